From an optimization exercise on the open Yosys and OpenROAD flow, aimed at small area, a short achievable clock period and few clock cycles per item; shortcuts taken in it are not production practice.
Only simulation tests tie the RTL to the original design; equivalence was not proved.
Order is by start time. A run may have started before the one above it ended, and the first run may already hold edits.
Some runs may be left out. An edit can pass the tests and still lose a function that they never use.

**design/flow/run.sh**
```bash
#!/bin/bash
# synth_recipe.tcl (not shown) runs the flow's synth.tcl, then flattens the netlist and writes it again
# the make line also repeats each setting of config.mk as NAME=value (left out here)
make -C /OpenROAD-flow-scripts/flow DESIGN_CONFIG=/design/flow/config.mk WORK_HOME=/design/flow/orfs CLKGATE_MAP_FILE= SYNTH_SCRIPT=/design/flow/synth_recipe.tcl finish
```
**design/flow/config.mk**
```make
export PLATFORM = sky130hd
export DESIGN_NAME = mul
export DESIGN_NICKNAME = mul
export VERILOG_FILES = /design/flow/design.v
export SDC_FILE = /design/flow/constraint.sdc
export NUM_CORES = 4
export LEC_CHECK = 0
export CAP_MARGIN = 20
export CORE_MARGIN = 2
export CORE_UTILIZATION = 40
export SETUP_SLACK_MARGIN = 0.3
export SLEW_MARGIN = 20
```
**design/flow/constraint.sdc**
```tcl
create_clock -name core_clock -period 14.0 [get_ports {CLK}]
set_input_delay 2.8000 -clock core_clock [delete_from_list [all_inputs] [get_ports {CLK}]]
set_output_delay 2.8000 -clock core_clock [all_outputs]
set_load 0.01 [all_outputs]
```
**design/flow/design.v**
```verilog
`timescale 1 ns / 1 ps
module gen_dffr # (
	parameter DW = 32,
	parameter rstValue = {DW{1'b0}}
)
(
	input [DW-1:0] dnxt,
	output [DW-1:0] qout,
	input CLK,
	input RSTn
);
reg [DW-1:0] qout_r;
always @(posedge CLK or negedge RSTn) begin
	if ( ~RSTn )
		qout_r <= rstValue;
	else                  
		qout_r <= dnxt;
end
assign qout = qout_r;
endmodule
`timescale 1 ns / 1 ps
module gen_rsffr # (
	parameter DW = 1,
	parameter rstValue = {DW{1'b0}}
)
(
	input [DW-1:0] set_in,
	input [DW-1:0] rst_in,
	output [DW-1:0] qout,
	input CLK,
	input RSTn
);
reg [DW-1:0] qout_r;
generate
	for ( genvar i = 0; i < DW; i = i + 1 ) begin
		always @(posedge CLK or negedge RSTn) begin
			if ( ~RSTn ) begin
				qout_r[i] <= rstValue[i];
			end 
			else begin
				qout_r[i] <= qout_r[i];
				if ( set_in[i] ) begin
					qout_r[i] <= 1'b1;
				end
				if ( rst_in[i] ) begin
					qout_r[i] <= 1'b0;	
				end
			end
		end
	end
endgenerate
assign qout = qout_r;
endmodule
`timescale 1 ns / 1 ps
module mul #(
	parameter DW = 13+(5+$clog2(4))
)
(
	input mul_exeparam_valid,
	output mul_execute_ready,
	input [DW-1:0] mul_exeparam,
	output mul_writeback_valid,
	output [63:0] mul_res_qout,
	output [(5+$clog2(4))-1:0] mul_rd0_qout,
	input [63:0] src1,
	input [63:0] src2,
	input flush,
	input CLK,
	input RSTn		
);
	wire rv64m_mul, rv64m_mulh, rv64m_mullhsu, rv64m_mulhu, rv64m_div, rv64m_divu, rv64m_rem, rv64m_remu, rv64m_mulw, rv64m_divw, rv64m_divuw, rv64_remw, rv64m_remuw;
	wire [(5+$clog2(4))-1:0] mul_rd0_dnxt;
	assign {
			rv64m_mul,
			rv64m_mulh,
			rv64m_mullhsu,
			rv64m_mulhu,
			rv64m_div,
			rv64m_divu,
			rv64m_rem,
			rv64m_remu,
			rv64m_mulw,
			rv64m_divw,
			rv64m_divuw,
			rv64_remw,
			rv64m_remuw,
			mul_rd0_dnxt
			} = mul_exeparam;
	wire valid_dnxt;
	wire mul_fun = rv64m_mul | rv64m_mulh | rv64m_mullhsu | rv64m_mulhu | rv64m_mulw;
	wire mul_op1_sign = (rv64m_mul | rv64m_mulh | rv64m_mullhsu | rv64m_mulw) & ( rv64m_mulw ? src1[31] : src1[63]);
	wire mul_op2_sign = (rv64m_mul | rv64m_mulh | rv64m_mulw) & ( rv64m_mulw ? src2[31] : src2[63]);
	wire [64:0] mul_op1 = rv64m_mulw ? { {33{mul_op1_sign}}, src1[31:0] } : { mul_op1_sign, src1 };
	wire [64:0] mul_op2 = rv64m_mulw ? { {33{mul_op2_sign}}, src2[31:0] } : { mul_op2_sign, src2 };
	wire signed [127:0] muls = $signed(mul_op1) * $signed(mul_op2);
	wire div_fun = 
		rv64m_div
		| rv64m_divu
		| rv64m_rem
		| rv64m_remu
		| rv64m_divw
		| rv64m_divuw
		| rv64_remw
		| rv64m_remuw;
	wire is32w = rv64m_divw | rv64m_divuw | rv64_remw | rv64m_remuw;
	wire isUsi = rv64m_divu | rv64m_remu | rv64m_divuw | rv64m_remuw;
	wire [127:0] dividend_dnxt, dividend_qout;
	wire [63:0] divisor_dnxt, divisor_qout;
	wire [63:0] div_res_dnxt, div_res_qout;
	wire [6:0] div_cnt_dnxt, div_cnt_qout;
	wire [63:0] dividend_load = isUsi ? 
									(is32w ? {32'b0, src1[31:0]} : src1) : 
									( 
										is32w ?  
											{ 32'b0, (src1[31] ? $signed(-src1[31:0]) : src1[31:0])} : 
											(src1[63] ? $signed(-src1) : src1)
									);
	wire [63:0] divisor_load = isUsi ? 
									(is32w ? {32'b0, src2[31:0]} : src2) : 
									( 
										is32w ?  
										{ {32'b0}, (src2[31] ? $signed(-src2[31:0]) : src2[31:0])} : 
											(src2[63] ? $signed(-src2) : src2)
									);
	wire div_cmp;
	wire [127:0] dividend_shift;
	wire [127:0] divided;
	assign dividend_dnxt = 
		(mul_exeparam_valid & div_fun) ? 
			{64'd0, dividend_load} :
			((div_cnt_qout == 7'd64) ? dividend_qout : divided)
			;
	assign divisor_dnxt = (mul_exeparam_valid & div_fun) ? 
						divisor_load :
						divisor_qout;
	assign div_cnt_dnxt = (mul_exeparam_valid & div_fun) ? 
							7'd0 :
							(div_cnt_qout == 7'd65 ? div_cnt_qout : div_cnt_qout + 1);
	assign dividend_shift = dividend_qout << 1;
	assign div_cmp = dividend_shift[127:64] >= divisor_qout;
	assign divided = div_cmp ? 
						{(dividend_shift[127:64] - divisor_qout), dividend_shift[63:1], 1'b1} :
						dividend_shift;
	wire dividend_sign = isUsi ? 1'b0 : (is32w ? src1[31] : src1[63]);
	wire divisor_sign  = isUsi ? 1'b0 : (is32w ? src2[31] : src2[63]);
	wire div_by_zero = is32w ? (src2[31:0] == 32'd0) : (src2 == 64'd0);
	wire div_overflow = ~isUsi & 
							(
								(is32w & (src1[31] & ~(|src1[30:0])) & (&src2[31:0]))
								|
								(~is32w & (src1[63] & ~(|src1[62:0])) & (&src2[63:0]))								
							);
	wire [63:0] quot = 
		({64{div_by_zero}} & {64{1'b1}})
		|
		({64{div_overflow}} & (is32w ? { {33{1'b1}}, 31'b0 } : {1'b1, 63'b0}))
		|
		(
			{64{(~div_by_zero)&(~div_overflow)}} &
				((dividend_sign^divisor_sign) ? $signed(-dividend_qout[63:0]) : dividend_qout[63:0])
		);
	wire [63:0] rema = 
		({64{div_by_zero}} & (is32w ? { {32{src1[31]}}, src1} : src1 ) )
		|
		({64{div_overflow}} & 64'd0 )
		|
		(
			{64{(~div_by_zero)&(~div_overflow)}} &
				((dividend_sign) ? $signed(-dividend_qout[127:64]): dividend_qout[127:64])
		);
	gen_dffr # (.DW(128)) dividend ( .dnxt(dividend_dnxt), .qout(dividend_qout), .CLK(CLK), .RSTn(RSTn));
	gen_dffr # (.DW(64)) divisor ( .dnxt(divisor_dnxt), .qout(divisor_qout), .CLK(CLK), .RSTn(RSTn));
	gen_dffr # (.DW(7)) div_cnt ( .dnxt(div_cnt_dnxt), .qout(div_cnt_qout), .CLK(CLK), .RSTn(RSTn));
	wire [63:0] mul_res_dnxt = {64{valid_dnxt}} & 
		(
			( {64{rv64m_mul}} & muls[63:0] )
			| ({64{rv64m_mulh}} & muls[127:64] )
			| ({64{rv64m_mullhsu}} & muls[127:64] )
			| ({64{rv64m_mulhu}} & muls[127:64] )
			| ({64{rv64m_div}} & quot)
			| ({64{rv64m_divu}} & quot)
			| ({64{rv64m_rem}} & rema)
			| ({64{rv64m_remu}} & rema)
			| ({64{rv64m_mulw}} & {{32{muls[31]}},muls[31:0]} )
			| ({64{rv64m_divw}} & {{32{quot[31]}}, quot[31:0]} )
			| ({64{rv64m_divuw}} & {{32{quot[31]}}, quot[31:0]} )
			| ({64{rv64_remw}} & { {32{rema[31]}}, rema[31:0] } )
			| ({64{rv64m_remuw}} & { {32{rema[31]}}, rema[31:0]})
		);
	wire mul_valid;
	wire div_valid;
	assign mul_valid = mul_exeparam_valid & mul_fun;
	assign div_valid = div_fun & 
						(
							(mul_exeparam_valid & (div_by_zero | div_overflow))
							|
							(div_cnt_qout == 7'd64 & ~mul_execute_ready)
						);
	assign valid_dnxt = (~flush) & (mul_valid | div_valid);
	wire ready_set;
	wire ready_rst;
	assign ready_set = (mul_valid | div_valid) | flush;
	assign ready_rst = ~ready_set & mul_exeparam_valid & ~flush;
	gen_dffr # (.DW((5+$clog2(4)))) mul_rd0 ( .dnxt(mul_rd0_dnxt), .qout(mul_rd0_qout), .CLK(CLK), .RSTn(RSTn));
	gen_dffr # (.DW(64)) mul_res ( .dnxt(mul_res_dnxt), .qout(mul_res_qout), .CLK(CLK), .RSTn(RSTn));
	gen_dffr # (.DW(1)) valid ( .dnxt(valid_dnxt), .qout(mul_writeback_valid), .CLK(CLK), .RSTn(RSTn));
	gen_rsffr # (.DW(1), .rstValue(1'b1)) ready_rsffr ( .set_in(ready_set), .rst_in(ready_rst), .qout(mul_execute_ready), .CLK(CLK), .RSTn(RSTn));
endmodule
```
==> results.py, run 1 <==
metrics = {
    "setup_path": {
        "crit_top_cell": "fa_1",
        "rrSetupSlack_ns": 9.16,
        "end_kind": "flip-flop",
        "path_class": "primary input to flip-flop",
        "rr_startpoint": "dividend.qout_r[78]",
        "crit_required_ns": 14.42,
        "critPathMaxStageDelay_ns": 0.68,
        "critPathMaxFanout": 47,
        "start_kind": "primary input",
        "crit_path_top_delay_cell": "or4_1",
        "r2r-end": "mul_res.qout_r[61]",
        "arrival_ns": 13.89,
        "rr_worst_depth": 13,
    },
    "layout": {
        "syn_to_final_growth_pct": 8.07,
        "post-route-util_pct": 43.5,
        "fillers": 40300,
        "final_cell_mix": "fa_1 (4467), inv_1 (4210), nand2_1 (2492), and2_1 (1451), nor2_1 (1112)",
        "nets": 23400,
        "fin_cells": 23700,
        "final_common_cell": "fa_1",
        "drive_gt1_share_pct": 5.66,
    },
    "run_status": {
        "run_status": "timing/DRC/antenna clean",
    },
    "global_route": {
        "grt_max_degree": 116,
        "track_usage_pct": 31.0,
        "grt_pass1_vias": 137000,
        "grt_overflow": 0,
        "grt_pass1_wl_mm": 942,
        "antenna_found_initial": 61,
    },
    "route": {
        "drc": 0,
        "routed_wl_mm": 634,
        "viasPerCell": 5.49,
        "wl_per_cell_um": 26.7,
        "dr.pass1.iters": 6,
        "drt_iter0_drc": 12600,
        "antenna_left": 0,
        "vias": 130000,
    },
    "sta": {
        "period_share_pct": 96.2,
        "final_hold_viol_count": 0,
        "clock.fmax_mhz": 74.2,
        "relSlewSlack_pct": 19.6,
        "maxSlewViolCount": 0,
        "rsz0062_at_grt": "no",
        "setup_viol": 0,
        "tightest_slew_ns": 1.21,
        "fin_crit_ns": 13.47,
        "finalClockSkew_ns": 0.0263,
    },
    "floorplanning": {
        "die_area_um2": 414000,
        "die_h_um": 644,
        "start_util_pct": 40.2,
        "die_w_um": 644,
        "io_pins": 225,
        "core-area_um2": 407000,
        "rows": 234,
    },
    "yosys": {
        "yosys_warnings": 5,
        "syn_area_um2": 164000,
        "synth_seq_area_share_pct": 4.16,
        "syn_nets": 23600,
        "synthFlopType": "dfrtp_1",
        "syn_area_per_cell_um2": 8.88,
        "netlist_instances": 18400,
        "synth_seq_cells": 272,
        "synthArstFlopShare_pct": 100,
        "synth_edf_count": 0,
        "ys_types": 95,
    },
    "worst_hold_path": {
        "worstHoldEndpoint": "divisor.qout_r[25]",
        "min_path_cells": 2,
        "hold_start": "divisor.qout_r[25]",
        "hold_class": "flip-flop to flip-flop",
    },
    "cts": {
        "path_clk_slew_ns": 0.06,
        "cts_max_level": 2,
        "clock-root-buffer": "clkbuf_16",
        "cts_buffers": 34,
        "clock-sinks": 272,
        "insertion_delay_ns": 0.60,
        "cts_buffer_depth": 3,
        "tritoncts": "yes",
    },
    "run": {
        "maxCapViolCount": 0,
    },
    "place": {
        "numPortBuffers": 224,
        "hpwl_mm": 531,
        "dpl.cell_count": 23600,
        "gp_congestion": 1.04,
    },
}
layer usage:
metal	share of wire [%]	vias up	wire, um	global-route usage [%]
li1	-	53500	-	-
met1	39	69200	250000	41.2
met2	45	6168	283000	48.1
met3	9.8	1282	62000	6.74
met4	6.2	30	39200	15.5
met5	0.036	-	227	0
per-stage QoR:
stage	setup WS (ns)	hold slack (ns)	cell area (um^2)	TNS, ns
final	0.526	0.481	177000	0
after global routing	0.305	0.504	177000	0
after CTS	0.587	0.484	177000	0
after detailed placement	0.0579	0.471	175000	0
after global placement	-0.0732	0.465	175000	-0.0732
after floorplan	0.432	0.450	164000	0
critical path: cells and delay by family:
kind / cells / cell delay, ns
adders and majority gates: 11 / 5.83
xor gates and xnor gates: 1 / 0.42
buffers and inverters: 8 / 1.38
and+or+nand+nor: 6 / 2.20
AOI/OAI and AO/OA: 5 / 0.99
worst max-delay path by stage:
stage	cells after the start	end	slack, ns	start
6_report	31	mul_res.qout_r[46]	0.53	mul_exeparam[11]
5_1_grt	31	mul_res.qout_r[42]	0.30	mul_exeparam[11]
4_1_cts	32	mul_res.qout_r[29]	0.59	src1[44]
3_5_place_dp	31	mul_res.qout_r[42]	0.06	src1[44]
3_3_place_gp	33	mul_res.qout_r[54]	-0.07	mul_exeparam[17]
2_1_floorplan	37	mul_res.qout_r[62]	0.43	src1[31]
cells by family (layout without fill, tap and decap cells):
logic type / Yosys count / after routing / share of synthesized area [%]
AO/OA/AOI/OAI: 1624 / 1624 / 6.14
XOR/XNOR: 424 / 424 / 2.27
adder cells (fa/ha/maj): 4988 / 4988 / 58.6
buffers and inverters: 5385 / 5215 / 12.4
flip-flops: 272 / 272 / 4.16
multiplexers: 37 / 37 / 0.229
other: 0 / 27 / 0
AND/OR/NAND/NOR: 5703 / 5703 / 16.2
registers in the layout, indices dropped and copies added, names as in the netlist:
signal	flops
dividend.qout_r	128
div_cnt.qout_r	7
divisor.qout_r	64
ready_rsffr.qout_r	1
mul_rd0.qout_r	7
mul_res.qout_r	64
valid.qout_r	1
Yosys cell counts (9+ instances only):
library cell / count / area [um^2]
o21ai_1: 28 / 140
xnor2_1: 271 / 2370
a2111oi_0: 13 / 114
ha_1: 519 / 6490
a22oi_1: 35 / 263
and3_1: 36 / 225
o221ai_1: 9 / 78.8
o41ai_1: 23 / 201
or4_1: 23 / 173
mux2i_1: 34 / 340
o21ai_0: 323 / 1620
a211oi_1: 38 / 285
o211ai_1: 33 / 248
nor3_1: 110 / 551
nand4_1: 111 / 694
a21oi_1: 526 / 2630
nand3_1: 99 / 495
and2_1: 1454 / 9100
nand2b_1: 35 / 219
fa_1: 4469 / 89500
o21a_1: 33 / 248
inv_1: 4210 / 15800
or3_1: 36 / 225
dfrtp_1: 271 / 6780
o22ai_1: 115 / 719
nor2_1: 1116 / 4190
a221oi_1: 16 / 140
nand2_1: 2497 / 9370
xor2_1: 153 / 1340
a21boi_0: 14 / 105
o31ai_1: 44 / 330
nor4_1: 63 / 394
o21bai_1: 39 / 293
clkbuf_1: 1103 / 4140
a21o_1: 103 / 773
nor2b_1: 61 / 382
buf_2: 12 / 60.1
a31oi_1: 105 / 657
a41oi_1: 10 / 87.6
a311oi_1: 26 / 228
or2_2: 12 / 75.1
a211o_1: 10 / 87.6
buf_1: 49 / 184
final cells by class:
| cell class | instances | area [um^2] | share of cell area (%) |
|---|---|---|---|
| clock buffers | 45 | 993 | 0.562 |
| multi-input cells | 12800 | 138000 | 77.8 |
| repair buffers | 937 | 8550 | 4.84 |
| flip-flops and latches | 272 | 6810 | 3.85 |
| clock inverters | 16 | 166 | 0.0941 |
| inverters | 4217 | 15800 | 8.95 |
| well taps | 5428 | 6790 | 3.84 |
| diodes | 27 | 67.6 | 0.0382 |
what timing repair did:
item / 4_1_cts / 5_1_grt
hold buffers: 0 / 0
resized for setup: 0 / 5
setup endpoints to repair: 0 / 8
setup buffers: 0 / 15
Testbench counts, summed over its fixed seeds: cycles 85,175, items 2,560.
Power of run 1 is not shown: default switching activity piles up to over one toggle a cycle in this logic, so the estimate is an artifact.
==> inputs of run 2 (changes only) <==
==> design/flow/design.v (replaced) <==
`timescale 1 ns / 1 ps
module gen_dffr # (
	parameter DW = 32,
	parameter rstValue = {DW{1'b0}}
)
(
	input [DW-1:0] dnxt,
	output [DW-1:0] qout,
	input CLK,
	input RSTn
);
reg [DW-1:0] qout_r;
always @(posedge CLK or negedge RSTn) begin
	if ( ~RSTn )
		qout_r <= rstValue;
	else                  
		qout_r <= dnxt;
end
assign qout = qout_r;
endmodule
`timescale 1 ns / 1 ps
module gen_rsffr # (
	parameter DW = 1,
	parameter rstValue = {DW{1'b0}}
)
(
	input [DW-1:0] set_in,
	input [DW-1:0] rst_in,
	output [DW-1:0] qout,
	input CLK,
	input RSTn
);
reg [DW-1:0] qout_r;
generate
	for ( genvar i = 0; i < DW; i = i + 1 ) begin
		always @(posedge CLK or negedge RSTn) begin
			if ( ~RSTn ) begin
				qout_r[i] <= rstValue[i];
			end 
			else begin
				qout_r[i] <= qout_r[i];
				if ( set_in[i] ) begin
					qout_r[i] <= 1'b1;
				end
				if ( rst_in[i] ) begin
					qout_r[i] <= 1'b0;	
				end
			end
		end
	end
endgenerate
assign qout = qout_r;
endmodule
`timescale 1 ns / 1 ps
module mul #(
	parameter DW = 13+(5+$clog2(4))
)
(
	input mul_exeparam_valid,
	output mul_execute_ready,
	input [DW-1:0] mul_exeparam,
	output mul_writeback_valid,
	output [63:0] mul_res_qout,
	output [(5+$clog2(4))-1:0] mul_rd0_qout,
	input [63:0] src1,
	input [63:0] src2,
	input flush,
	input CLK,
	input RSTn
);
	function [6:0] bitlen64;
		input [63:0] v;
		integer j;
		begin
			bitlen64 = 7'd0;
			for (j = 0; j < 64; j = j + 1)
				if (v[j]) bitlen64 = j + 1;
		end
	endfunction
	function lowmask64;
		input [63:0] v;
		begin
			lowmask64 = ((v >> 1) & ~v) == 64'd0;
		end
	endfunction
	function [2:0] chunks;
		input [63:0] v;
		input s;
		begin
			if (s ? (&v[63:15] | ~|v[63:15]) : ~|v[63:16]) chunks = 3'd1;
			else if (s ? (&v[63:31] | ~|v[63:31]) : ~|v[63:32]) chunks = 3'd2;
			else if (s ? (&v[63:47] | ~|v[63:47]) : ~|v[63:48]) chunks = 3'd3;
			else chunks = 3'd4;
		end
	endfunction
	reg ready_q;
	reg c_valid;
	reg [63:0] c_a, c_b;
	reg [12:0] c_op;
	reg [6:0] c_tag;
	always @(posedge CLK) begin
		if (ready_q) begin
			c_a <= src1;
			c_b <= src2;
			c_op <= mul_exeparam[19:7];
			c_tag <= mul_exeparam[6:0];
		end
	end
	wire op_mul    = c_op[12];
	wire op_mulh   = c_op[11];
	wire op_mulhsu = c_op[10];
	wire op_mulhu  = c_op[9];
	wire op_div    = c_op[8];
	wire op_divu   = c_op[7];
	wire op_rem    = c_op[6];
	wire op_remu   = c_op[5];
	wire op_mulw   = c_op[4];
	wire op_divw   = c_op[3];
	wire op_divuw  = c_op[2];
	wire op_remw   = c_op[1];
	wire op_remuw  = c_op[0];
	wire c_is_mul = op_mul | op_mulh | op_mulhsu | op_mulhu | op_mulw;
	wire ms_a = op_mul | op_mulh | op_mulhsu | op_mulw;
	wire ms_b = op_mul | op_mulh | op_mulw;
	wire [63:0] ma = op_mulw ? {{32{c_a[31]}}, c_a[31:0]} : c_a;
	wire [63:0] mb = op_mulw ? {{32{c_b[31]}}, c_b[31:0]} : c_b;
	wire [2:0] na = chunks(ma, ms_a);
	wire [2:0] nb = chunks(mb, ms_b);
	wire mswap = na < nb;
	wire [64:0] m_x = mswap ? {ms_b & mb[63], mb} : {ms_a & ma[63], ma};
	wire [63:0] m_y = mswap ? ma : mb;
	wire m_ys = mswap ? ms_a : ms_b;
	wire [2:0] m_n = mswap ? na : nb;
	wire d_word = op_divw | op_divuw | op_remw | op_remuw;
	wire d_sgn = op_div | op_rem | op_divw | op_remw;
	wire d_isrem = op_rem | op_remu | op_remw | op_remuw;
	wire [63:0] da = d_word ? {{32{d_sgn & c_a[31]}}, c_a[31:0]} : c_a;
	wire [63:0] db = d_word ? {{32{d_sgn & c_b[31]}}, c_b[31:0]} : c_b;
	wire d_nega = d_sgn & da[63];
	wire d_negb = d_sgn & db[63];
	wire [63:0] d_absa = d_nega ? -da : da;
	wire [63:0] d_absb = d_negb ? -db : db;
	wire d_zero = d_word ? (c_b[31:0] == 32'd0) : (c_b == 64'd0);
	wire [63:0] d_ca = da ^ {64{d_nega}};
	wire [63:0] d_cb = db ^ {64{d_negb}};
	wire [6:0] la = bitlen64(d_ca) + {6'd0, d_nega & lowmask64(d_ca)};
	wire [6:0] lb = bitlen64(d_cb) + {6'd0, d_negb & lowmask64(d_cb)};
	wire [7:0] nq = {1'b0, la} - {1'b0, lb} + 8'd1;    
	wire [5:0] d_c = (d_zero | nq[7] | (nq == 8'd0)) ? 6'd0 : nq[6:1] + {5'd0, nq[0]};
	wire [63:0] r0 = d_absa;
	wire [5:0] d_n = (d_c == 6'd0) ? 6'd1 : d_c;
	wire [63:0] r1 = d_n[0] ? {r0[1:0], r0[63:2]} : r0;
	wire [63:0] r2 = d_n[1] ? {r1[3:0], r1[63:4]} : r1;
	wire [63:0] r3 = d_n[2] ? {r2[7:0], r2[63:8]} : r2;
	wire [63:0] r4 = d_n[3] ? {r3[15:0], r3[63:16]} : r3;
	wire [63:0] r5 = d_n[4] ? {r4[31:0], r4[63:32]} : r4;
	wire [63:0] d_mask = {64{1'b1}} >> {d_n, 1'b0};
	wire [63:0] d_r = r5 & d_mask;
	wire [63:0] d_q = r5 & ~d_mask;
	reg i_valid;
	reg [5:0] i_cnt;
	reg i_last;            
	reg [2:0] i_n;
	reg [81:0] i_acc;      
	reg [63:0] i_q;        
	reg [64:0] i_x;        
	reg i_yb;              
	reg i_ys;              
	reg [6:0] i_tag;
	reg i_mul, i_mulw, i_mulhi, i_word, i_rem, i_neg, i_zero;
	wire i_end = i_valid & i_last;
	wire i_free = ~i_valid | i_last;
	wire p_move = c_valid & i_free;
	wire [16:0] yb = {i_q[15:0], i_yb};
	wire [66:0] xs = {{2{i_x[64]}}, i_x};
	reg [66:0] pp [0:8];
	reg [16:0] negrow;
	integer j;
	always @(*) begin
		negrow = 17'd0;
		for (j = 0; j < 8; j = j + 1) begin : booth
			reg b0, b1, b2, one, two, neg;
			reg [66:0] sel;
			b0 = yb[2*j]; b1 = yb[2*j+1]; b2 = yb[2*j+2];
			one = b1 ^ b0;
			two = (b2 & ~b1 & ~b0) | (~b2 & b1 & b0);
			neg = b2;
			sel = ({67{one}} & xs) | ({67{two}} & {xs[65:0], 1'b0});
			sel = sel ^ {67{neg}};
			pp[j] = {~sel[66], sel[65:0]};
			negrow[2*j] = neg;
		end
		pp[8] = (i_last & ~i_ys & i_q[15]) ? {~xs[66], xs[65:0]} : {1'b1, 66'd0};
	end
	localparam [81:0] MCONST = - ((82'd1 << 66) + (82'd1 << 68) + (82'd1 << 70) + (82'd1 << 72)
	                            + (82'd1 << 74) + (82'd1 << 76) + (82'd1 << 78) + (82'd1 << 80)
	                            + (82'd1 << 82) + (82'd1 << 65));
	wire [81:0] m_next = {16'd0, ~i_acc[81], i_acc[80:16]}
	                   + {15'd0, pp[0]}
	                   + {13'd0, pp[1], 2'd0}
	                   + {11'd0, pp[2], 4'd0}
	                   + {9'd0, pp[3], 6'd0}
	                   + {7'd0, pp[4], 8'd0}
	                   + {5'd0, pp[5], 10'd0}
	                   + {3'd0, pp[6], 12'd0}
	                   + {1'd0, pp[7], 14'd0}
	                   + {pp[8][65:0], 16'd0}
	                   + {65'd0, negrow}
	                   + MCONST;
	wire [63:0] m_qnext = {m_next[15:0], i_q[63:16]};
	wire [64:0] t1 = {i_acc[63:0], i_q[63]};
	wire [65:0] s1 = {1'b0, t1} - {2'b0, i_x[63:0]};
	wire g1 = ~s1[65];
	wire [63:0] r1n = g1 ? s1[63:0] : t1[63:0];
	wire [63:0] q1n = {i_q[62:0], g1};
	wire [64:0] t2 = {r1n, q1n[63]};
	wire [65:0] s2 = {1'b0, t2} - {2'b0, i_x[63:0]};
	wire g2 = ~s2[65];
	wire [63:0] r2n = g2 ? s2[63:0] : t2[63:0];
	wire [63:0] q2n = {q1n[62:0], g2};
	wire [5:0] new_n = c_is_mul ? {3'd0, m_n} : d_n;
	wire [5:0] cnt_next = p_move ? new_n : i_cnt - 6'd1;
	wire i_valid_next = ~flush & (p_move | (i_valid & ~i_last));
	wire c_valid_next = ~flush & ((mul_exeparam_valid & ready_q) | (c_valid & ~p_move));
	wire last_next = (cnt_next == 6'd1);
	wire ready_next = ~c_valid_next | ~i_valid_next | last_next;
	always @(posedge CLK) begin
		if (p_move) begin
			i_n <= m_n;
			i_acc <= c_is_mul ? 82'd0 : {18'd0, d_r};
			i_q <= c_is_mul ? m_y : d_q;
			i_x <= c_is_mul ? m_x : {1'b0, d_absb};
			i_yb <= 1'b0;
			i_ys <= m_ys;
			i_tag <= c_tag;
			i_mul <= c_is_mul;
			i_mulw <= op_mulw;
			i_mulhi <= op_mulh | op_mulhsu | op_mulhu;
			i_word <= d_word;
			i_rem <= d_isrem;
			i_neg <= d_isrem ? d_nega : (d_nega ^ d_negb);
			i_zero <= d_zero;
		end else begin
			i_acc <= i_mul ? m_next : {18'd0, r2n};
			i_q <= i_mul ? m_qnext : q2n;
			i_yb <= i_q[15];
		end
	end
	reg g_valid;
	reg [81:0] g_hi;
	reg [47:0] g_lo;
	reg [2:0] g_n;
	reg [6:0] g_tag;
	reg g_mul, g_mulw, g_mulhi, g_word, g_rem, g_neg, g_zero;
	always @(posedge CLK) begin
		g_hi <= i_mul ? m_next : {18'd0, i_rem ? r2n : q2n};
		g_lo <= i_q[63:16];
		g_n <= i_n;
		g_tag <= i_tag;
		g_mul <= i_mul;
		g_mulw <= i_mulw;
		g_mulhi <= i_mulhi;
		g_word <= i_word;
		g_rem <= i_rem;
		g_neg <= i_neg;
		g_zero <= i_zero;
	end
	always @(posedge CLK or negedge RSTn) begin
		if (~RSTn) begin
			ready_q <= 1'b1;
			c_valid <= 1'b0;
			i_valid <= 1'b0;
			i_cnt <= 6'd0;
			i_last <= 1'b0;
			g_valid <= 1'b0;
		end else begin
			ready_q <= ready_next;
			c_valid <= c_valid_next;
			i_valid <= i_valid_next;
			i_cnt <= cnt_next;
			i_last <= last_next;
			g_valid <= i_end & ~flush;
		end
	end
	reg [63:0] lo64;
	always @(*) begin
		case (g_n)
			3'd1: lo64 = g_hi[63:0];
			3'd2: lo64 = {g_hi[47:0], g_lo[47:32]};
			3'd3: lo64 = {g_hi[31:0], g_lo[47:16]};
			default: lo64 = {g_hi[15:0], g_lo[47:0]};
		endcase
	end
	reg [63:0] hi64;
	always @(*) begin
		case (g_n)
			3'd1: hi64 = {{46{g_hi[81]}}, g_hi[81:64]};
			3'd2: hi64 = {{30{g_hi[81]}}, g_hi[81:48]};
			3'd3: hi64 = {{14{g_hi[81]}}, g_hi[81:32]};
			default: hi64 = g_hi[79:16];
		endcase
	end
	wire [63:0] m_res = g_mulhi ? hi64 : g_mulw ? {{32{lo64[31]}}, lo64[31:0]} : lo64;
	wire [63:0] d_raw = g_hi[63:0];
	wire [63:0] d_sres = g_neg ? -d_raw : d_raw;
	wire [63:0] d_res1 = (g_zero & ~g_rem) ? {64{1'b1}} : d_sres;
	wire [63:0] d_res = g_word ? {{32{d_res1[31]}}, d_res1[31:0]} : d_res1;
	reg [63:0] out_res;
	reg [6:0] out_tag;
	reg out_valid;
	always @(posedge CLK) begin
		out_res <= g_mul ? m_res : d_res;
		out_tag <= g_tag;
	end
	always @(posedge CLK or negedge RSTn) begin
		if (~RSTn) out_valid <= 1'b0;
		else out_valid <= g_valid & ~flush;
	end
	assign mul_execute_ready = ready_q;
	assign mul_writeback_valid = out_valid;
	assign mul_res_qout = out_res;
	assign mul_rd0_qout = out_tag;
endmodule
--- a/design/flow/config.mk
+++ b/design/flow/config.mk
@@ -10,3 +10,3 @@
 export CORE_UTILIZATION = 40
-export SETUP_SLACK_MARGIN = 0.3
+export SETUP_SLACK_MARGIN = 5
 export SLEW_MARGIN = 20
==> run 2 against run 1 <==
Maximum frequency increased by 50%. Critical path depth decreased by 1. Highest routed layer unchanged. Largest cell class unchanged. Die area decreased by 45%. Wire length decreased by 21%. Synthesized cell count decreased by 32%. Utilization increased by 0.69 points. Via count decreased by 21%. Non-clock buffer count decreased by 300. Count of clock-buffer cells in the layout increased by 52. Synthesized area decreased by 45%. Worst setup slack improved by 4.5 ns.
==> results.py, run 2 <==
metrics = {
    "floorplanning": {
        "die_w_um": 477,
        "core-area_um2": 223000,
        "rows": 173,
        "io_pins": 225,
        "die_h_um": 477,
        "start_util_pct": 40.3,
        "die_area_um2": 228000,
    },
    "sta": {
        "setup_viol": 0,
        "period_share_pct": 64.0,
        "rsz0062_at_grt": "no",
        "final_hold_viol_count": 0,
        "finalClockSkew_ns": 0.0506,
        "maxSlewViolCount": 0,
        "tightest_slew_ns": 1.31,
        "relSlewSlack_pct": 11.1,
        "fin_crit_ns": 8.97,
        "setup_slack_ns": 5.03,
        "clock.fmax_mhz": 112,
        "fin_tns_setup_ns": 0,
    },
    "cts": {
        "cts_hold_buffers": 0,
        "tritoncts": "yes",
        "clock-sinks": 607,
        "cts_buffer_depth": 3,
        "path_clk_slew_ns": 0.06,
        "insertion_delay_ns": 0.76,
        "clock-root-buffer": "clkbuf_16",
        "cts_buffers": 74,
        "cts_max_level": 3,
    },
    "place": {
        "hpwl_mm": 375,
        "gp_congestion": 1.12,
        "numPortBuffers": 223,
        "dp_slack_ns": 2.48,
        "placed_cell_area_um2": 93500,
    },
    "route": {
        "drt_iter0_drc": 14800,
        "drc": 0,
        "antenna_left": 0,
        "viasPerCell": 6.88,
        "routed_wl_mm": 502,
        "vias": 103000,
        "wl_per_cell_um": 33.6,
        "dr.pass1.iters": 7,
    },
    "yosys": {
        "yosys_warnings": 2,
        "synth_seq_area_share_pct": 16.2,
        "synth_seq_cells": 607,
        "synth_edf_count": 230,
        "syn_nets": 13500,
        "synth_largest_area_cell": "fa_1",
        "synthFlopType": "dfxtp_1",
        "ys_types": 98,
        "synth_common_cells": "a21oi_1 (1743), nor2_1 (1208), clkbuf_1 (1176), nand2_1 (1066), o21ai_0 (743)",
        "synthArstFlopShare_pct": 1.98,
        "syn_area_per_cell_um2": 7.18,
        "netlist_instances": 12500,
        "synth_area_leaders": "fa_1 (12%), a21oi_1 (9.7%), dfxtp_1 (8.2%), edfxtp_1 (7.7%), nor2_1 (5.1%)",
        "syn_area_um2": 89600,
        "yosysMostFrequentCell": "a21oi_1",
        "yosysTopAreaCellShare_pct": 11.5,
    },
    "setup_path": {
        "critPathMaxStageDelay_ns": 0.63,
        "crit_path_top_delay_cell": "or4_1",
        "rr_startpoint": "i_x[21]",
        "crit_required_ns": 14.58,
        "start_kind": "flip-flop",
        "critPathMaxFanout": 36,
        "end_kind": "flip-flop",
        "path_class": "flip-flop to flip-flop",
        "rr_worst_depth": 30,
        "rrSetupSlack_ns": 5.03,
        "r2r-end": "i_acc[15]",
        "arrival_ns": 9.55,
    },
    "layout": {
        "final_cell_mix": "a21oi_1 (1725), nor2_1 (1183), nand2_1 (1048), o21ai_0 (714), inv_1 (705)",
        "syn_to_final_growth_pct": 9.69,
        "design_area_um2": 98300,
        "nets": 12900,
        "fillers": 23000,
        "largestRegisters": "g_hi x82, i_acc x82, i_x x65",
        "drive_gt1_share_pct": 8.55,
        "final_common_cell": "a21oi_1",
    },
    "global_route": {
        "grt_overflow": 0,
        "antenna_found_initial": 39,
        "grt_pass1_vias": 93700,
        "grt_max_degree": 158,
        "track_usage_pct": 42.1,
        "grt_pass1_wl_mm": 705,
    },
    "worst_hold_path": {
        "min_path_cells": 0,
        "hold_start": "g_tag[5]",
        "hold_class": "flip-flop to flip-flop",
        "worstHoldEndpoint": "out_tag[5]",
    },
    "run": {
        "maxCapViolCount": 0,
    },
    "run_status": {
        "run_status": "timing/DRC/antenna clean",
    },
}
-- run 2: area by class of cell --
class | count | area (um^2) | share of cell area (%)
Clock inverter | 36 | 444 | 0.452
Timing Repair Buffer | 637 | 5940 | 6.04
Tap cell | 2975 | 3720 | 3.79
Clock buffer | 97 | 2100 | 2.14
Inverter | 775 | 2960 | 3.01
Sequential cell | 607 | 14600 | 14.8
Multi-Input combinational cell | 9749 | 68400 | 69.6
Antenna cell | 37 | 92.6 | 0.0942
-- run 2: timing repair --
| item | 4_1_cts | 5_1_grt |
|---|---|---|
| gates cloned | 7 | 2 |
| endpoints found under the hold margin | 0 | 0 |
| setup endpoints to repair | 232 | 208 |
| pin swaps | 16 | 16 |
| resized for setup | 183 | 145 |
| buffers inserted | 44 | 24 |
-- run 2: how the worst max path moves through the flow --
stage | slack, ns | cells past startpoint | end | from
final | 5.03 | 30 | i_acc[15] | i_x[21]
after CTS | 4.96 | 25 | g_hi[49] | i_q[2]
after global routing | 4.93 | 35 | i_q[41] | c_op[1]
after global placement | 2.55 | 31 | i_q[28] | c_op[6]
after detailed placement | 2.48 | 31 | i_q[28] | c_op[6]
after floorplan | 5.24 | 37 | i_acc[21] | c_op[3]
-- run 2: kinds of logic (layout without fill, tap and decap cells) --
| logic type | count (synthesis) | in the layout | synth area share, % |
|---|---|---|---|
| fa+ha+maj | 875 | 875 | 16.5 |
| flops | 607 | 607 | 16.2 |
| compound gates | 4857 | 4858 | 34.1 |
| mux | 414 | 414 | 4.80 |
| simple gates | 3257 | 3261 | 16.1 |
| buf+inv | 2118 | 1545 | 8.92 |
| other cells | 0 | 37 | 0 |
| xor+xnor | 341 | 341 | 3.33 |
-- run 2: critical path, delay by kind of cell (launching register included) --
kind	cells	cell delay, ns
AO/OA/AOI/OAI	16	4.80
adder cells (fa/ha/maj)	2	0.48
buffers and inverters	7	1.38
flip-flops	1	0.34
multiplexers	2	0.82
AND/OR/NAND/NOR	3	0.83
-- run 2: layer usage --
layer	up-vias	routed length [um]	GRT usage, %
met5	-	72	0
met4	12	45700	32.0
met3	1534	54800	9.75
met2	7438	214000	62.8
met1	49500	187000	52.6
li1	44100	-	-
-- run 2: metrics by stage --
| step | hold WS [ns] | utilization, % | cells |
|---|---|---|---|
| 6_report | 0.322 | 44.2 | 14900 |
| 2_1_floorplan | 0.310 | - | 12500 |
| 5_1_grt | 0.329 | 44.1 | 14900 |
| 4_1_cts | 0.323 | 43.7 | 14800 |
| 3_5_place_dp | 0.312 | 42.0 | 14700 |
| 3_3_place_gp | 0.310 | 42.0 | 14700 |
Testbench counts for the RTL of run 2, summed over its fixed seeds: cycles 8,120, items 2,560.
Power of run 2 is left out for the same reason.
==> inputs of run 3 (changes only) <==
--- a/design/flow/design.v
+++ b/design/flow/design.v
@@ -95,2 +95,10 @@
 	endfunction
+	wire [12:0] in_op = mul_exeparam[19:7];
+	wire in_mulw = in_op[4];
+	wire in_ms_a = in_op[12] | in_op[11] | in_op[10] | in_op[4];
+	wire in_ms_b = in_op[12] | in_op[11] | in_op[4];
+	wire [63:0] in_ma = in_mulw ? {{32{src1[31]}}, src1[31:0]} : src1;
+	wire [63:0] in_mb = in_mulw ? {{32{src2[31]}}, src2[31:0]} : src2;
+	wire in_dword = in_op[3] | in_op[2] | in_op[1] | in_op[0];
+	wire in_dsgn = in_op[8] | in_op[6] | in_op[3] | in_op[1];
 	reg ready_q;
@@ -100,2 +108,5 @@
 	reg [6:0] c_tag;
+	reg [2:0] na, nb;
+	reg [6:0] la, lb;
+	reg d_zero;
 	always @(posedge CLK) begin
@@ -104,4 +115,9 @@
 			c_b <= src2;
-			c_op <= mul_exeparam[19:7];
+			c_op <= in_op;
 			c_tag <= mul_exeparam[6:0];
+			na <= chunks(in_ma, in_ms_a);
+			nb <= chunks(in_mb, in_ms_b);
+			la <= abslen(src1, in_dword, in_dsgn);
+			lb <= abslen(src2, in_dword, in_dsgn);
+			d_zero <= in_dword ? (src2[31:0] == 32'd0) : (src2 == 64'd0);
 		end
@@ -126,4 +142,2 @@
 	wire [63:0] mb = op_mulw ? {{32{c_b[31]}}, c_b[31:0]} : c_b;
-	wire [2:0] na = chunks(ma, ms_a);
-	wire [2:0] nb = chunks(mb, ms_b);
 	wire mswap = na < nb;
@@ -142,11 +156,19 @@
 	wire [63:0] d_absb = d_negb ? -db : db;
-	wire d_zero = d_word ? (c_b[31:0] == 32'd0) : (c_b == 64'd0);
-	wire [63:0] d_ca = da ^ {64{d_nega}};
-	wire [63:0] d_cb = db ^ {64{d_negb}};
-	wire [6:0] la = bitlen64(d_ca) + {6'd0, d_nega & lowmask64(d_ca)};
-	wire [6:0] lb = bitlen64(d_cb) + {6'd0, d_negb & lowmask64(d_cb)};
-	wire [7:0] nq = {1'b0, la} - {1'b0, lb} + 8'd1;    
-	wire [5:0] d_c = (d_zero | nq[7] | (nq == 8'd0)) ? 6'd0 : nq[6:1] + {5'd0, nq[0]};
+	function [6:0] abslen;
+		input [63:0] v;
+		input word, sgn;
+		reg [6:0] l64p, l64n, l32p, l32n;
+		begin
+			l64p = bitlen64(v);
+			l64n = bitlen64(~v) + {6'd0, lowmask64(~v)};
+			l32p = bitlen64({32'd0, v[31:0]});
+			l32n = bitlen64({32'd0, ~v[31:0]}) + {6'd0, lowmask64({32'd0, ~v[31:0]})};
+			if (word) abslen = (sgn & v[31]) ? l32n : l32p;
+			else abslen = (sgn & v[63]) ? l64n : l64p;
+		end
+	endfunction
+	wire [7:0] d_t = {1'b0, la} - {1'b0, lb};
+	wire [7:0] d_t2 = d_t + 8'd2;
+	wire [5:0] d_n = (d_zero | d_t[7] | (d_t == 8'd0)) ? 6'd1 : d_t2[6:1];
 	wire [63:0] r0 = d_absa;
-	wire [5:0] d_n = (d_c == 6'd0) ? 6'd1 : d_c;
 	wire [63:0] r1 = d_n[0] ? {r0[1:0], r0[63:2]} : r0;
@@ -173,38 +195,7 @@
 	wire p_move = c_valid & i_free;
-	wire [16:0] yb = {i_q[15:0], i_yb};
-	wire [66:0] xs = {{2{i_x[64]}}, i_x};
-	reg [66:0] pp [0:8];
-	reg [16:0] negrow;
-	integer j;
-	always @(*) begin
-		negrow = 17'd0;
-		for (j = 0; j < 8; j = j + 1) begin : booth
-			reg b0, b1, b2, one, two, neg;
-			reg [66:0] sel;
-			b0 = yb[2*j]; b1 = yb[2*j+1]; b2 = yb[2*j+2];
-			one = b1 ^ b0;
-			two = (b2 & ~b1 & ~b0) | (~b2 & b1 & b0);
-			neg = b2;
-			sel = ({67{one}} & xs) | ({67{two}} & {xs[65:0], 1'b0});
-			sel = sel ^ {67{neg}};
-			pp[j] = {~sel[66], sel[65:0]};
-			negrow[2*j] = neg;
-		end
-		pp[8] = (i_last & ~i_ys & i_q[15]) ? {~xs[66], xs[65:0]} : {1'b1, 66'd0};
-	end
-	localparam [81:0] MCONST = - ((82'd1 << 66) + (82'd1 << 68) + (82'd1 << 70) + (82'd1 << 72)
-	                            + (82'd1 << 74) + (82'd1 << 76) + (82'd1 << 78) + (82'd1 << 80)
-	                            + (82'd1 << 82) + (82'd1 << 65));
-	wire [81:0] m_next = {16'd0, ~i_acc[81], i_acc[80:16]}
-	                   + {15'd0, pp[0]}
-	                   + {13'd0, pp[1], 2'd0}
-	                   + {11'd0, pp[2], 4'd0}
-	                   + {9'd0, pp[3], 6'd0}
-	                   + {7'd0, pp[4], 8'd0}
-	                   + {5'd0, pp[5], 10'd0}
-	                   + {3'd0, pp[6], 12'd0}
-	                   + {1'd0, pp[7], 14'd0}
-	                   + {pp[8][65:0], 16'd0}
-	                   + {65'd0, negrow}
-	                   + MCONST;
+	wire c_valid_next = ~flush & ((mul_exeparam_valid & ready_q) | (c_valid & ~p_move));
+	wire [16:0] m_d = {i_last & i_ys & i_q[15], i_q[15:0]};
+	wire signed [81:0] m_prod = $signed(i_x) * $signed(m_d);
+	wire signed [81:0] m_acc = $signed(i_acc) >>> 16;
+	wire [81:0] m_next = m_prod + m_acc;
 	wire [63:0] m_qnext = {m_next[15:0], i_q[63:16]};
@@ -223,3 +214,2 @@
 	wire i_valid_next = ~flush & (p_move | (i_valid & ~i_last));
-	wire c_valid_next = ~flush & ((mul_exeparam_valid & ready_q) | (c_valid & ~p_move));
 	wire last_next = (cnt_next == 6'd1);
@@ -248,12 +238,26 @@
 	end
+	reg [63:0] lo64;
+	always @(*) begin
+		case (i_n)
+			3'd1: lo64 = m_next[63:0];
+			3'd2: lo64 = {m_next[47:0], i_q[63:48]};
+			3'd3: lo64 = {m_next[31:0], i_q[63:32]};
+			default: lo64 = {m_next[15:0], i_q[63:16]};
+		endcase
+	end
+	reg [63:0] hi64;
+	always @(*) begin
+		case (i_n)
+			3'd1: hi64 = {{46{m_next[81]}}, m_next[81:64]};
+			3'd2: hi64 = {{30{m_next[81]}}, m_next[81:48]};
+			3'd3: hi64 = {{14{m_next[81]}}, m_next[81:32]};
+			default: hi64 = m_next[79:16];
+		endcase
+	end
 	reg g_valid;
-	reg [81:0] g_hi;
-	reg [47:0] g_lo;
-	reg [2:0] g_n;
+	reg [63:0] g_res;
 	reg [6:0] g_tag;
-	reg g_mul, g_mulw, g_mulhi, g_word, g_rem, g_neg, g_zero;
+	reg g_mul, g_mulw, g_word, g_rem, g_neg, g_zero;
 	always @(posedge CLK) begin
-		g_hi <= i_mul ? m_next : {18'd0, i_rem ? r2n : q2n};
-		g_lo <= i_q[63:16];
-		g_n <= i_n;
+		g_res <= i_mul ? (i_mulhi ? hi64 : lo64) : (i_rem ? r2n : q2n);
 		g_tag <= i_tag;
@@ -261,3 +265,2 @@
 		g_mulw <= i_mulw;
-		g_mulhi <= i_mulhi;
 		g_word <= i_word;
@@ -284,23 +287,4 @@
 	end
-	reg [63:0] lo64;
-	always @(*) begin
-		case (g_n)
-			3'd1: lo64 = g_hi[63:0];
-			3'd2: lo64 = {g_hi[47:0], g_lo[47:32]};
-			3'd3: lo64 = {g_hi[31:0], g_lo[47:16]};
-			default: lo64 = {g_hi[15:0], g_lo[47:0]};
-		endcase
-	end
-	reg [63:0] hi64;
-	always @(*) begin
-		case (g_n)
-			3'd1: hi64 = {{46{g_hi[81]}}, g_hi[81:64]};
-			3'd2: hi64 = {{30{g_hi[81]}}, g_hi[81:48]};
-			3'd3: hi64 = {{14{g_hi[81]}}, g_hi[81:32]};
-			default: hi64 = g_hi[79:16];
-		endcase
-	end
-	wire [63:0] m_res = g_mulhi ? hi64 : g_mulw ? {{32{lo64[31]}}, lo64[31:0]} : lo64;
-	wire [63:0] d_raw = g_hi[63:0];
-	wire [63:0] d_sres = g_neg ? -d_raw : d_raw;
+	wire [63:0] m_res = g_mulw ? {{32{g_res[31]}}, g_res[31:0]} : g_res;
+	wire [63:0] d_sres = g_neg ? -g_res : g_res;
 	wire [63:0] d_res1 = (g_zero & ~g_rem) ? {64{1'b1}} : d_sres;
==> run 3 against run 2 <==
Sequential share of layout area decreased by 0.28 points. Count of clock-buffer cells in the layout decreased by 2. Synthesized area down 5.8%. Utilization is 0.98 points higher. Critical endpoint is now g_res[37]. Hold slack lost 0.0035 ns. Critical path depth decreased by 3. Via count is 20% lower. Final cell count fell by 11%. Wire length shrank 8.5%.
==> results.py, run 3 <==
metrics = {
    "run_status": {
        "run_status": "timing/DRC/antenna clean",
    },
    "cts": {
        "cts_buffer_depth": 3,
        "path_clk_slew_ns": 0.06,
        "cts_buffers": 74,
        "cts_hold_buffers": 0,
        "clock-sinks": 557,
        "insertion_delay_ns": 0.75,
        "tritoncts": "yes",
        "clock-root-buffer": "clkbuf_16",
        "cts_max_level": 3,
    },
    "sta": {
        "rsz0062_at_grt": "no",
        "maxSlewViolCount": 0,
        "fin_tns_setup_ns": 0,
        "final_hold_viol_count": 0,
        "whs_ns": 0.319,
        "tightest_slew_ns": 1.31,
        "fin_crit_ns": 9.19,
        "finalClockSkew_ns": 0.0538,
        "setup_viol": 0,
        "clock.fmax_mhz": 109,
        "period_share_pct": 65.7,
        "relSlewSlack_pct": 12.4,
    },
    "floorplanning": {
        "start_util_pct": 40.3,
        "rows": 168,
        "io_pins": 225,
        "die_w_um": 463,
        "die_area_um2": 215000,
        "core-area_um2": 210000,
        "die_h_um": 463,
    },
    "yosys": {
        "synth_compound_area_share_pct": 19.3,
        "syn_area_um2": 84400,
        "synth_area_leaders": "fa_1 (26%), edfxtp_1 (8.9%), dfxtp_1 (7.0%), nand2_1 (6.2%), inv_1 (5.8%)",
        "synth_top_family_by_area": "adder cells",
        "syn_area_per_cell_um2": 8.13,
        "yosysTopAreaCellShare_pct": 25.7,
        "synth_seq_area_share_pct": 16.3,
        "synth_edf_count": 251,
        "synthArstFlopShare_pct": 2.15,
        "synth_common_cells": "nand2_1 (1393), inv_1 (1309), fa_1 (1084), nor2_1 (781), a21oi_1 (707)",
        "netlist_instances": 10400,
        "synth-simple-area-share_pct": 18.0,
        "muxShareOfSynthArea_pct": 3.48,
        "synthFlopType": "dfxtp_1",
        "synthAdderAreaFrac_pct": 30.7,
        "synthXorXnorAreaFrac_pct": 3.65,
        "yosysMostFrequentCell": "nand2_1",
        "yosys_warnings": 1,
        "synth_seq_cells": 557,
        "ys_types": 116,
        "syn_nets": 12000,
        "synth_largest_area_cell": "fa_1",
    },
    "layout": {
        "fillers": 20900,
        "nets": 12000,
        "final_cell_mix": "nand2_1 (1389), inv_1 (1302), fa_1 (1078), nor2_1 (773), a21oi_1 (689)",
        "largestRegisters": "i_acc x82, i_x x65",
        "syn_to_final_growth_pct": 12.1,
        "largest_reg_flops": 82,
        "drive_gt1_share_pct": 7.74,
        "final_common_cell": "nand2_1",
        "top_register": "i_acc",
    },
    "route": {
        "antenna_left": 0,
        "drt_iter0_drc": 9461,
        "routed_wl_mm": 459,
        "vias": 82500,
        "viasPerCell": 6.20,
        "dr.pass1.iters": 6,
        "wl_per_cell_um": 34.5,
        "drc": 0,
    },
    "setup_path": {
        "crit_top_cell": "fa_1",
        "arrival_ns": 9.74,
        "start_kind": "flip-flop",
        "path_class": "flip-flop to flip-flop",
        "crit_path_top_delay_cell": "o211ai_1",
        "path_buf_inv": 6,
        "r2r-end": "g_res[37]",
        "crit_path_start": "i_x[37]",
        "critPathMaxStageDelay_ns": 0.71,
        "critPathMaxFanout": 17,
        "rrSetupSlack_ns": 4.81,
        "rr_worst_depth": 27,
        "rr_startpoint": "i_x[37]",
        "crit_required_ns": 14.55,
        "end_kind": "flip-flop",
        "crit_family": "adder cells",
    },
    "global_route": {
        "grt_pass1_wl_mm": 634,
        "grt_max_degree": 106,
        "antenna_found_initial": 49,
        "track_usage_pct": 41.7,
        "grt_pass1_vias": 81300,
        "grt_overflow": 0,
    },
    "worst_hold_path": {
        "min_path_cells": 0,
        "worstHoldEndpoint": "out_tag[3]",
        "hold_start": "g_tag[3]",
        "hold_class": "flip-flop to flip-flop",
    },
    "place": {
        "gp_congestion": 1.10,
        "hpwl_mm": 363,
        "numPortBuffers": 223,
    },
    "run": {
        "maxCapViolCount": 0,
    },
}
-- run 3: cell count changes after synthesis, moves of 128 or more --
cell	delta
a21oi_1	-1036
a221oi_1	-128
a22oi_1	-180
and2_1	+359
clkbuf_1	-642
fa_1	+568
inv_1	+599
nand2_1	+327
nor2_1	-427
o21ai_0	-146
o22ai_1	-499
o31ai_1	-146
-- run 3: per-stage QoR --
step	std cells	util, %	setup WS [ns]	instance area, um^2
after global routing	13300	45.1	4.96	94600
after detailed placement	13100	43.1	3.06	90400
final	13300	45.1	4.81	94600
after CTS	13300	44.8	5.00	93900
after global placement	13100	43.1	3.20	90300
after floorplan	10400	-	6.65	84400
-- run 3: worst max-delay path by stage --
stage                     cells past startpoint        end  slack, ns
after floorplan                              25  g_res[16]       6.65
after global placement                       23  g_res[18]       3.20
after detailed placement                     27  g_res[20]       3.06
after CTS                                    28  g_res[37]       5.00
after global routing                         36  g_res[47]       4.96
final                                        27  g_res[37]       4.81
-- run 3: per-layer routing --
metal / routed length (um) / vias to the layer above / part of all wire, % / track usage (%)
li1: - / 35100 / - / -
met1: 179000 / 41500 / 39 / 52.6
met2: 196000 / 4711 / 43 / 62.9
met3: 44200 / 1141 / 9.6 / 9.94
met4: 39700 / 8 / 8.6 / 29.4
met5: 46 / - / 0.010 / 0
-- run 3: repair_timing --
item                                    in CTS  in global routing
gates resized for setup                    114                 73
setup buffers                               45                 25
gates cloned                                 2                  5
endpoints found under the setup margin     145                120
pin swaps                                   11                 13
endpoints found under the hold margin        0                  0
-- run 3: cell type report --
cell class / count / area, um^2 / share of cell area, %
multi-input combinational: 7903 / 64400 / 68.0
clock inverter: 40 / 432 / 0.456
sequential: 557 / 13800 / 14.6
tap: 2805 / 3510 / 3.71
clock buffer: 95 / 2030 / 2.15
inverter: 1314 / 4960 / 5.24
antenna: 17 / 42.5 / 0.0450
timing repair buffer: 570 / 5490 / 5.81
-- run 3: kinds of logic after synthesis --
family,after synthesis
fa+ha+maj,1422
buf+inv,1928
simple gates,3304
flops,557
xor+xnor,350
mux,286
compound gates,2537
Testbench counts for the RTL of run 3, summed over its fixed seeds: cycles 8,120, items 2,560.
Power of run 3 is left out for the same reason.
==> inputs of run 4 (changes only) <==
--- a/design/flow/design.v
+++ b/design/flow/design.v
@@ -170,13 +170,13 @@
 	wire [7:0] d_t = {1'b0, la} - {1'b0, lb};
-	wire [7:0] d_t2 = d_t + 8'd2;
-	wire [5:0] d_n = (d_zero | d_t[7] | (d_t == 8'd0)) ? 6'd1 : d_t2[6:1];
+	wire [7:0] d_t4 = d_t + 8'd4;
+	wire [4:0] d_n = (d_zero | d_t[7] | (d_t == 8'd0)) ? 5'd1 : d_t4[6:2];
 	wire [63:0] r0 = d_absa;
-	wire [63:0] r1 = d_n[0] ? {r0[1:0], r0[63:2]} : r0;
-	wire [63:0] r2 = d_n[1] ? {r1[3:0], r1[63:4]} : r1;
-	wire [63:0] r3 = d_n[2] ? {r2[7:0], r2[63:8]} : r2;
-	wire [63:0] r4 = d_n[3] ? {r3[15:0], r3[63:16]} : r3;
-	wire [63:0] r5 = d_n[4] ? {r4[31:0], r4[63:32]} : r4;
-	wire [63:0] d_mask = {64{1'b1}} >> {d_n, 1'b0};
+	wire [63:0] r2 = d_n[0] ? {r0[3:0], r0[63:4]} : r0;
+	wire [63:0] r3 = d_n[1] ? {r2[7:0], r2[63:8]} : r2;
+	wire [63:0] r4 = d_n[2] ? {r3[15:0], r3[63:16]} : r3;
+	wire [63:0] r5 = d_n[3] ? {r4[31:0], r4[63:32]} : r4;
+	wire [63:0] d_mask = {64{1'b1}} >> {d_n, 2'b0};
 	wire [63:0] d_r = r5 & d_mask;
 	wire [63:0] d_q = r5 & ~d_mask;
+	wire [65:0] d_abs3 = {2'b0, d_absb} + {1'b0, d_absb, 1'b0};
 	reg i_valid;
@@ -188,2 +188,3 @@
 	reg [64:0] i_x;        
+	reg [65:0] i_x3;       
 	reg i_yb;              
@@ -201,13 +202,25 @@
 	wire [63:0] m_qnext = {m_next[15:0], i_q[63:16]};
-	wire [64:0] t1 = {i_acc[63:0], i_q[63]};
-	wire [65:0] s1 = {1'b0, t1} - {2'b0, i_x[63:0]};
-	wire g1 = ~s1[65];
-	wire [63:0] r1n = g1 ? s1[63:0] : t1[63:0];
-	wire [63:0] q1n = {i_q[62:0], g1};
-	wire [64:0] t2 = {r1n, q1n[63]};
-	wire [65:0] s2 = {1'b0, t2} - {2'b0, i_x[63:0]};
-	wire g2 = ~s2[65];
-	wire [63:0] r2n = g2 ? s2[63:0] : t2[63:0];
-	wire [63:0] q2n = {q1n[62:0], g2};
-	wire [5:0] new_n = c_is_mul ? {3'd0, m_n} : d_n;
+	function [65:0] rdx4;      
+		input [63:0] r;
+		input [1:0] nb;
+		input [63:0] d;
+		input [65:0] d3;
+		reg [65:0] t;
+		reg [66:0] e1, e2, e3;
+		reg q1, q2, q3;
+		begin
+			t = {r, nb};
+			e1 = {1'b0, t} - {3'b0, d};
+			e2 = {1'b0, t} - {2'b0, d, 1'b0};
+			e3 = {1'b0, t} - {1'b0, d3};
+			q1 = ~e1[66]; q2 = ~e2[66]; q3 = ~e3[66];
+			rdx4[63:0] = q3 ? e3[63:0] : q2 ? e2[63:0] : q1 ? e1[63:0] : t[63:0];
+			rdx4[65:64] = {q2, q3 | (q1 & ~q2)};
+		end
+	endfunction
+	wire [65:0] dv1 = rdx4(i_acc[63:0], i_q[63:62], i_x[63:0], i_x3);
+	wire [65:0] dv2 = rdx4(dv1[63:0], i_q[61:60], i_x[63:0], i_x3);
+	wire [63:0] r2n = dv2[63:0];
+	wire [63:0] q2n = {i_q[59:0], dv1[65:64], dv2[65:64]};
+	wire [5:0] new_n = c_is_mul ? {3'd0, m_n} : {1'b0, d_n};
 	wire [5:0] cnt_next = p_move ? new_n : i_cnt - 6'd1;
@@ -222,2 +235,3 @@
 			i_x <= c_is_mul ? m_x : {1'b0, d_absb};
+			i_x3 <= d_abs3;
 			i_yb <= 1'b0;
==> run 4 against run 3 <==
Synthesized area is 25% higher. Die area rose by 25%. Critical path depth up 4. Final cell count increased by 28%. Synthesized cell count increased by 26%. First-iteration DRC count grew 39%. Critical endpoint is now i_acc[63]. Critical path type unchanged. Still clean on timing, DRC and antenna. Clock skew is 0.035 ns higher. Sequential share of layout area fell by 1.5 points.
==> results.py, run 4 <==
metrics = {
    "setup_path": {
        "path_class": "flip-flop to flip-flop",
        "crit_path_start": "i_x[26]",
        "start_kind": "flip-flop",
        "r2r-end": "i_acc[63]",
        "crit_required_ns": 14.73,
        "critPathMaxFanout": 17,
        "rrSetupSlack_ns": 4.88,
        "critPathMaxStageDelay_ns": 0.81,
        "arrival_ns": 9.85,
        "rr_startpoint": "i_x[26]",
        "rr_worst_depth": 31,
        "path_buf_inv": 6,
        "crit_path_top_delay_cell": "nor3_1",
        "crit_family": "compound AO/OA/AOI/OAI gates",
        "end_kind": "flip-flop",
    },
    "floorplanning": {
        "die_w_um": 517,
        "io_pins": 225,
        "rows": 188,
        "die_area_um2": 267000,
        "start_util_pct": 40.2,
        "core-area_um2": 262000,
        "die_h_um": 517,
    },
    "sta": {
        "fin_crit_ns": 9.12,
        "rsz0062_at_grt": "yes",
        "tightest_slew_ns": 1.29,
        "maxSlewViolCount": 0,
        "finalClockSkew_ns": 0.0892,
        "setup_viol": 0,
        "period_share_pct": 65.2,
        "fin_tns_setup_ns": 0,
        "clock.fmax_mhz": 110,
        "relSlewSlack_pct": 14.0,
        "final_hold_viol_count": 0,
    },
    "cts": {
        "path_clk_slew_ns": 0.06,
        "cts_buffer_depth": 3,
        "clock-root-buffer": "clkbuf_16",
        "insertion_delay_ns": 0.82,
        "tritoncts": "yes",
        "cts_buffers": 77,
        "cts_hold_buffers": 0,
        "clock-sinks": 623,
        "cts_max_level": 3,
    },
    "yosys": {
        "syn_nets": 15000,
        "netlist_instances": 13100,
        "syn_area_um2": 105000,
        "yosysTopAreaCellShare_pct": 20.7,
        "syn_area_per_cell_um2": 8.02,
        "synth_largest_area_cell": "fa_1",
        "ys_types": 103,
        "synth_edf_count": 317,
        "synth_common_cells": "nand2_1 (1621), inv_1 (1434), fa_1 (1089), a21oi_1 (973), nor2_1 (833)",
        "synth_seq_cells": 623,
        "synthArstFlopShare_pct": 1.93,
        "yosysMostFrequentCell": "nand2_1",
        "yosys_warnings": 1,
        "synth_seq_area_share_pct": 14.9,
        "synth_area_leaders": "fa_1 (21%), edfxtp_1 (9.0%), ha_1 (7.9%), nand2_1 (5.8%), dfxtp_1 (5.6%)",
        "synthFlopType": "edfxtp_1",
    },
    "route": {
        "routed_wl_mm": 632,
        "wl_per_cell_um": 37.1,
        "viasPerCell": 6.35,
        "dr.pass1.iters": 6,
        "vias": 108000,
        "antenna_left": 0,
        "drt_iter0_drc": 13200,
        "drc": 0,
    },
    "layout": {
        "top_register": "i_acc",
        "fin_cells": 17000,
        "syn_to_final_growth_pct": 14.6,
        "drive_gt1_share_pct": 10.2,
        "nets": 15300,
        "largestRegisters": "i_acc x82, i_x3 x66, i_x x65",
        "final_cell_mix": "nand2_1 (1613), inv_1 (1395), fa_1 (1083), a21oi_1 (937), nor2_1 (816)",
        "fillers": 26800,
        "final_common_cell": "nand2_1",
        "largest_reg_flops": 82,
    },
    "worst_hold_path": {
        "worstHoldEndpoint": "out_tag[4]",
        "hold_class": "flip-flop to flip-flop",
        "hold_start": "g_tag[4]",
        "min_path_cells": 0,
    },
    "place": {
        "hpwl_mm": 508,
        "numPortBuffers": 223,
        "gp_congestion": 1.11,
        "dpl.cell_count": 16700,
    },
    "global_route": {
        "track_usage_pct": 46.4,
        "antenna_found_initial": 80,
        "grt_pass1_vias": 103000,
        "grt_pass1_wl_mm": 853,
        "grt_overflow": 0,
        "grt_max_degree": 115,
    },
    "run_status": {
        "run_status": "timing/DRC/antenna clean",
    },
    "run": {
        "maxCapViolCount": 0,
    },
}
## run 4: changes by cell type in the layout (fill, tap and decap cells not counted), moves of 70 or more
cell     previous run  this run
a21o_1            123       298
nor2b_1            28       108
ha_1              333       643
nand2_1          1389      1613
xnor2_1           158       315
buf_4             281       549
inv_1            1302      1395
o21ai_0           582       757
mux2i_1           218       288
a21oi_1           689       937
xor2_1            154       267
nor3_1            123       217
## run 4: timing repair
item	4_1_cts	5_1_grt
buffers inserted	103	60
pin swaps	26	45
gates cloned	1	6
resized for setup	282	176
setup endpoints to repair	146	134
## run 4: cells by family (layout without fill, tap and decap cells)
family,after synthesis,count (layout),share of synthesized area [%]
buffers and inverters,2130,2463,7.64
other,0,57,0
DFF,623,623,14.9
and+or+nand+nor,4042,4043,18.0
adders and majority gates,1753,1753,28.6
AOI/OAI and AO/OA,3521,3522,21.4
xor gates and xnor gates,638,638,5.31
muxes,421,421,4.15
## run 4: how the worst max path moves through the flow
| stage | to | slack [ns] | cells after the start |
|---|---|---|---|
| floorplan | g_res[55] | 6.42 | 27 |
| CTS | g_res[34] | 4.93 | 27 |
| detailed placement | g_res[38] | 2.85 | 29 |
| global placement | g_res[38] | 2.73 | 29 |
| global route | g_res[5] | 4.95 | 33 |
| finish | i_acc[63] | 4.88 | 31 |
## run 4: layout make-up
cell class / instances / area, um^2 / area share [%]
Clock inverter: 52 / 613 / 0.508
Antenna cell: 57 / 143 / 0.118
Sequential cell: 623 / 15800 / 13.1
Timing Repair Buffer: 880 / 8310 / 6.89
Tap cell: 3515 / 4400 / 3.64
Multi-Input combinational cell: 10400 / 83900 / 69.5
Clock buffer: 92 / 2020 / 1.68
Inverter: 1439 / 5550 / 4.60
## run 4: metrics by stage
| step | setup WS, ns | hold slack, ns | instance area, um^2 | utilization [%] |
|---|---|---|---|---|
| 2_1_floorplan | 6.42 | 0.310 | 105000 | - |
| 3_3_place_gp | 2.73 | 0.312 | 114000 | 43.4 |
| 3_5_place_dp | 2.85 | 0.316 | 114000 | 43.5 |
| 4_1_cts | 4.93 | 0.331 | 119000 | 45.4 |
| 5_1_grt | 4.95 | 0.335 | 121000 | 46.0 |
| 6_report | 4.88 | 0.328 | 121000 | 46.1 |
## run 4: metal layers
layer,vias up,wire [um],global-route usage [%]
li1,46000,-,-
met1,53900,237000,56.3
met2,6565,266000,68.3
met3,1733,65600,13.3
met4,28,63700,37.6
met5,-,170,0
Testbench counts for the RTL of run 4, summed over its fixed seeds: cycles 6,185, items 2,560.
Power of run 4 is left out for the same reason.
==> inputs of run 5 (changes only) <==
--- a/design/flow/design.v
+++ b/design/flow/design.v
@@ -181,23 +181,73 @@
 	wire [65:0] d_abs3 = {2'b0, d_absb} + {1'b0, d_absb, 1'b0};
-	reg i_valid;
-	reg [5:0] i_cnt;
-	reg i_last;            
-	reg [2:0] i_n;
-	reg [81:0] i_acc;      
-	reg [63:0] i_q;        
-	reg [64:0] i_x;        
-	reg [65:0] i_x3;       
-	reg i_yb;              
-	reg i_ys;              
-	reg [6:0] i_tag;
-	reg i_mul, i_mulw, i_mulhi, i_word, i_rem, i_neg, i_zero;
-	wire i_end = i_valid & i_last;
-	wire i_free = ~i_valid | i_last;
-	wire p_move = c_valid & i_free;
-	wire c_valid_next = ~flush & ((mul_exeparam_valid & ready_q) | (c_valid & ~p_move));
-	wire [16:0] m_d = {i_last & i_ys & i_q[15], i_q[15:0]};
-	wire signed [81:0] m_prod = $signed(i_x) * $signed(m_d);
-	wire signed [81:0] m_acc = $signed(i_acc) >>> 16;
+	reg mu_valid, mu_last;
+	reg du_valid, du_last;
+	reg gm_valid, gd_valid;
+	reg [3:0] ord;         
+	reg [2:0] ord_cnt;
+	wire ret_m = (ord_cnt != 3'd0) & ~ord[0] & gm_valid;
+	wire ret_d = (ord_cnt != 3'd0) & ord[0] & gd_valid;
+	wire retire = ret_m | ret_d;
+	wire mu_fin = mu_valid & mu_last;
+	wire du_fin = du_valid & du_last;
+	wire mu_done = mu_fin & (~gm_valid | ret_m);
+	wire du_done = du_fin & (~gd_valid | ret_d);
+	wire mu_free = ~mu_valid | mu_done;
+	wire du_free = ~du_valid | du_done;
+	wire c_disp = c_valid & (c_is_mul ? mu_free : du_free);
+	wire mu_load = c_disp & c_is_mul;
+	wire du_load = c_disp & ~c_is_mul;
+	reg [2:0] mu_cnt;
+	reg [2:0] mu_n;
+	reg [81:0] mu_acc;     
+	reg [63:0] mu_q;       
+	reg [64:0] mu_x;       
+	reg mu_ys, mu_mulw, mu_mulhi;
+	reg [6:0] mu_tag;
+	wire [16:0] m_d = {mu_last & mu_ys & mu_q[15], mu_q[15:0]};
+	wire signed [81:0] m_prod = $signed(mu_x) * $signed(m_d);
+	wire signed [81:0] m_acc = $signed(mu_acc) >>> 16;
 	wire [81:0] m_next = m_prod + m_acc;
-	wire [63:0] m_qnext = {m_next[15:0], i_q[63:16]};
+	wire [63:0] m_qnext = {m_next[15:0], mu_q[63:16]};
+	reg [63:0] lo64;
+	always @(*) begin
+		case (mu_n)
+			3'd1: lo64 = m_next[63:0];
+			3'd2: lo64 = {m_next[47:0], mu_q[63:48]};
+			3'd3: lo64 = {m_next[31:0], mu_q[63:32]};
+			default: lo64 = {m_next[15:0], mu_q[63:16]};
+		endcase
+	end
+	reg [63:0] hi64;
+	always @(*) begin
+		case (mu_n)
+			3'd1: hi64 = {{46{m_next[81]}}, m_next[81:64]};
+			3'd2: hi64 = {{30{m_next[81]}}, m_next[81:48]};
+			3'd3: hi64 = {{14{m_next[81]}}, m_next[81:32]};
+			default: hi64 = m_next[79:16];
+		endcase
+	end
+	wire mu_step = mu_load | ~mu_fin;     
+	wire [2:0] mu_cnt_next = mu_load ? m_n : (mu_valid & ~mu_last) ? mu_cnt - 3'd1 : mu_cnt;
+	wire mu_valid_next = ~flush & (mu_load | (mu_valid & ~mu_done));
+	wire mu_last_next = (mu_cnt_next == 3'd1);
+	always @(posedge CLK) begin
+		if (mu_load) begin
+			mu_n <= m_n;
+			mu_acc <= 82'd0;
+			mu_q <= m_y;
+			mu_x <= m_x;
+			mu_ys <= m_ys;
+			mu_tag <= c_tag;
+			mu_mulw <= op_mulw;
+			mu_mulhi <= op_mulh | op_mulhsu | op_mulhu;
+		end else if (mu_step) begin
+			mu_acc <= m_next;
+			mu_q <= m_qnext;
+		end
+	end
+	reg [4:0] du_cnt;
+	reg [63:0] du_r, du_q, du_x;
+	reg [65:0] du_x3;
+	reg du_word, du_rem, du_neg, du_zero;
+	reg [6:0] du_tag;
 	function [65:0] rdx4;      
@@ -220,66 +270,63 @@
 	endfunction
-	wire [65:0] dv1 = rdx4(i_acc[63:0], i_q[63:62], i_x[63:0], i_x3);
-	wire [65:0] dv2 = rdx4(dv1[63:0], i_q[61:60], i_x[63:0], i_x3);
-	wire [63:0] r2n = dv2[63:0];
-	wire [63:0] q2n = {i_q[59:0], dv1[65:64], dv2[65:64]};
-	wire [5:0] new_n = c_is_mul ? {3'd0, m_n} : {1'b0, d_n};
-	wire [5:0] cnt_next = p_move ? new_n : i_cnt - 6'd1;
-	wire i_valid_next = ~flush & (p_move | (i_valid & ~i_last));
-	wire last_next = (cnt_next == 6'd1);
-	wire ready_next = ~c_valid_next | ~i_valid_next | last_next;
+	wire [65:0] dv1 = rdx4(du_r, du_q[63:62], du_x, du_x3);
+	wire [65:0] dv2 = rdx4(dv1[63:0], du_q[61:60], du_x, du_x3);
+	wire [63:0] r_next = dv2[63:0];
+	wire [63:0] q_next = {du_q[59:0], dv1[65:64], dv2[65:64]};
+	wire du_step = du_load | ~du_fin;
+	wire [4:0] du_cnt_next = du_load ? d_n : (du_valid & ~du_last) ? du_cnt - 5'd1 : du_cnt;
+	wire du_valid_next = ~flush & (du_load | (du_valid & ~du_done));
+	wire du_last_next = (du_cnt_next == 5'd1);
 	always @(posedge CLK) begin
-		if (p_move) begin
-			i_n <= m_n;
-			i_acc <= c_is_mul ? 82'd0 : {18'd0, d_r};
-			i_q <= c_is_mul ? m_y : d_q;
-			i_x <= c_is_mul ? m_x : {1'b0, d_absb};
-			i_x3 <= d_abs3;
-			i_yb <= 1'b0;
-			i_ys <= m_ys;
-			i_tag <= c_tag;
-			i_mul <= c_is_mul;
-			i_mulw <= op_mulw;
-			i_mulhi <= op_mulh | op_mulhsu | op_mulhu;
-			i_word <= d_word;
-			i_rem <= d_isrem;
-			i_neg <= d_isrem ? d_nega : (d_nega ^ d_negb);
-			i_zero <= d_zero;
-		end else begin
-			i_acc <= i_mul ? m_next : {18'd0, r2n};
-			i_q <= i_mul ? m_qnext : q2n;
-			i_yb <= i_q[15];
+		if (du_load) begin
+			du_r <= d_r;
+			du_q <= d_q;
+			du_x <= d_absb;
+			du_x3 <= d_abs3;
+			du_tag <= c_tag;
+			du_word <= d_word;
+			du_rem <= d_isrem;
+			du_neg <= d_isrem ? d_nega : (d_nega ^ d_negb);
+			du_zero <= d_zero;
+		end else if (du_step) begin
+			du_r <= r_next;
+			du_q <= q_next;
 		end
 	end
-	reg [63:0] lo64;
-	always @(*) begin
-		case (i_n)
-			3'd1: lo64 = m_next[63:0];
-			3'd2: lo64 = {m_next[47:0], i_q[63:48]};
-			3'd3: lo64 = {m_next[31:0], i_q[63:32]};
-			default: lo64 = {m_next[15:0], i_q[63:16]};
-		endcase
+	reg [63:0] gm_res, gd_res;
+	reg [6:0] gm_tag, gd_tag;
+	reg gm_mulw, gd_word, gd_rem, gd_neg, gd_zero;
+	always @(posedge CLK) begin
+		if (mu_done) begin
+			gm_res <= mu_mulhi ? hi64 : lo64;
+			gm_tag <= mu_tag;
+			gm_mulw <= mu_mulw;
+		end
+		if (du_done) begin
+			gd_res <= du_rem ? r_next : q_next;
+			gd_tag <= du_tag;
+			gd_word <= du_word;
+			gd_rem <= du_rem;
+			gd_neg <= du_neg;
+			gd_zero <= du_zero;
+		end
 	end
-	reg [63:0] hi64;
+	wire gm_valid_next = ~flush & (mu_done | (gm_valid & ~ret_m));
+	wire gd_valid_next = ~flush & (du_done | (gd_valid & ~ret_d));
+	wire [2:0] ord_keep = ord_cnt - {2'd0, retire};
+	wire [3:0] ord_shift = retire ? {1'b0, ord[3:1]} : ord;
+	reg [3:0] ord_next;
 	always @(*) begin
-		case (i_n)
-			3'd1: hi64 = {{46{m_next[81]}}, m_next[81:64]};
-			3'd2: hi64 = {{30{m_next[81]}}, m_next[81:48]};
-			3'd3: hi64 = {{14{m_next[81]}}, m_next[81:32]};
-			default: hi64 = m_next[79:16];
-		endcase
-	end
-	reg g_valid;
-	reg [63:0] g_res;
-	reg [6:0] g_tag;
-	reg g_mul, g_mulw, g_word, g_rem, g_neg, g_zero;
-	always @(posedge CLK) begin
-		g_res <= i_mul ? (i_mulhi ? hi64 : lo64) : (i_rem ? r2n : q2n);
-		g_tag <= i_tag;
-		g_mul <= i_mul;
-		g_mulw <= i_mulw;
-		g_word <= i_word;
-		g_rem <= i_rem;
-		g_neg <= i_neg;
-		g_zero <= i_zero;
+		ord_next = ord_shift;
+		if (c_disp) ord_next[ord_keep[1:0]] = ~c_is_mul;
 	end
+	wire [2:0] ord_cnt_next = flush ? 3'd0 : ord_keep + {2'd0, c_disp};
+	wire issue = mul_exeparam_valid & ready_q;
+	wire in_is_mul = in_op[12] | in_op[11] | in_op[10] | in_op[9] | in_op[4];
+	wire c_valid_next = ~flush & (issue | (c_valid & ~c_disp));
+	wire nxt_is_mul = issue ? in_is_mul : c_is_mul;
+	wire ret_m_next = (ord_cnt_next != 3'd0) & ~ord_next[0] & gm_valid_next;
+	wire ret_d_next = (ord_cnt_next != 3'd0) & ord_next[0] & gd_valid_next;
+	wire mu_free_next = ~mu_valid_next | (mu_last_next & (~gm_valid_next | ret_m_next));
+	wire du_free_next = ~du_valid_next | (du_last_next & (~gd_valid_next | ret_d_next));
+	wire ready_next = ~c_valid_next | (nxt_is_mul ? mu_free_next : du_free_next);
 	always @(posedge CLK or negedge RSTn) begin
@@ -288,6 +335,12 @@
 			c_valid <= 1'b0;
-			i_valid <= 1'b0;
-			i_cnt <= 6'd0;
-			i_last <= 1'b0;
-			g_valid <= 1'b0;
+			mu_valid <= 1'b0;
+			mu_cnt <= 3'd0;
+			mu_last <= 1'b0;
+			du_valid <= 1'b0;
+			du_cnt <= 5'd0;
+			du_last <= 1'b0;
+			gm_valid <= 1'b0;
+			gd_valid <= 1'b0;
+			ord <= 4'd0;
+			ord_cnt <= 3'd0;
 		end else begin
@@ -295,12 +348,18 @@
 			c_valid <= c_valid_next;
-			i_valid <= i_valid_next;
-			i_cnt <= cnt_next;
-			i_last <= last_next;
-			g_valid <= i_end & ~flush;
+			mu_valid <= mu_valid_next;
+			mu_cnt <= mu_cnt_next;
+			mu_last <= mu_last_next;
+			du_valid <= du_valid_next;
+			du_cnt <= du_cnt_next;
+			du_last <= du_last_next;
+			gm_valid <= gm_valid_next;
+			gd_valid <= gd_valid_next;
+			ord <= ord_next;
+			ord_cnt <= ord_cnt_next;
 		end
 	end
-	wire [63:0] m_res = g_mulw ? {{32{g_res[31]}}, g_res[31:0]} : g_res;
-	wire [63:0] d_sres = g_neg ? -g_res : g_res;
-	wire [63:0] d_res1 = (g_zero & ~g_rem) ? {64{1'b1}} : d_sres;
-	wire [63:0] d_res = g_word ? {{32{d_res1[31]}}, d_res1[31:0]} : d_res1;
+	wire [63:0] m_res = gm_mulw ? {{32{gm_res[31]}}, gm_res[31:0]} : gm_res;
+	wire [63:0] d_sres = gd_neg ? -gd_res : gd_res;
+	wire [63:0] d_res1 = (gd_zero & ~gd_rem) ? {64{1'b1}} : d_sres;
+	wire [63:0] d_res = gd_word ? {{32{d_res1[31]}}, d_res1[31:0]} : d_res1;
 	reg [63:0] out_res;
@@ -309,4 +368,4 @@
 	always @(posedge CLK) begin
-		out_res <= g_mul ? m_res : d_res;
-		out_tag <= g_tag;
+		out_res <= ord[0] ? d_res : m_res;
+		out_tag <= ord[0] ? gd_tag : gm_tag;
 	end
@@ -314,3 +373,3 @@
 		if (~RSTn) out_valid <= 1'b0;
-		else out_valid <= g_valid & ~flush;
+		else out_valid <= retire & ~flush;
 	end
==> run 5 against run 4 <==
Final cell count is 2.3% higher. Count of clock-buffer cells in the layout is 33 higher. Clock skew is 0.038 ns lower. Highest routed layer unchanged. Via count is 2.9% lower. Sequential cell count is 263 higher. Largest cell class unchanged. Design area is 4.5% higher. Wire length is 24% lower. Global-route usage is 14 points lower.
==> results.py, run 5 <==
metrics = {
    "run_status": {
        "run_status": "timing/DRC/antenna clean",
    },
    "place": {
        "numPortBuffers": 223,
        "gp_congestion": 1.03,
        "dpl.cell_count": 17100,
        "placed_cell_area_um2": 121000,
        "hpwl_mm": 382,
    },
    "setup_path": {
        "crit_path_top_delay_cell": "edfxtp_1",
        "critPathMaxStageDelay_ns": 0.64,
        "start_kind": "flip-flop",
        "r2r-end": "du_r[56]",
        "arrival_ns": 9.43,
        "end_kind": "flip-flop",
        "crit_required_ns": 14.49,
        "critPathMaxFanout": 31,
        "rr_worst_depth": 27,
        "rrSetupSlack_ns": 5.06,
        "crit_top_cell": "and3_1",
        "path_class": "flip-flop to flip-flop",
        "rr_startpoint": "du_r[32]",
    },
    "route": {
        "routed_wl_mm": 481,
        "drt_iter0_drc": 14000,
        "dr.pass1.iters": 7,
        "wl_per_cell_um": 27.6,
        "drc": 0,
        "vias": 105000,
        "viasPerCell": 6.03,
        "antenna_left": 0,
    },
    "yosys": {
        "synth_common_cells": "nand2_1 (1970), inv_1 (1458), fa_1 (1089), a21oi_1 (999), nor2_1 (874)",
        "synth_seq_cells": 886,
        "synthArstFlopShare_pct": 2.71,
        "yosys_warnings": 1,
        "netlist_instances": 13600,
        "synth_area_leaders": "fa_1 (19%), edfxtp_1 (19%), ha_1 (7.3%), nand2_1 (6.4%), inv_1 (4.8%)",
        "synth_edf_count": 725,
        "ys_types": 110,
        "yosysTopAreaCellShare_pct": 19.0,
        "syn_area_um2": 115000,
        "synth_largest_area_cell": "fa_1",
        "syn_area_per_cell_um2": 8.41,
        "synth_seq_area_share_pct": 21.9,
        "yosysMostFrequentCell": "nand2_1",
        "syn_nets": 15500,
        "synthFlopType": "edfxtp_1",
    },
    "layout": {
        "nets": 15500,
        "syn_to_final_growth_pct": 10.0,
        "fin_cells": 17400,
        "final_cell_mix": "nand2_1 (1958), inv_1 (1456), fa_1 (1089), a21oi_1 (975), nor2_1 (862)",
        "drive_gt1_share_pct": 5.76,
        "design_area_um2": 126000,
        "largestRegisters": "mu_acc x66, du_x3 x65, mu_x x65",
        "largest_reg_flops": 66,
        "final_common_cell": "nand2_1",
        "top_register": "mu_acc",
    },
    "cts": {
        "clock-root-buffer": "clkbuf_16",
        "cts_buffer_depth": 3,
        "clock-sinks": 886,
        "path_clk_slew_ns": 0.07,
        "tritoncts": "yes",
        "insertion_delay_ns": 0.79,
        "cts_max_level": 3,
        "cts_buffers": 103,
    },
    "floorplanning": {
        "die_area_um2": 291000,
        "core-area_um2": 285000,
        "rows": 196,
        "start_util_pct": 40.2,
        "die_w_um": 539,
        "io_pins": 225,
        "die_h_um": 539,
    },
    "worst_hold_path": {
        "worstHoldEndpoint": "gm_mulw",
        "min_path_cells": 0,
        "hold_start": "mu_mulw",
        "hold_class": "flip-flop to flip-flop",
    },
    "sta": {
        "setup_viol": 0,
        "final_hold_viol_count": 0,
        "fin_crit_ns": 8.94,
        "rsz0062_at_grt": "no",
        "whs_ns": 0.400,
        "maxSlewViolCount": 0,
        "period_share_pct": 63.8,
        "fin_tns_setup_ns": 0,
        "finalClockSkew_ns": 0.0511,
        "relSlewSlack_pct": 12.6,
        "tightest_slew_ns": 1.30,
        "clock.fmax_mhz": 112,
    },
    "global_route": {
        "grt_max_degree": 91,
        "antenna_found_initial": 54,
        "grt_pass1_vias": 98100,
        "grt_pass1_wl_mm": 692,
        "grt_overflow": 0,
        "track_usage_pct": 32.1,
    },
    "run": {
        "maxCapViolCount": 0,
    },
}
[run 5: changes by cell type after synthesis, sizes merged, moves of 29 or more]
cell    change
xnor2      +40
clkbuf     +29
xor2       -36
mux2i     -103
edfxtp    +408
nand2b     +83
a211oi     -31
o31ai      -47
o21ai      -62
dfxtp     -157
mux2       -61
nor2       +40
nand2     +350
a31oi      +41
[run 5: layer usage]
| metal | wire length (um) | share of wire [%] | up-vias | GRT usage (%) |
|---|---|---|---|---|
| met1 | 205000 | 43 | 51600 | 45.8 |
| li1 | - | - | 46900 | - |
| met4 | 26700 | 5.5 | 34 | 15.0 |
| met5 | 230 | 0.048 | - | 0 |
| met2 | 196000 | 41 | 5654 | 45.8 |
| met3 | 52800 | 11 | 878 | 7.31 |
[run 5: cells by family after synthesis]
kind of cell / after synthesis / synth area share, %
and+or+nand+nor: 4439 / 17.8
AOI/OAI and AO/OA: 3482 / 19.6
buffers and inverters: 2165 / 7.14
adders and majority gates: 1761 / 26.3
DFF: 886 / 21.9
xor gates and xnor gates: 642 / 4.90
muxes: 257 / 2.31
[run 5: final cells by class]
| class | instances | area, um^2 |
|---|---|---|
| diodes | 33 | 82.6 |
| clock buffers | 125 | 2850 |
| clock inverters | 68 | 649 |
| fillers | 28300 | 159000 |
| inverters | 1463 | 5510 |
| multi-input cells | 10600 | 82300 |
| flip-flops and latches | 886 | 25100 |
| well taps | 3762 | 4710 |
| repair buffers | 512 | 4970 |
[run 5: what timing repair did]
item / in CTS / in global routing
gates cloned: 2 / 5
gates resized for setup: 107 / 97
buffers inserted: 81 / 18
pin swaps: 6 / 10
setup endpoints to repair: 212 / 173
hold buffers: 0 / 0
[run 5: worst max-delay path: cells and delay by family, from the launching register on]
family | cells | cell delay [ns]
AND/OR/NAND/NOR | 8 | 1.95
flip-flops | 1 | 0.64
XOR/XNOR | 1 | 0.48
AO/OA/AOI/OAI | 15 | 4.45
buffers and inverters | 1 | 0.22
adder cells (fa/ha/maj) | 2 | 0.87
[run 5: per-stage QoR]
| stage | utilization (%) | worst slack (ns) |
|---|---|---|
| 2_1_floorplan | - | 5.19 |
| 3_3_place_gp | 42.3 | 3.26 |
| 3_5_place_dp | 42.3 | 3.33 |
| 4_1_cts | 44.0 | 4.98 |
| 5_1_grt | 44.2 | 4.95 |
| 6_report | 44.2 | 5.06 |
[run 5: worst max-delay path by stage]
stage                from          to  slack (ns)  cells past startpoint
3_3_place_gp      mu_q[9]  gm_res[40]        3.26                     24
3_5_place_dp     mu_q[15]  gm_res[40]        3.33                     24
5_1_grt           mu_q[4]   gm_res[7]        4.95                     28
6_report         du_r[32]    du_r[56]        5.06                     27
2_1_floorplan  ord_cnt[2]     du_q[0]        5.19                      9
4_1_cts           du_x[0]  gd_res[11]        4.98                     30
Testbench counts for the RTL of run 5, summed over its fixed seeds: cycles 5,288, items 2,560.
Power of run 5 is left out for the same reason.
==> inputs of run 6 (changes only) <==
--- a/design/flow/design.v
+++ b/design/flow/design.v
@@ -200,3 +200,3 @@
 	reg [2:0] mu_n;
-	reg [81:0] mu_acc;     
+	reg [65:0] mu_acc;     
 	reg [63:0] mu_q;       
@@ -207,3 +207,3 @@
 	wire signed [81:0] m_prod = $signed(mu_x) * $signed(m_d);
-	wire signed [81:0] m_acc = $signed(mu_acc) >>> 16;
+	wire signed [81:0] m_acc = $signed(mu_acc);
 	wire [81:0] m_next = m_prod + m_acc;
@@ -235,3 +235,3 @@
 			mu_n <= m_n;
-			mu_acc <= 82'd0;
+			mu_acc <= 66'd0;
 			mu_q <= m_y;
@@ -243,3 +243,3 @@
 		end else if (mu_step) begin
-			mu_acc <= m_next;
+			mu_acc <= m_next[81:16];
 			mu_q <= m_qnext;
--- a/design/flow/config.mk
+++ b/design/flow/config.mk
@@ -10,2 +10,4 @@
 export CORE_UTILIZATION = 40
+export CTS_BUF_LIST = sky130_fd_sc_hd__clkbuf_8
+export CTS_CLUSTER_SIZE = 20
 export SETUP_SLACK_MARGIN = 5
==> run 6 against run 5 <==
Clock skew is 0.052 ns higher. Register-to-register slack worse by 0.05 ns. Critical path depth grew 4. Global-route usage grew 1.2 points. Die area up 0.46%. Design area up 0.52%. Utilization down 0.073 points. Sequential cell count unchanged. First-iteration DRC count decreased by 7.8%. Still clean on timing, DRC and antenna. Worst setup slack worse by 0.046 ns.
==> results.py, run 6 <==
metrics = {
    "yosys": {
        "synth_largest_area_cell": "fa_1",
        "syn_area_per_cell_um2": 8.47,
        "synth-simple-area-share_pct": 17.4,
        "synth_seq_area_share_pct": 21.8,
        "synthXorXnorAreaFrac_pct": 4.90,
        "synth_top_family_by_area": "adder cells",
        "synth_edf_count": 725,
        "synthFlopType": "edfxtp_1",
        "ys_types": 114,
        "synth_common_cells": "nand2_1 (1879), inv_1 (1464), fa_1 (1089), a21oi_1 (988), nor2_1 (890)",
        "synthAdderAreaFrac_pct": 26.2,
        "netlist_instances": 13600,
        "syn_area_um2": 115000,
        "muxShareOfSynthArea_pct": 2.57,
        "yosysTopAreaCellShare_pct": 18.9,
        "syn_nets": 15500,
        "yosysMostFrequentCell": "nand2_1",
        "synthArstFlopShare_pct": 2.71,
        "yosys_warnings": 1,
        "synth_seq_cells": 886,
        "synth_area_leaders": "fa_1 (19%), edfxtp_1 (19%), ha_1 (7.3%), nand2_1 (6.1%), inv_1 (4.8%)",
        "synth_compound_area_share_pct": 19.9,
    },
    "setup_path": {
        "crit_family": "compound AO/OA/AOI/OAI gates",
        "path_buf_inv": 6,
        "path_class": "flip-flop to flip-flop",
        "arrival_ns": 9.67,
        "end_kind": "flip-flop",
        "critPathMaxStageDelay_ns": 0.56,
        "critPathMaxFanout": 37,
        "crit_path_top_delay_cell": "o41a_1",
        "crit_required_ns": 14.68,
        "start_kind": "flip-flop",
    },
    "cts": {
        "clock-sinks": 886,
        "cts_buffers": 172,
        "tritoncts": "yes",
        "cts_max_level": 4,
        "insertion_delay_ns": 1.05,
        "cts_buffer_depth": 4,
        "path_clk_slew_ns": 0.06,
        "clock-root-buffer": "clkbuf_8",
    },
    "sta": {
        "fin_tns_setup_ns": 0,
        "tightest_slew_ns": 1.35,
        "finalClockSkew_ns": 0.103,
        "period_share_pct": 64.2,
        "relSlewSlack_pct": 9.46,
        "rsz0062_at_grt": "no",
        "maxSlewViolCount": 0,
        "final_hold_viol_count": 0,
        "clock.fmax_mhz": 111,
        "whs_ns": 0.417,
        "setup_viol": 0,
        "fin_crit_ns": 8.98,
    },
    "place": {
        "dpl.cell_count": 17100,
        "hpwl_mm": 398,
        "gp_congestion": 1.07,
        "numPortBuffers": 223,
    },
    "route": {
        "wl_per_cell_um": 28.4,
        "vias": 106000,
        "viasPerCell": 6.05,
        "drc": 0,
        "antenna_left": 0,
        "dr.pass1.iters": 8,
        "routed_wl_mm": 498,
        "drt_iter0_drc": 13000,
    },
    "floorplanning": {
        "io_pins": 225,
        "die_w_um": 541,
        "die_area_um2": 292000,
        "rows": 197,
        "start_util_pct": 40.1,
        "core-area_um2": 287000,
        "die_h_um": 541,
    },
    "global_route": {
        "grt_overflow": 0,
        "antenna_found_initial": 54,
        "met1_usage_pct": 45.9,
        "busiest_layer": "met2",
        "track_usage_pct": 33.3,
        "met2_usage_pct": 48.6,
        "grt_max_degree": 105,
        "grt_pass1_vias": 100000,
        "use_met3_pct": 7.29,
        "grt_pass1_wl_mm": 715,
    },
    "layout": {
        "final_common_cell": "nand2_1",
        "syn_to_final_growth_pct": 10.1,
        "largestRegisters": "du_x3 x66, mu_acc x66, mu_x x65",
        "drive_gt1_share_pct": 6.35,
        "final_cell_mix": "nand2_1 (1871), inv_1 (1508), fa_1 (1089), a21oi_1 (967), nor2_1 (880)",
        "fin_cells": 17500,
        "nets": 15500,
    },
    "run": {
        "maxCapViolCount": 0,
    },
    "worst_hold_path": {
        "hold_class": "flip-flop to flip-flop",
    },
    "run_status": {
        "run_status": "timing/DRC/antenna clean",
    },
}
==> run 6: kinds of logic after synthesis <==
group,after synthesis
and+or+nand+nor,4333
AOI/OAI and AO/OA,3506
muxes,288
buffers and inverters,2179
DFF,886
adders and majority gates,1761
xor gates and xnor gates,644
==> run 6: worst register-to-register path, delay by kind of cell, from the launching register on <==
family	cells	cell delay, ns
buf+inv	6	1.26
compound gates	18	5.17
simple gates	5	0.93
fa+ha+maj	2	0.81
flops	1	0.52
==> run 6: worst paths after layout <==
path	startpoint	to	slack, ns	cells after the start
min reg2reg	du_tag[5]	gd_tag[5]	0.42	0
min in group asynchronous	RSTn	out_valid	2.17	2
max	du_r[6]	du_r[18]	5.02	31
max in group asynchronous	RSTn	ord[3]	11.48	2
min	du_tag[5]	gd_tag[5]	0.42	0
max reg2reg	du_r[6]	du_r[18]	5.02	31
==> run 6: layout make-up <==
type	instances	area (um^2)
clock inverters	120	895
multi-input cells	10500	82900
clock buffers	187	2570
repair buffers	520	4970
flip-flops and latches	886	25100
well taps	3781	4730
diodes	27	67.6
inverters	1472	5540
fillers	28500	160000
==> run 6: routing by layer <==
metal | wire (um) | part of all wire, %
met2 | 207000 | 42
met5 | 221 | 0.044
met4 | 32400 | 6.5
met1 | 208000 | 42
met3 | 50100 | 10
==> run 6: stage by stage <==
stage | utilization, % | instance area [um^2] | setup WS [ns]
finish | 44.2 | 127000 | 5.02
global route | 44.1 | 127000 | 4.92
detailed placement | 42.2 | 121000 | 2.64
floorplan | - | 115000 | 5.21
global placement | 42.2 | 121000 | 2.41
CTS | 43.8 | 126000 | 5.02
==> run 6: what timing repair did <==
item	in CTS	in global routing
gates resized for setup	145	98
cloned	2	1
hold buffers	0	0
setup endpoints to repair	213	189
buffers inserted	47	44
pin swaps	17	16
Testbench counts for the RTL of run 6, summed over its fixed seeds: cycles 5,288, items 2,560.
Power of run 6 is left out for the same reason.
==> inputs of run 7 (changes only) <==
==> design/flow/flow/run.sh (new file) <==
#!/bin/bash
set -euo pipefail
bash standard.sh SETUP_SLACK_MARGIN=6 finish > standard.log 2>&1
==> design/flow/standard.sh (new file) <==
#!/bin/bash
# synth_recipe.tcl (not shown) runs the flow's synth.tcl, then flattens the netlist and writes it again
# the make line also repeats each setting of config.mk as NAME=value (left out here)
make -C /OpenROAD-flow-scripts/flow DESIGN_CONFIG=/design/flow/config.mk WORK_HOME=/design/flow/orfs CLKGATE_MAP_FILE= SYNTH_SCRIPT=/design/flow/synth_recipe.tcl "${@:-finish}"
--- a/design/flow/config.mk
+++ b/design/flow/config.mk
@@ -10,4 +10,2 @@
 export CORE_UTILIZATION = 40
-export CTS_BUF_LIST = sky130_fd_sc_hd__clkbuf_8
-export CTS_CLUSTER_SIZE = 20
 export SETUP_SLACK_MARGIN = 5
removed: design/flow/run.sh
==> run 7 against run 6 <==
Still clean on timing, DRC and antenna. Synthesized cell count did not move. Die area did not move. Critical path depth shrank 4. Non-clock buffer count up 395. Wire length grew 4.1%. Sequential cell count did not move. Final cell count increased by 1.6%. Synthesized area unchanged. Hold slack improved by 0.00081 ns. Sequential share of layout area shrank 1.1 points. Worst setup slack better by 0.66 ns. Highest routed layer unchanged.
==> results.py, run 7 <==
metrics = {
    "sta": {
        "maxSlewViolCount": 0,
        "rsz0062_at_grt": "yes",
        "period_share_pct": 59.5,
        "setup_viol": 0,
        "fin_crit_ns": 8.32,
        "setup_slack_ns": 5.68,
        "final_hold_viol_count": 0,
        "clock.fmax_mhz": 120,
        "tightest_slew_ns": 1.36,
        "finalClockSkew_ns": 0.0783,
        "relSlewSlack_pct": 6.90,
        "fin_tns_setup_ns": 0,
    },
    "yosys": {
        "synth_area_leaders": "fa_1 (19%), edfxtp_1 (19%), ha_1 (7.3%), nand2_1 (6.1%), inv_1 (4.8%)",
        "syn_area_um2": 115000,
        "yosysMostFrequentCell": "nand2_1",
        "synthArstFlopShare_pct": 2.71,
        "synth_largest_area_cell": "fa_1",
        "synth_edf_count": 725,
        "synth_seq_area_share_pct": 21.8,
        "ys_types": 114,
        "yosysTopAreaCellShare_pct": 18.9,
        "yosys_warnings": 1,
        "syn_area_per_cell_um2": 8.47,
        "synth_seq_cells": 886,
        "syn_nets": 15500,
        "synthFlopType": "edfxtp_1",
        "synth_common_cells": "nand2_1 (1879), inv_1 (1464), fa_1 (1089), a21oi_1 (988), nor2_1 (890)",
        "netlist_instances": 13600,
    },
    "global_route": {
        "grt_overflow": 0,
        "antenna_found_initial": 62,
        "track_usage_pct": 33.7,
        "grt_pass1_wl_mm": 722,
        "grt_pass1_vias": 101000,
        "grt_max_degree": 169,
    },
    "worst_hold_path": {
        "hold_class": "flip-flop to flip-flop",
        "min_path_cells": 0,
    },
    "route": {
        "wl_per_cell_um": 29.1,
        "drt-met1-wl_mm": 210,
        "drt_iter0_drc": 14800,
        "viasPerCell": 6.12,
        "dr.pass1.iters": 9,
        "routed_wl_mm": 519,
        "drc": 0,
        "vias": 109000,
        "antenna_left": 0,
        "wl_met3_mm": 55.7,
        "wl_met2_mm": 215,
        "top_layer": "met5",
    },
    "floorplanning": {
        "io_pins": 225,
        "die_area_um2": 292000,
        "core-area_um2": 287000,
        "start_util_pct": 40.1,
        "rows": 197,
        "die_h_um": 541,
        "die_w_um": 541,
    },
    "layout": {
        "nets": 15800,
        "design_area_um2": 135000,
        "syn_to_final_growth_pct": 16.9,
        "final_common_cell": "nand2_1",
        "fin_cells": 17800,
        "drive_gt1_share_pct": 11.1,
        "largestRegisters": "du_x3 x66, mu_acc x66, mu_x x65",
        "final_cell_mix": "nand2_1 (1859), inv_1 (1438), fa_1 (1080), a21oi_1 (940), nor2_1 (872)",
    },
    "setup_path": {
        "crit_path_top_delay_cell": "o211ai_1",
        "rr_worst_depth": 27,
        "arrival_ns": 8.84,
        "r2r-end": "gm_res[23]",
        "endpoint": "gm_res[23]",
        "critPathMaxStageDelay_ns": 0.86,
        "rrSetupSlack_ns": 5.68,
        "critPathMaxFanout": 16,
        "path_buf_inv": 6,
        "crit_top_cell": "fa_1",
        "start_kind": "flip-flop",
        "path_class": "flip-flop to flip-flop",
        "crit_family": "compound AO/OA/AOI/OAI gates",
        "crit_required_ns": 14.52,
        "crit_path_start": "mu_q[3]",
        "end_kind": "flip-flop",
        "cp.depth": 27,
        "rr_startpoint": "mu_q[3]",
    },
    "place": {
        "numPortBuffers": 223,
        "hpwl_mm": 393,
        "dp_slack_ns": 2.67,
        "placed_cell_area_um2": 121000,
        "dpl.cell_count": 17100,
        "gp_congestion": 1.07,
    },
    "cts": {
        "cts_max_level": 3,
        "cts_hold_buffers": 0,
        "path_clk_slew_ns": 0.06,
        "clock-sinks": 886,
        "cts_buffer_depth": 4,
        "cts_buffers": 108,
        "clock-root-buffer": "clkbuf_16",
        "tritoncts": "yes",
        "insertion_delay_ns": 0.89,
    },
    "run_status": {
        "run_status": "timing/DRC/antenna clean",
    },
    "run": {
        "maxCapViolCount": 0,
    },
}
[run 7: logic make-up after synthesis]
group,Yosys count,synth area share (%)
adders and majority gates,1761,26.2
AOI/OAI and AO/OA,3506,19.9
DFF,886,21.8
xor gates and xnor gates,644,4.90
muxes,288,2.57
buffers and inverters,2179,7.20
and+or+nand+nor,4333,17.4
[run 7: worst min-delay path by stage]
stage | from | endpoint | slack (ns)
after global routing | mu_tag[0] | gm_tag[0] | 0.43
after CTS | mu_tag[0] | gm_tag[0] | 0.42
after floorplan | du_neg | gd_neg | 0.40
after detailed placement | du_tag[1] | gd_tag[1] | 0.40
after global placement | du_tag[6] | gd_tag[6] | 0.40
final | du_tag[3] | gd_tag[3] | 0.42
[run 7: area by class of cell]
type	instances	area, um^2
Antenna cell	26	65.1
Inverter	1472	5570
Timing Repair Buffer	915	9690
Sequential cell	886	25100
Clock buffer	126	2880
Tap cell	3781	4730
Fill cell	27700	153000
Clock inverter	69	628
Multi-Input combinational cell	10500	85900
[run 7: timing repair]
action | 4_1_cts | 5_1_grt
gates resized for setup | 474 | 430
buffers inserted | 245 | 182
setup endpoints to repair | 241 | 206
cloned | 25 | 24
pin swaps | 73 | 163
hold endpoints to repair | 0 | 0
[run 7: metrics by stage]
stage	utilization (%)	hold WS, ns
CTS	45.4	0.419
global placement	42.3	0.401
finish	46.9	0.418
global route	46.9	0.426
floorplan	-	0.400
detailed placement	42.3	0.405
[run 7: metal layers]
metal / vias to the layer above / global-route usage, %
met5: - / 0
met4: 38 / 18.7
met3: 1227 / 6.66
met2: 6176 / 49.4
met1: 53700 / 46.5
li1: 47800 / -
[run 7: worst reg2reg max path, stage by stage (launching register included)]
cell       delay, ns
edfxtp_1        0.40
buf_4           0.22
buf_16          0.19
and2_1          0.19
fa_1            0.51
inv_1           0.07
fa_1            0.54
inv_1           0.06
ha_1            0.21
fa_1            0.52
fa_1            0.45
fa_2            0.63
ha_4            0.23
a21o_1          0.19
a2111oi_2       0.37
o31a_1          0.26
o211ai_1        0.10
buf_4           0.17
a31oi_4         0.34
nor4_4          0.11
o2111ai_2       0.34
a31oi_4         0.18
a31oi_4         0.25
o21ai_2         0.10
xnor2_2         0.23
buf_6           0.16
o311ai_2        0.11
o211ai_1        0.86
Power of run 7 is left out for the same reason.
==> inputs of run 8 (changes only) <==
==> design/flow/flow/run.sh (replaced) <==
#!/bin/bash
set -euo pipefail
bash standard.sh SETUP_SLACK_MARGIN=7 finish > standard.log 2>&1
==> run 8 against run 7 <==
Clock skew fell by 0.012 ns. Register-to-register slack improved by 0.27 ns. Wire length rose by 0.62%. Non-clock buffer count up 283. Highest routed layer unchanged.
==> results.py, run 8 <==
metrics = {
    "floorplanning": {
        "rows": 197,
        "die_area_um2": 292000,
        "die_w_um": 541,
        "die_h_um": 541,
        "io_pins": 225,
        "core-area_um2": 287000,
        "start_util_pct": 40.1,
    },
    "global_route": {
        "grt_max_degree": 111,
        "antenna_found_initial": 71,
        "grt_overflow": 0,
        "grt_pass1_wl_mm": 732,
        "grt_pass1_vias": 104000,
        "track_usage_pct": 34.2,
    },
    "route": {
        "wl_per_cell_um": 28.8,
        "antenna_left": 0,
        "wl_met2_mm": 216,
        "drt-met1-wl_mm": 201,
        "routed_wl_mm": 522,
        "wl_met3_mm": 59.9,
        "drc": 0,
        "drt_iter0_drc": 14800,
        "dr.pass1.iters": 9,
        "vias": 111000,
        "top_layer": "met5",
        "viasPerCell": 6.13,
    },
    "layout": {
        "largestRegisters": "du_x3 x66, mu_acc x66, mu_x x65",
        "final_common_cell": "nand2_1",
        "nets": 16100,
        "final_cell_mix": "nand2_1 (1838), inv_1 (1422), fa_1 (1073), a21oi_1 (876), nor2_1 (856)",
        "fillers": 26600,
        "syn_to_final_growth_pct": 23.5,
        "drive_gt1_share_pct": 16.0,
    },
    "sta": {
        "clock.fmax_mhz": 124,
        "rsz0062_at_grt": "yes",
        "fin_tns_setup_ns": 0,
        "period_share_pct": 57.5,
        "relSlewSlack_pct": 3.90,
        "tightest_slew_ns": 1.40,
        "fin_crit_ns": 8.06,
        "finalClockSkew_ns": 0.0659,
        "setup_viol": 0,
        "maxSlewViolCount": 0,
        "final_hold_viol_count": 0,
    },
    "cts": {
        "tritoncts": "yes",
        "path_clk_slew_ns": 0.07,
        "insertion_delay_ns": 0.89,
        "clock-root-buffer": "clkbuf_16",
        "cts_hold_buffers": 0,
        "cts_buffers": 107,
        "cts_buffer_depth": 4,
        "clock-sinks": 886,
        "cts_max_level": 3,
    },
    "place": {
        "hpwl_mm": 379,
        "gp_congestion": 1.05,
        "numPortBuffers": 223,
    },
    "yosys": {
        "synthArstFlopShare_pct": 2.71,
        "yosysTopAreaCellShare_pct": 18.9,
        "ys_types": 114,
        "synthFlopType": "edfxtp_1",
        "synth_common_cells": "nand2_1 (1879), inv_1 (1464), fa_1 (1089), a21oi_1 (988), nor2_1 (890)",
        "yosys_warnings": 1,
        "syn_area_um2": 115000,
        "netlist_instances": 13600,
        "synth_largest_area_cell": "fa_1",
        "synth_edf_count": 725,
        "synth_seq_area_share_pct": 21.8,
        "syn_nets": 15500,
        "synth_area_leaders": "fa_1 (19%), edfxtp_1 (19%), ha_1 (7.3%), nand2_1 (6.1%), inv_1 (4.8%)",
        "syn_area_per_cell_um2": 8.47,
        "yosysMostFrequentCell": "nand2_1",
        "synth_seq_cells": 886,
    },
    "setup_path": {
        "critPathMaxFanout": 37,
        "arrival_ns": 8.63,
        "crit_required_ns": 14.58,
        "critPathMaxStageDelay_ns": 0.58,
        "path_class": "flip-flop to flip-flop",
        "crit_top_cell": "fa_1",
        "crit_path_top_delay_cell": "fa_1",
        "start_kind": "flip-flop",
        "end_kind": "flip-flop",
    },
    "run_status": {
        "run_status": "timing/DRC/antenna clean",
    },
    "run": {
        "maxCapViolCount": 0,
    },
    "worst_hold_path": {
        "hold_class": "flip-flop to flip-flop",
    },
}
## run 8: cell count changes in the layout (fill, tap and decap cells not counted), sizes merged
cell	previous run	this run
buf	661	947
bufbuf	10	19
bufinv	8	10
clkbuf	147	138
clkinv	45	46
clkinvlp	11	12
diode	26	32
inv	1477	1471
nor2	893	892
## run 8: logic make-up after synthesis
logic type / after synthesis / share of synthesized area [%]
fa+ha+maj: 1761 / 26.2
flops: 886 / 21.8
compound gates: 3506 / 19.9
xor+xnor: 644 / 4.90
simple gates: 4333 / 17.4
mux: 288 / 2.57
buf+inv: 2179 / 7.20
## run 8: area by class of cell
type                    count  area, um^2  area share (%)
flip-flops and latches    886       25100            17.7
inverters                1472        5580            3.92
clock buffers             129        2910            2.04
well taps                3781        4730            3.32
multi-input cells       10500       89700            63.1
clock inverters            67         662           0.465
diodes                     32        80.1          0.0563
repair buffers           1198       13500            9.48
## run 8: per-stage QoR
step / setup slack, ns / std cells / hold slack, ns / util (%) / instance area (um^2)
floorplan: 6.97 / 13600 / 0.400 / - / 115000
global placement: 3.35 / 17100 / 0.400 / 42.2 / 121000
detailed placement: 3.39 / 17100 / 0.405 / 42.2 / 121000
CTS: 6.09 / 17900 / 0.400 / 48.2 / 138000
global route: 5.86 / 18100 / 0.416 / 49.5 / 142000
finish: 5.94 / 18100 / 0.393 / 49.6 / 142000
## run 8: path summary, 6_finish.rpt
check | depth (start not counted) | startpoint | end | slack [ns]
setup reg to reg | 30 | mu_q[15] | gm_res[38] | 5.94
hold reg to reg | 0 | du_zero | gd_zero | 0.39
hold / removal | 0 | du_zero | gd_zero | 0.39
min in group asynchronous | 2 | RSTn | out_valid | 2.30
setup / recovery | 30 | mu_q[15] | gm_res[38] | 5.94
max in group asynchronous | 2 | RSTn | ready_q | 11.36
## run 8: timing repair
item | CTS | global route
setup endpoints to repair | 273 | 250
pin swaps | 358 | 281
gates cloned | 68 | 8
buffers inserted | 550 | 158
gates resized for setup | 1349 | 461
## run 8: routing by layer
layer / vias to the layer above / global-route usage [%]
met5: - / 0
met4: 56 / 23.7
met3: 1558 / 8.71
met2: 6867 / 49.7
met1: 54100 / 44.3
li1: 48400 / -
## run 8: critical path, delay by kind of cell, from the launching register on
family	cells	cell delay (ns)
AND/OR/NAND/NOR	2	0.18
AO/OA/AOI/OAI	11	2.24
flip-flops	1	0.40
XOR/XNOR	1	0.14
buffers and inverters	9	1.36
adder cells (fa/ha/maj)	7	3.26
Power of run 8 is left out for the same reason.
==> inputs of run 9 (changes only) <==
==> design/flow/flow/run.sh (replaced) <==
#!/bin/bash
set -euo pipefail
bash standard.sh SETUP_SLACK_MARGIN=6 finish > standard.log 2>&1
--- a/design/flow/config.mk
+++ b/design/flow/config.mk
@@ -9,3 +9,3 @@
 export CORE_MARGIN = 2
-export CORE_UTILIZATION = 40
+export CORE_UTILIZATION = 50
 export SETUP_SLACK_MARGIN = 5
==> run 9 against run 8 <==
Clock skew increased by 0.0085 ns. Count of clock-buffer cells in the layout grew 4. Die area is 20% lower. Utilization rose by 8.8 points. Register-to-register slack worse by 0.07 ns. Hold slack improved by 0.022 ns. Global-route usage increased by 8.1 points. Critical path type unchanged. Highest routed layer unchanged.
==> results.py, run 9 <==
metrics = {
    "setup_path": {
        "critPathMaxFanout": 32,
        "crit_path_top_delay_cell": "fa_1",
        "critPathMaxStageDelay_ns": 0.53,
        "crit_required_ns": 14.60,
        "path_class": "flip-flop to flip-flop",
        "end_kind": "flip-flop",
        "start_kind": "flip-flop",
        "arrival_ns": 8.72,
    },
    "floorplanning": {
        "die_w_um": 484,
        "die_h_um": 484,
        "rows": 176,
        "start_util_pct": 50.2,
        "core-area_um2": 229000,
        "die_area_um2": 234000,
        "io_pins": 225,
    },
    "yosys": {
        "synth_largest_area_cell": "fa_1",
        "ys_types": 114,
        "synth_area_leaders": "fa_1 (19%), edfxtp_1 (19%), ha_1 (7.3%), nand2_1 (6.1%), inv_1 (4.8%)",
        "syn_area_um2": 115000,
        "yosysTopAreaCellShare_pct": 18.9,
        "syn_area_per_cell_um2": 8.47,
        "yosysMostFrequentCell": "nand2_1",
        "synthArstFlopShare_pct": 2.71,
        "synthFlopType": "edfxtp_1",
        "synth_edf_count": 725,
        "synth_seq_cells": 886,
        "synth_seq_area_share_pct": 21.8,
        "synth_common_cells": "nand2_1 (1879), inv_1 (1464), fa_1 (1089), a21oi_1 (988), nor2_1 (890)",
        "netlist_instances": 13600,
        "yosys_warnings": 1,
        "syn_nets": 15500,
    },
    "place": {
        "hpwl_mm": 395,
        "gp_congestion": 1.08,
        "numPortBuffers": 223,
        "dpl.cell_count": 16300,
    },
    "sta": {
        "clock.fmax_mhz": 123,
        "period_share_pct": 58.1,
        "setup_viol": 0,
        "maxSlewViolCount": 0,
        "rsz0062_at_grt": "yes",
        "tightest_slew_ns": 1.37,
        "final_hold_viol_count": 0,
        "finalClockSkew_ns": 0.0744,
        "fin_crit_ns": 8.13,
        "fin_tns_setup_ns": 0,
        "whs_ns": 0.415,
        "relSlewSlack_pct": 7.96,
    },
    "cts": {
        "cts_buffers": 109,
        "tritoncts": "yes",
        "cts_max_level": 3,
        "path_clk_slew_ns": 0.06,
        "clock-root-buffer": "clkbuf_16",
        "cts_hold_buffers": 0,
        "insertion_delay_ns": 0.83,
        "cts_buffer_depth": 3,
        "clock-sinks": 886,
    },
    "layout": {
        "largestRegisters": "du_x3 x66, mu_acc x66, mu_x x65",
        "nets": 15800,
        "final_common_cell": "nand2_1",
        "drive_gt1_share_pct": 11.5,
        "syn_to_final_growth_pct": 16.3,
        "final_cell_mix": "nand2_1 (1867), inv_1 (1440), fa_1 (1081), a21oi_1 (932), nor2_1 (873)",
        "fin_cells": 17000,
    },
    "route": {
        "antenna_left": 0,
        "wl_per_cell_um": 30.8,
        "routed_wl_mm": 524,
        "viasPerCell": 6.54,
        "drt_iter0_drc": 15000,
        "drc": 0,
        "vias": 111000,
        "dr.pass1.iters": 6,
    },
    "global_route": {
        "track_usage_pct": 42.2,
        "grt_pass1_wl_mm": 728,
        "grt_overflow": 0,
        "grt_max_degree": 139,
        "antenna_found_initial": 48,
        "grt_pass1_vias": 106000,
    },
    "run_status": {
        "run_status": "timing/DRC/antenna clean",
    },
    "run": {
        "maxCapViolCount": 0,
    },
    "worst_hold_path": {
        "hold_class": "flip-flop to flip-flop",
    },
}
-- run 9: cell count changes in the layout (fill, tap and decap cells not counted), sizes merged, moves of 4 or more --
cell      before   now
inv         1471  1484
clkbuf       138   156
diode         32    24
buf          947   634
clkinvlp      12     8
clkinv        46    42
bufbuf        19     2
-- run 9: cell families after synthesis --
| group | Yosys count | share of synthesized area, % |
|---|---|---|
| simple gates | 4333 | 17.4 |
| compound gates | 3506 | 19.9 |
| buf+inv | 2179 | 7.20 |
| fa+ha+maj | 1761 | 26.2 |
| flops | 886 | 21.8 |
| xor+xnor | 644 | 4.90 |
| mux | 288 | 2.57 |
-- run 9: worst paths after layout --
| check | from | to | slack (ns) | depth (start not counted) |
|---|---|---|---|---|
| max | mu_q[8] | gm_res[32] | 5.87 | 26 |
| min | du_tag[3] | gd_tag[3] | 0.41 | 0 |
| max reg2reg | mu_q[8] | gm_res[32] | 5.87 | 26 |
| min reg2reg | du_tag[3] | gd_tag[3] | 0.41 | 0 |
| max in group asynchronous | RSTn | ready_q | 11.31 | 2 |
| min in group asynchronous | RSTn | du_cnt[1] | 2.39 | 2 |
-- run 9: through the flow --
step,instance area (um^2),util (%),worst slack (ns)
final,134000,58.4,5.87
after global placement,120000,52.4,2.31
after floorplan,115000,-,6.61
after CTS,129000,56.0,5.95
after global routing,134000,58.4,5.75
after detailed placement,120000,52.4,2.33
-- run 9: final cells by class --
cell class,count,area [um^2]
Antenna cell,24,60.1
Clock buffer,133,2910
Clock inverter,71,736
Fill cell,20200,95500
Inverter,1472,5560
Multi-Input combinational cell,10500,86500
Sequential cell,886,25100
Tap cell,3026,3790
Timing Repair Buffer,882,9290
-- run 9: timing repair --
action,CTS,global route
resized for setup,453,600
setup endpoints to repair,258,217
gates cloned,13,28
setup buffers,213,204
pin swaps,63,176
-- run 9: routing by layer --
layer	global-route usage [%]	up-vias	wire, um
li1	-	47800	-
met1	53.3	54800	194000
met2	64.0	7112	226000
met3	9.52	1670	56700
met4	30.2	22	47800
met5	0	-	160
-- run 9: worst max-delay path, delay by kind of cell (launching register included) --
family,cells,cell delay [ns]
fa+ha+maj,7,3.35
compound gates,10,2.55
buf+inv,7,1.29
flops,1,0.42
simple gates,1,0.15
mux,1,0.13
Power of run 9 is left out for the same reason.
==> inputs of run 10 (changes only) <==
--- a/design/flow/config.mk
+++ b/design/flow/config.mk
@@ -7,6 +7,6 @@
 export LEC_CHECK = 0
-export CAP_MARGIN = 20
+export CAP_MARGIN = 10
 export CORE_MARGIN = 2
-export CORE_UTILIZATION = 50
+export CORE_UTILIZATION = 40
 export SETUP_SLACK_MARGIN = 5
-export SLEW_MARGIN = 20
+export SLEW_MARGIN = 10
==> run 10 against run 9 <==
Still clean on timing, DRC and antenna. Non-clock buffer count shrank 31. Largest cell class unchanged. Maximum frequency grew 0.45%. Global-route usage shrank 8.6 points. Hold slack gained 0.0027 ns. Sequential share of layout area grew 0.061 points.
==> results.py, run 10 <==
metrics = {
    "setup_path": {
        "critPathMaxStageDelay_ns": 0.72,
        "crit_top_cell": "fa_1",
        "critPathMaxFanout": 9,
        "arrival_ns": 8.63,
        "path_class": "flip-flop to flip-flop",
        "crit_path_top_delay_cell": "o211ai_1",
        "start_kind": "flip-flop",
        "rr_startpoint": "mu_last",
        "end_kind": "flip-flop",
        "crit_required_ns": 14.54,
        "crit_path_start": "mu_last",
    },
    "floorplanning": {
        "start_util_pct": 40.1,
        "rows": 197,
        "die_area_um2": 292000,
        "die_w_um": 541,
        "io_pins": 225,
        "core-area_um2": 287000,
        "die_h_um": 541,
    },
    "route": {
        "drc": 0,
        "dr.pass1.iters": 7,
        "wl_per_cell_um": 28.9,
        "antenna_left": 0,
        "drt_iter0_drc": 14100,
        "viasPerCell": 6.09,
        "vias": 108000,
        "routed_wl_mm": 513,
    },
    "sta": {
        "final_hold_viol_count": 0,
        "maxSlewViolCount": 0,
        "fin_crit_ns": 8.09,
        "fin_tns_setup_ns": 0,
        "finalClockSkew_ns": 0.0945,
        "period_share_pct": 57.8,
        "setup_viol": 0,
        "relSlewSlack_pct": 3.39,
        "clock.fmax_mhz": 124,
        "tightest_slew_ns": 1.41,
        "rsz0062_at_grt": "yes",
    },
    "place": {
        "gp_congestion": 1.07,
        "hpwl_mm": 393,
        "numPortBuffers": 223,
    },
    "cts": {
        "cts_buffers": 108,
        "insertion_delay_ns": 0.89,
        "clock-sinks": 886,
        "clock-root-buffer": "clkbuf_16",
        "cts_buffer_depth": 4,
        "tritoncts": "yes",
        "cts_hold_buffers": 0,
        "cts_max_level": 3,
        "path_clk_slew_ns": 0.06,
    },
    "layout": {
        "regArea_um2": 25100,
        "multi_input_area_um2": 85300,
        "nets": 15800,
        "post-route-util_pct": 46.5,
        "final_cell_mix": "nand2_1 (1858), inv_1 (1440), fa_1 (1069), a21oi_1 (940), nor2_1 (872)",
        "syn_to_final_growth_pct": 15.9,
        "fillers": 27800,
        "final_common_cell": "nand2_1",
        "largestRegisters": "du_x3 x66, mu_acc x66, mu_x x65",
        "drive_gt1_share_pct": 10.5,
    },
    "yosys": {
        "yosysTopAreaCellShare_pct": 18.9,
        "syn_area_per_cell_um2": 8.47,
        "yosysMostFrequentCell": "nand2_1",
        "synth_top_family_by_area": "adder cells",
        "synth_seq_area_share_pct": 21.8,
        "synthFlopType": "edfxtp_1",
        "synthAdderAreaFrac_pct": 26.2,
        "synth-simple-area-share_pct": 17.4,
        "synth_area_leaders": "fa_1 (19%), edfxtp_1 (19%), ha_1 (7.3%), nand2_1 (6.1%), inv_1 (4.8%)",
        "ys_types": 114,
        "synth_compound_area_share_pct": 19.9,
        "synthXorXnorAreaFrac_pct": 4.90,
        "muxShareOfSynthArea_pct": 2.57,
        "synth_largest_area_cell": "fa_1",
        "synthArstFlopShare_pct": 2.71,
        "synth_seq_cells": 886,
        "netlist_instances": 13600,
        "synth_common_cells": "nand2_1 (1879), inv_1 (1464), fa_1 (1089), a21oi_1 (988), nor2_1 (890)",
        "synth_edf_count": 725,
        "yosys_warnings": 1,
        "syn_area_um2": 115000,
        "syn_nets": 15500,
    },
    "global_route": {
        "antenna_found_initial": 61,
        "grt_max_degree": 169,
        "grt_pass1_vias": 101000,
        "track_usage_pct": 33.6,
        "grt_pass1_wl_mm": 720,
        "grt_overflow": 0,
    },
    "run_status": {
        "run_status": "timing/DRC/antenna clean",
    },
    "worst_hold_path": {
        "hold_start": "mu_tag[0]",
        "hold_class": "flip-flop to flip-flop",
    },
    "run": {
        "maxCapViolCount": 0,
    },
}
==> run 10: cell types whose count changed in the layout (fill, tap and decap cells not counted), moves of 12 or more <==
cell      change
xnor2_1      +16
ha_2         -16
fa_2         +12
fa_1         -12
ha_1         +23
buf_6        -17
o21ai_2      -12
buf_4        -12
xnor2_2      -12
o21ai_0      +30
a211oi_2     -13
o21ai_1      -16
==> run 10: routing by layer <==
metal  global-route usage, %  routed length [um]
met1                    45.9              207000
met2                    48.7              214000
met3                    7.51               55600
met4                    19.4               36200
met5                       0                 212
==> run 10: path summary, 6_finish.rpt <==
path | endpoint | slack [ns] | cells past startpoint
setup / recovery | gm_res[23] | 5.91 | 28
hold / removal | gm_tag[0] | 0.42 | 0
setup reg to reg | gm_res[23] | 5.91 | 28
hold reg to reg | gm_tag[0] | 0.42 | 0
max in group asynchronous | ready_q | 11.38 | 2
min in group asynchronous | mu_cnt[1] | 2.30 | 2
==> run 10: cell families (layout without fill, tap and decap cells) <==
| logic type | Yosys count | in the layout |
|---|---|---|
| multiplexers | 288 | 288 |
| adder cells (fa/ha/maj) | 1761 | 1761 |
| XOR/XNOR | 644 | 644 |
| other | 0 | 31 |
| buffers and inverters | 2179 | 2521 |
| AO/OA/AOI/OAI | 3506 | 3506 |
| AND/OR/NAND/NOR | 4333 | 4337 |
| flip-flops | 886 | 886 |
==> run 10: through the flow <==
step	area (um^2)	hold slack, ns	setup WS, ns	cells
2_1_floorplan	115000	0.400	6.61	13600
3_3_place_gp	121000	0.401	2.76	17100
3_5_place_dp	121000	0.405	2.74	17100
4_1_cts	130000	0.416	5.94	17600
5_1_grt	133000	0.426	5.67	17700
6_report	134000	0.417	5.91	17800
==> run 10: layout make-up <==
class,instances,share of cell area [%]
antenna,31,0.0581
clock buffer,129,2.19
clock inverter,69,0.498
inverter,1472,4.16
multi-input combinational,10500,63.9
sequential,886,18.8
tap,3781,3.54
timing repair buffer,851,6.82
==> run 10: critical path: cells and delay by family, from the launching register on <==
| kind | cells | cell delay (ns) |
|---|---|---|
| simple gates | 4 | 0.80 |
| buf+inv | 6 | 0.82 |
| xor+xnor | 1 | 0.16 |
| flops | 1 | 0.41 |
| fa+ha+maj | 7 | 3.30 |
| compound gates | 10 | 2.28 |
==> run 10: what timing repair did <==
| item | in CTS | in global routing |
|---|---|---|
| setup buffers | 232 | 136 |
| hold endpoints to repair | 0 | 0 |
| endpoints found under the setup margin | 239 | 206 |
| pin swaps | 66 | 142 |
| gates resized for setup | 433 | 393 |
| cloned | 21 | 20 |
Power of run 10 is left out for the same reason.
==> inputs of run 11 (changes only) <==
--- a/design/flow/config.mk
+++ b/design/flow/config.mk
@@ -7,6 +7,7 @@
 export LEC_CHECK = 0
-export CAP_MARGIN = 10
+export CAP_MARGIN = 20
 export CORE_MARGIN = 2
 export CORE_UTILIZATION = 40
+export PLACE_DENSITY = 0.75
 export SETUP_SLACK_MARGIN = 5
-export SLEW_MARGIN = 10
+export SLEW_MARGIN = 20
==> run 11 against run 10 <==
Global-route usage decreased by 0.94 points. Clock skew decreased by 0.0065 ns. Utilization about the same. Hold slack improved by 0.0024 ns.
==> results.py, run 11 <==
metrics = {
    "floorplanning": {
        "start_util_pct": 40.1,
        "rows": 197,
        "die_h_um": 541,
        "core-area_um2": 287000,
        "die_area_um2": 292000,
        "die_w_um": 541,
        "io_pins": 225,
    },
    "sta": {
        "maxSlewViolCount": 0,
        "fin_crit_ns": 8.15,
        "clock.fmax_mhz": 123,
        "setup_viol": 0,
        "period_share_pct": 58.2,
        "finalClockSkew_ns": 0.0881,
        "final_hold_viol_count": 0,
        "relSlewSlack_pct": 3.18,
        "rsz0062_at_grt": "yes",
        "tightest_slew_ns": 1.45,
        "fin_tns_setup_ns": 0,
    },
    "cts": {
        "cts_buffers": 109,
        "cts_hold_buffers": 0,
        "cts_buffer_depth": 4,
        "path_clk_slew_ns": 0.06,
        "tritoncts": "yes",
        "insertion_delay_ns": 0.91,
        "clock-sinks": 886,
        "clock-root-buffer": "clkbuf_16",
        "cts_max_level": 3,
    },
    "yosys": {
        "synth_area_leaders": "fa_1 (19%), edfxtp_1 (19%), ha_1 (7.3%), nand2_1 (6.1%), inv_1 (4.8%)",
        "yosysTopAreaCellShare_pct": 18.9,
        "synth_edf_count": 725,
        "syn_area_per_cell_um2": 8.47,
        "synthArstFlopShare_pct": 2.71,
        "syn_nets": 15500,
        "synth_common_cells": "nand2_1 (1879), inv_1 (1464), fa_1 (1089), a21oi_1 (988), nor2_1 (890)",
        "synth_seq_area_share_pct": 21.8,
        "yosys_warnings": 1,
        "synthFlopType": "edfxtp_1",
        "synth_largest_area_cell": "fa_1",
        "yosysMostFrequentCell": "nand2_1",
        "syn_area_um2": 115000,
        "ys_types": 114,
        "synth_seq_cells": 886,
        "netlist_instances": 13600,
    },
    "worst_hold_path": {
        "min_path_cells": 0,
        "worstHoldEndpoint": "gd_tag[5]",
        "hold_class": "flip-flop to flip-flop",
        "hold_start": "du_tag[5]",
    },
    "layout": {
        "drive_gt1_share_pct": 10.3,
        "largestRegisters": "du_x3 x66, mu_acc x66, mu_x x65",
        "final_cell_mix": "nand2_1 (1868), inv_1 (1450), fa_1 (1081), a21oi_1 (937), nor2_1 (875)",
        "final_common_cell": "nand2_1",
        "syn_to_final_growth_pct": 15.9,
        "nets": 15800,
    },
    "setup_path": {
        "rr_worst_depth": 22,
        "end_kind": "flip-flop",
        "start_kind": "flip-flop",
        "rrSetupSlack_ns": 5.85,
        "path_cells": "and3_4 > buf_4 > buf_16 > nand2b_1 > fa_1 > fa_1 > fa_1 > fa_1 > fa_1 > inv_1 > fa_1 > ha_1 > nand2_1 > o21ai_0 > o2111ai_4 > a31oi_4 > a31oi_4 > o21ai_2 > xnor2_1 > buf_4 > o311ai_4 > o211ai_1",
        "crit_path_top_delay_cell": "o21ai_0",
        "crit_top_cell": "fa_1",
        "path_class": "flip-flop to flip-flop",
        "r2r-end": "gm_res[23]",
        "critPathMaxFanout": 16,
        "path_buf_inv": 4,
        "critPathMaxStageDelay_ns": 0.94,
        "arrival_ns": 8.74,
        "crit_required_ns": 14.59,
        "rr_startpoint": "mu_q[15]",
        "crit_family": "adder cells",
    },
    "global_route": {
        "grt_max_degree": 145,
        "grt_pass1_vias": 103000,
        "antenna_found_initial": 57,
        "grt_pass1_wl_mm": 709,
        "grt_overflow": 0,
        "track_usage_pct": 32.7,
    },
    "route": {
        "wl_per_cell_um": 28.4,
        "antenna_left": 0,
        "dr.pass1.iters": 14,
        "viasPerCell": 6.23,
        "drc": 0,
        "vias": 111000,
        "routed_wl_mm": 504,
        "drt_iter0_drc": 15900,
    },
    "place": {
        "gp_congestion": 1.06,
        "numPortBuffers": 223,
        "hpwl_mm": 380,
    },
    "run": {
        "maxCapViolCount": 0,
    },
    "run_status": {
        "run_status": "timing/DRC/antenna clean",
    },
}
-- run 11: cell counts after synthesis --
Identical to the previous run, type by type.
-- run 11: metal layers --
layer  wire [um]  up-vias  track usage (%)  part of all wire (%)
li1            -    47700                -                     -
met3       62000     1641             8.21                    12
met2      211000     7410             48.5                    42
met5         256        -            0.444                 0.051
met1      189000    53900             42.4                    38
met4       41400       20             20.6                   8.2
-- run 11: worst register-to-register path, stage by stage, from the launching register on --
cell	delay [ns]
edfxtp_1	0.45
and3_4	0.24
buf_4	0.22
buf_16	0.22
nand2b_1	0.11
fa_1	0.52
fa_1	0.47
fa_1	0.56
fa_1	0.47
fa_1	0.50
inv_1	0.05
fa_1	0.45
ha_1	0.44
nand2_1	0.12
o21ai_0	0.94
o2111ai_4	0.26
a31oi_4	0.32
a31oi_4	0.15
o21ai_2	0.17
xnor2_1	0.16
buf_4	0.19
o311ai_4	0.11
o211ai_1	0.73
-- run 11: kinds of logic after synthesis --
group,Yosys count,share of synthesized area [%]
AOI/OAI and AO/OA,3506,19.9
xor gates and xnor gates,644,4.90
adders and majority gates,1761,26.2
buffers and inverters,2179,7.20
DFF,886,21.8
muxes,288,2.57
and+or+nand+nor,4333,17.4
-- run 11: layout make-up --
class	instances	area, um^2
fillers	27000	154000
multi-input cells	10500	85400
flip-flops and latches	886	25100
repair buffers	841	9020
inverters	1472	5550
well taps	3781	4730
clock buffers	142	3060
clock inverters	50	497
diodes	43	108
-- run 11: worst max-delay path by stage --
stage              from         end  slack (ns)  depth (start not counted)
6_report       mu_q[15]  gm_res[23]        5.85                         22
5_1_grt         mu_q[2]  gm_res[23]        5.83                         31
4_1_cts         mu_q[9]  gm_res[32]        6.00                         27
3_5_place_dp   du_q[63]  gd_res[23]        2.69                         26
3_3_place_gp   du_q[63]  gd_res[23]        2.78                         26
2_1_floorplan   mu_q[2]  gm_res[42]        6.61                         27
-- run 11: timing repair --
action                     in CTS  in global routing
setup endpoints to repair     243                213
pin swaps                      63                138
resized for setup             401                427
gates cloned                   18                 25
buffers inserted              233                154
-- run 11: through the flow --
step | utilization (%) | instance area [um^2] | cells | hold slack [ns] | worst slack [ns]
6_report | 46.5 | 133000 | 17800 | 0.420 | 5.85
5_1_grt | 46.5 | 133000 | 17700 | 0.421 | 5.83
4_1_cts | 45.0 | 129000 | 17500 | 0.419 | 6.00
3_5_place_dp | 42.2 | 121000 | 17100 | 0.406 | 2.69
3_3_place_gp | 42.2 | 121000 | 17100 | 0.401 | 2.78
2_1_floorplan | - | 115000 | 13600 | 0.400 | 6.61
Power of run 11 is left out for the same reason.
==> inputs of run 12 (changes only) <==
--- a/design/flow/config.mk
+++ b/design/flow/config.mk
@@ -7,7 +7,6 @@
 export LEC_CHECK = 0
-export CAP_MARGIN = 20
+export CAP_MARGIN = 10
 export CORE_MARGIN = 2
-export CORE_UTILIZATION = 40
-export PLACE_DENSITY = 0.75
+export CORE_UTILIZATION = 50
 export SETUP_SLACK_MARGIN = 5
-export SLEW_MARGIN = 20
+export SLEW_MARGIN = 10
==> run 12 against run 11 <==
Critical path depth up 13. Final cell count down 3.8%. Sequential share of layout area fell by 0.20 points. Critical endpoint is now du_r[18].
==> results.py, run 12 <==
metrics = {
    "cts": {
        "cts_buffer_depth": 3,
        "tritoncts": "yes",
        "path_clk_slew_ns": 0.07,
        "cts_buffers": 106,
        "insertion_delay_ns": 0.80,
        "clock-root-buffer": "clkbuf_16",
        "cts_max_level": 3,
        "clock-sinks": 886,
    },
    "yosys": {
        "synthXorXnorAreaFrac_pct": 4.90,
        "netlist_instances": 13600,
        "synth_seq_area_share_pct": 21.8,
        "syn_area_per_cell_um2": 8.47,
        "synth_largest_area_cell": "fa_1",
        "syn_area_um2": 115000,
        "synth_area_leaders": "fa_1 (19%), edfxtp_1 (19%), ha_1 (7.3%), nand2_1 (6.1%), inv_1 (4.8%)",
        "muxShareOfSynthArea_pct": 2.57,
        "synth_seq_cells": 886,
        "syn_nets": 15500,
        "yosysTopAreaCellShare_pct": 18.9,
        "synthAdderAreaFrac_pct": 26.2,
        "synth_compound_area_share_pct": 19.9,
        "yosysMostFrequentCell": "nand2_1",
        "ys_types": 114,
        "synthFlopType": "edfxtp_1",
        "synth_top_family_by_area": "adder cells",
        "synthArstFlopShare_pct": 2.71,
        "synth_edf_count": 725,
        "synth_common_cells": "nand2_1 (1879), inv_1 (1464), fa_1 (1089), a21oi_1 (988), nor2_1 (890)",
        "yosys_warnings": 1,
        "synth-simple-area-share_pct": 17.4,
    },
    "sta": {
        "maxSlewViolCount": 0,
        "final_hold_viol_count": 0,
        "tightest_slew_ns": 1.35,
        "setup_viol": 0,
        "clock.fmax_mhz": 121,
        "fin_crit_ns": 8.28,
        "period_share_pct": 59.1,
        "rsz0062_at_grt": "yes",
        "relSlewSlack_pct": 9.40,
        "finalClockSkew_ns": 0.0494,
        "fin_tns_setup_ns": 0,
    },
    "global_route": {
        "antenna_found_initial": 49,
        "track_usage_pct": 42.4,
        "grt_max_degree": 139,
        "grt_pass1_vias": 106000,
        "grt_overflow": 0,
        "grt_pass1_wl_mm": 730,
    },
    "setup_path": {
        "crit_path_top_delay_cell": "a221o_4",
        "rrSetupSlack_ns": 5.72,
        "rr_startpoint": "du_x3[0]",
        "path_buf_inv": 9,
        "arrival_ns": 8.80,
        "critPathMaxStageDelay_ns": 0.52,
        "end_kind": "flip-flop",
        "start_kind": "flip-flop",
        "r2r-end": "du_r[18]",
        "path_class": "flip-flop to flip-flop",
        "crit_path_start": "du_x3[0]",
        "critPathMaxFanout": 41,
        "crit_family": "compound AO/OA/AOI/OAI gates",
        "crit_required_ns": 14.52,
        "rr_worst_depth": 35,
        "cp.depth": 35,
    },
    "place": {
        "gp_congestion": 1.08,
        "hpwl_mm": 395,
        "numPortBuffers": 223,
        "dpl.cell_count": 16300,
    },
    "layout": {
        "final_common_cell": "nand2_1",
        "nets": 15800,
        "syn_to_final_growth_pct": 17.1,
        "drive_gt1_share_pct": 12.1,
        "largestRegisters": "du_x3 x66, mu_acc x66, mu_x x65",
        "fin_cells": 17100,
        "final_cell_mix": "nand2_1 (1864), inv_1 (1435), fa_1 (1077), a21oi_1 (929), nor2_1 (869)",
        "post-route-util_pct": 58.8,
    },
    "floorplanning": {
        "io_pins": 225,
        "core-area_um2": 229000,
        "die_area_um2": 234000,
        "die_w_um": 484,
        "start_util_pct": 50.2,
        "die_h_um": 484,
        "rows": 176,
    },
    "route": {
        "drc": 0,
        "viasPerCell": 6.53,
        "dr.pass1.iters": 9,
        "wl_per_cell_um": 30.8,
        "drt_iter0_drc": 15200,
        "routed_wl_mm": 525,
        "antenna_left": 0,
        "vias": 112000,
    },
    "worst_hold_path": {
        "worstHoldEndpoint": "gd_tag[3]",
        "min_path_cells": 0,
        "hold_class": "flip-flop to flip-flop",
        "hold_start": "du_tag[3]",
    },
    "run_status": {
        "run_status": "timing/DRC/antenna clean",
    },
    "run": {
        "maxCapViolCount": 0,
    },
}
-- run 12: final cells by class --
class | count | area (um^2)
clock buffer | 136 | 2900
clock inverter | 65 | 743
fill | 20100 | 94600
sequential | 886 | 25100
tap | 3026 | 3790
antenna | 28 | 70.1
timing repair buffer | 930 | 9870
multi-input combinational | 10500 | 86900
inverter | 1472 | 5550
-- run 12: through the flow --
step | hold WS [ns] | area (um^2) | setup WS [ns]
finish | 0.414 | 135000 | 5.72
floorplan | 0.400 | 115000 | 6.61
global placement | 0.400 | 120000 | 2.31
CTS | 0.416 | 129000 | 5.99
global route | 0.426 | 135000 | 5.72
detailed placement | 0.405 | 120000 | 2.32
-- run 12: routing by layer --
metal	part of all wire, %	vias to the layer above	track usage (%)
met2	43	7107	64.3
met1	37	54900	53.9
met3	11	1678	9.02
met5	0.028	-	0
met4	9.4	20	29.6
li1	-	47900	-
-- run 12: worst reg2reg max path, delay by kind of cell, from the launching register on --
family	cells	cell delay [ns]
adders and majority gates	3	0.86
buffers and inverters	9	1.76
and+or+nand+nor	7	1.45
AOI/OAI and AO/OA	16	3.47
DFF	1	0.50
-- run 12: cell families after synthesis --
| group | count (synthesis) |
|---|---|
| xor+xnor | 644 |
| mux | 288 |
| flops | 886 |
| buf+inv | 2179 |
| fa+ha+maj | 1761 |
| compound gates | 3506 |
| simple gates | 4333 |
-- run 12: worst max-delay path by stage --
| stage | end | slack (ns) |
|---|---|---|
| 2_1_floorplan | gm_res[42] | 6.61 |
| 3_3_place_gp | du_r[18] | 2.31 |
| 3_5_place_dp | du_r[18] | 2.32 |
| 4_1_cts | gm_res[61] | 5.99 |
| 5_1_grt | du_r[22] | 5.72 |
| 6_report | du_r[18] | 5.72 |
-- run 12: timing repair --
item                                    in CTS  in global routing
hold buffers                                 0                  0
resized for setup                          472                652
cloned                                      15                 29
endpoints found under the setup margin     259                215
setup buffers                              241                221
pin swaps                                   65                146
Power of run 12 is left out for the same reason.

[afterwards: timing with drivers on the ports]
In the flow no input, the clock included, has a driving cell. The finished layouts below were timed again as built, in two steps.
Step 1: set_driving_cell puts a clkbuf_16 on CLK and a buf_2 on each other input, an assumption about the parent block.
Step 2 also shifts input and output timing later by t, the mid clock arrival at the registers, as if the neighbouring blocks saw the same clock.
Three values: ideal ports, drivers, drivers and shift; two values: the first two.
run	shift t [ns]	setup slack, ns	hold WS [ns]	worst setup path at the end	worst data-port slew with drivers (ns)
run 1	0.635	0.526 / 0.525 / -0.110	0.481 / 0.481 / 0.481	input to register	0.21
run 2	0.824	5.035 / 5.035 / 5.035	0.322 / 0.322 / 0.322	register to register	0.08
run 3	0.815	4.808 / 4.808 / 4.808	0.319 / 0.319 / 0.319	register to register	0.17
run 4	0.861	4.876 / 4.876 / 4.876	0.328 / 0.328 / 0.328	register to register	0.06
run 5	0.867	5.065 / 5.065 / 5.065	0.400 / 0.400 / 0.400	register to register	0.16
run 6	1.108	5.019 / 5.019 / 5.019	0.417 / 0.417 / 0.417	register to register	0.17
run 7	0.960	5.676 / 5.676 / 5.676	0.418 / 0.418 / 0.418	register to register	0.22
run 8	0.963	5.945 / 5.945 / 5.945	0.393 / 0.393 / 0.393	register to register	0.20
run 9	0.889	5.871 / 5.871 / 5.871	0.415 / 0.415 / 0.415	register to register	0.11
run 10	0.948	5.907 / 5.907 / 5.907	0.417 / 0.417 / 0.417	register to register	0.20
run 11	0.962	5.851 / 5.851 / 5.851	0.420 / 0.420 / 0.420	register to register	0.24
run 12	0.881	5.724 / 5.724 / 5.724	0.414 / 0.414 / 0.414	register to register	0.12
Met with ideal ports but missed after step 2: setup timing in run 1. The setup slack of run 1, which loses most, moves by -0.001 ns with the drivers and by -0.636 ns with both steps.
